Context: an optimization exercise on an open-source flow, tuned for a short achievable clock period and few clock cycles. The choices shown serve that exercise and are no tape-out recipe.
Where RTL was checked, it was by simulation tests only, not by an equivalence proof against the original.
Runs are listed by start time; runs that overlapped did not see each other's results, and the first one shown may already differ from the original design.
Some runs may be left out. An edit can pass the tests and still lose a function that they never use.
No functional check of the RTL was part of runs 2 to 4.
Power figures rest on the tool's default switching activity, not on a simulated workload.

==> design.v <==
`timescale 1ns / 1ps
module ALU(
input	signed	[31:0]	ALU_A,		 
input	signed	[31:0]	ALU_B,		 
input			[2:0]	ALU_OP,		
output	reg		[31:0]	ALU_OUT,	
output	reg				zero		 
    );
parameter	A_NOP	= 3'h0;			
parameter	A_ADD	= 3'h1;			
parameter	A_SUB	= 3'h2;			
parameter	A_AND	= 3'h3;			
parameter	A_OR	= 3'h4;			
parameter	A_XOR	= 3'h5;			
parameter	A_NOR	= 3'h6;			
parameter	BGTZ	= 3'b111;
always@(*)
begin
	case(ALU_OP)
		A_NOP:		ALU_OUT = 32'h0;
		A_ADD:		ALU_OUT = ALU_A + ALU_B;
		A_SUB:		ALU_OUT = ALU_A - ALU_B;
		A_AND:		ALU_OUT = ALU_A & ALU_B;
		A_OR:		ALU_OUT = ALU_A | ALU_B;
		A_XOR:		ALU_OUT = ALU_A ^ ALU_B;
		A_NOR:		ALU_OUT = ~(ALU_A | ALU_B);
		BGTZ:		ALU_OUT = (ALU_A > 0) ? 32'h0 : 32'h1;
		default: 	ALU_OUT = 32'h0;
	endcase
end
always@(*)
begin
	zero = ALU_OUT ? 0 : 1;		 
end
endmodule
`timescale 1ns / 1ps
module Control_Unit(
input					clk,
input					rst_n,
input		[31:0]		memOut,
input					IorD,			
input					MemWrite,
input					MemtoReg,
input					IRWrite,
input					PCWrite,
input					RegWrite,
input					RegDst,
input					Branch,
input		[1:0]		PCSrc,
input		[2:0]		ALUControl,
input					ALUSrcA,
input		[1:0]		ALUSrcB,
input		[2:0]		ALUOP,
input		[31:0]		ALUResult,
input		[31:0]		r1_out,
input		[31:0]		r2_out,
input					zero,
output	reg	[7:0]		MemAddr,
output	reg	[31:0]		MemData,
output	reg	[4:0] 		r1_addr,
output	reg	[4:0]		r2_addr,
output	reg	[4:0]		r3_addr,
output	reg	[31:0]		r3_in,
output	reg	[31:0]		ALU_A,
output	reg	[31:0]		ALU_B,
output	reg	[31:0]		instr,
output	reg	[31:0]		data
    );
reg	signed	[31:0]	sign_extend;
reg			[31:0]		pc_sec;
reg			[31:0]		PC;
reg						PCEN;
reg			[31:0]		ALUOut;
always@(posedge clk or negedge rst_n)
begin
	if(~rst_n)
	begin
		instr <= 32'h0;
	end
	else
	begin
		instr <= IRWrite ? memOut : instr;
	end
end
always@(*)
begin
	if(~rst_n)
	begin
		data = 32'h0;
	end
	else
	begin
		data = memOut;
	end
end
always@(*)
begin
	sign_extend = $signed(instr[15:0]);
end
always@(*)
begin
	if(~rst_n)
	begin
		r1_addr = 5'h0;
		r2_addr = 5'h0;
		r3_addr = 5'h0;
	end
	else
	begin
		r1_addr = instr[25:21];
		r2_addr = instr[20:16];
		r3_addr = RegDst ? instr[15:11] : instr[20:16];
	end
end
always@(*)
begin
	if(~rst_n)
	begin
		ALU_A = 32'h0;
		ALU_B = 32'h0;
	end
	else
	begin
		ALU_A = ALUSrcA ? r1_out : PC;
		case(ALUSrcB)
			2'b00:	ALU_B = r2_out;
			2'b01:	ALU_B = 32'h4;
			2'b10:	ALU_B = sign_extend;
			2'b11:	ALU_B = (sign_extend << 2);
		endcase
	end
end
always@(posedge clk or negedge rst_n)
begin
	if(~rst_n)
	begin
		ALUOut <= 32'h0;
	end
	else
	begin
		ALUOut <= ALUResult;
	end
end
always@(*)
begin
	if(~rst_n)
	begin
		r3_in = 32'h0;
	end
	else
	begin
		r3_in = MemtoReg ? data : ALUOut;
	end
end
always@(*)
begin
	if(~rst_n)
	begin
		MemAddr = 8'd100;
	end
	else
	begin
		MemAddr = IorD ? (ALUOut >> 2) : (PC >> 2);		
	end
end
always@(*)
begin
	if(~rst_n)
	begin
		MemData = 32'h0;
	end
	else
	begin
		MemData = r2_out;
	end
end
always@(*)
begin
	if(~rst_n)
	begin
		pc_sec = 32'h0;
	end
	else
	begin
		case(PCSrc)
			2'b00:	pc_sec = ALUResult;
			2'b01:	pc_sec = ALUOut;
			2'b10:	pc_sec = {PC[31:28], instr[25:0], 2'b00};
			default:	pc_sec = {PC[31:28], instr[25:0], 2'b00};
		endcase
	end
end
always@(*)
begin
	if(~rst_n)
	begin
		PCEN = 0;
	end
	else
	begin
		PCEN = (zero && Branch) || PCWrite;
	end
end	
always@(posedge clk or negedge rst_n)
begin
	if(~rst_n)
	begin
		PC <= 32'h0;
	end
	else
	begin
		PC <= PCEN ? pc_sec : PC;
	end
end
endmodule
`timescale 1ns / 1ps
module Control_Unit_Signal(
input					clk,
input					rst_n,
input		[3:0]		curState,
output	reg				IorD,			 
output	reg				MemWrite,
output	reg				MemtoReg,
output	reg				IRWrite,
output	reg				PCWrite,
output	reg				RegWrite,
output	reg				RegDst,
output	reg				Branch,
output	reg	[1:0]		PCSrc,
output	reg	[2:0]		ALUControl,
output	reg				ALUSrcA,
output	reg	[1:0]		ALUSrcB,
output	reg	[2:0]		ALUOP
    );
parameter idle			= 4'b0000;
parameter fetch			= 4'b0001;		
parameter decode		= 4'b0010;		
parameter memAddress 	= 4'b0011;		
parameter memRead 		= 4'b0100;		
parameter memWriteBack	= 4'b0101;		
parameter memWrite		= 4'b0110;		
parameter execute		= 4'b0111;		
parameter ALUWriteBack	= 4'b1000;		 
parameter branch		= 4'b1001;		
parameter addiExecute	= 4'b1010;		 
parameter addiWriteBack = 4'b1011;		 
parameter jump			= 4'b1100;		
parameter suspend		= 4'b1101;
always@(*)
begin
	if(~rst_n)
	begin
		IorD		= 0;
		MemWrite	= 0;
		MemtoReg	= 0;
		IRWrite		= 0;
		PCWrite		= 0;
		RegWrite	= 0;
		RegDst		= 0;
		Branch		= 0;
		PCSrc		= 2'b00;
		ALUControl	= 3'b000;
		ALUSrcA		= 0;
		ALUSrcB		= 2'b00;
		ALUOP		= 2'b00;
	end
	else
	begin
		case(curState)
			idle:
				begin
					IorD		= 0;
					MemWrite	= 0;
					MemtoReg	= 0;
					IRWrite		= 0;
					PCWrite		= 0;
					RegWrite	= 0;
					RegDst		= 0;
					Branch		= 0;
					PCSrc		= 2'b00;
					ALUControl	= 3'b000;
					ALUSrcA		= 0;
					ALUSrcB		= 2'b00;
					ALUOP		= 2'b00;
				end
			fetch:
				begin
					IorD		= 0;
					MemWrite	= 0;
					MemtoReg	= 0;
					IRWrite		= 1;
					PCWrite		= 1;
					RegWrite	= 0;
					RegDst		= 0;
					Branch		= 0;
					PCSrc		= 2'b00;
					ALUControl	= 3'b000;
					ALUSrcA		= 0;
					ALUSrcB		= 2'b01;
					ALUOP		= 2'b001;
				end
			suspend:
				begin
					IorD		= 0;
					MemWrite	= 0;
					MemtoReg	= 0;
					IRWrite		= 1;
					PCWrite		= 0;
					RegWrite	= 0;
					RegDst		= 0;
					Branch		= 0;
					PCSrc		= 2'b00;
					ALUControl	= 3'b000;
					ALUSrcA		= 0;
					ALUSrcB		= 2'b01;
					ALUOP		= 2'b001;
				end
			decode:
				begin
					IorD		= 0;
					MemWrite	= 0;
					MemtoReg	= 0;
					IRWrite		= 0;
					PCWrite		= 0;
					RegWrite	= 0;
					RegDst		= 0;
					Branch		= 0;
					PCSrc		= 2'b00;
					ALUControl	= 3'b000;
					ALUSrcA		= 0;
					ALUSrcB		= 2'b11;
					ALUOP		= 2'b001;
				end
			memAddress:
				begin
					IorD		= 0;
					MemWrite	= 0;
					MemtoReg	= 0;
					IRWrite		= 0;
					PCWrite		= 0;
					RegWrite	= 0;
					RegDst		= 0;
					Branch		= 0;
					PCSrc		= 2'b00;
					ALUControl	= 3'b000;
					ALUSrcA		= 1;
					ALUSrcB		= 2'b10;
					ALUOP		= 2'b001;
				end
			memRead:
				begin
					IorD		= 1;
					MemWrite	= 0;
					MemtoReg	= 0;
					IRWrite		= 0;
					PCWrite		= 0;
					RegWrite	= 0;
					RegDst		= 0;
					Branch		= 0;
					PCSrc		= 2'b00;
					ALUControl	= 3'b000;
					ALUSrcA		= 0;
					ALUSrcB		= 2'b00;
					ALUOP		= 2'b001;
				end
			memWriteBack:
				begin
					IorD		= 0;
					MemWrite	= 0;
					MemtoReg	= 1;
					IRWrite		= 0;
					PCWrite		= 0;
					RegWrite	= 1;
					RegDst		= 0;
					Branch		= 0;
					PCSrc		= 2'b00;
					ALUControl	= 3'b000;
					ALUSrcA		= 0;
					ALUSrcB		= 2'b00;
					ALUOP		= 2'b001;
				end
			memWrite:
				begin
					IorD		= 1;
					MemWrite	= 1;
					MemtoReg	= 0;
					IRWrite		= 0;
					PCWrite		= 0;
					RegWrite	= 0;
					RegDst		= 0;
					Branch		= 0;
					PCSrc		= 2'b00;
					ALUControl	= 3'b000;
					ALUSrcA		= 0;
					ALUSrcB		= 2'b00;
					ALUOP		= 2'b001;
				end
			execute:
				begin
					IorD		= 0;
					MemWrite	= 0;
					MemtoReg	= 0;
					IRWrite		= 0;
					PCWrite		= 0;
					RegWrite	= 0;
					RegDst		= 0;
					Branch		= 0;
					PCSrc		= 2'b00;
					ALUControl	= 3'b000;
					ALUSrcA		= 1;
					ALUSrcB		= 2'b00;
					ALUOP		= 2'b001;
				end
			ALUWriteBack:
				begin
					IorD		= 0;
					MemWrite	= 0;
					MemtoReg	= 0;
					IRWrite		= 0;
					PCWrite		= 0;
					RegWrite	= 1;
					RegDst		= 1;
					Branch		= 0;
					PCSrc		= 2'b00;
					ALUControl	= 3'b000;
					ALUSrcA		= 0;
					ALUSrcB		= 2'b00;
					ALUOP		= 2'b001;
				end
			branch:
				begin
					IorD		= 0;
					MemWrite	= 0;
					MemtoReg	= 0;
					IRWrite		= 0;
					PCWrite		= 0;
					RegWrite	= 0;
					RegDst		= 0;
					Branch		= 1;
					PCSrc		= 2'b01;
					ALUControl	= 3'b000;
					ALUSrcA		= 1;
					ALUSrcB		= 2'b00;
					ALUOP		= 3'b111;
				end
			addiExecute:
				begin
					IorD		= 0;
					MemWrite	= 0;
					MemtoReg	= 0;
					IRWrite		= 0;
					PCWrite		= 0;
					RegWrite	= 0;
					RegDst		= 0;
					Branch		= 0;
					PCSrc		= 2'b00;
					ALUControl	= 3'b000;
					ALUSrcA		= 1;
					ALUSrcB		= 2'b10;
					ALUOP		= 2'b001;
				end
			addiWriteBack:
				begin
					IorD		= 0;
					MemWrite	= 0;
					MemtoReg	= 0;
					IRWrite		= 0;
					PCWrite		= 0;
					RegWrite	= 1;
					RegDst		= 0;
					Branch		= 0;
					PCSrc		= 2'b00;
					ALUControl	= 3'b000;
					ALUSrcA		= 0;
					ALUSrcB		= 2'b00;
					ALUOP		= 2'b001;
				end
			jump:
				begin
					IorD		= 0;
					MemWrite	= 0;
					MemtoReg	= 0;
					IRWrite		= 0;
					PCWrite		= 1;
					RegWrite	= 0;
					RegDst		= 0;
					Branch		= 0;
					PCSrc		= 2'b10;
					ALUControl	= 3'b000;
					ALUSrcA		= 0;
					ALUSrcB		= 2'b00;
					ALUOP		= 2'b001;
				end
			default:
				begin
					IorD		= 0;
					MemWrite	= 0;
					MemtoReg	= 0;
					IRWrite		= 0;
					PCWrite		= 0;
					RegWrite	= 0;
					RegDst		= 0;
					Branch		= 0;
					PCSrc		= 2'b00;
					ALUControl	= 3'b000;
					ALUSrcA		= 0;
					ALUSrcB		= 2'b00;
					ALUOP		= 2'b00;
				end
		endcase
	end
end
endmodule
`timescale 1ns / 1ps
module Finite_State_Machine(
input					clk,
input					rst_n,
input		[31:0]		In,
output	reg	[3:0]		currentState
    );
reg	[5:0]	OP;
reg	[5:0]	Funct;
reg	[3:0]	State;
reg	[3:0]	curState;
reg	[3:0]	nextState;
parameter idle			= 4'b0000;
parameter fetch			= 4'b0001;		
parameter decode		= 4'b0010;		
parameter memAddress 	= 4'b0011;		
parameter memRead 		= 4'b0100;		
parameter memWriteBack	= 4'b0101;		
parameter memWrite		= 4'b0110;		
parameter execute		= 4'b0111;		
parameter ALUWriteBack	= 4'b1000;		 
parameter branch		= 4'b1001;		
parameter addiExecute	= 4'b1010;		 
parameter addiWriteBack = 4'b1011;		 
parameter jump			= 4'b1100;		
parameter suspend		= 4'b1101;
parameter addi	= 6'b001000;
parameter add	= 6'b000000;
parameter lw	= 6'b100011;
parameter sw	= 6'b101011;
parameter bgtz	= 6'b000111;
parameter j		= 6'b000010;
always@(*)
begin
	OP = In[31:26];
	Funct = In[5:0];
end
always@(posedge clk or negedge rst_n)
begin
	if(~rst_n)
	begin
		curState <= idle;
	end
	else
	begin
		curState <= nextState;
	end
end
always@(*)
begin
	if(~rst_n)
	begin
		nextState = fetch;
	end
	else
	begin
		case(curState)
			idle:			nextState = fetch;
			fetch:			nextState = suspend;
			suspend:		nextState = decode;
			decode:
				case(OP)
					lw:		nextState = memAddress;
					sw:		nextState = memAddress;
					add:	nextState = execute;
					bgtz:	nextState = branch;
					addi:	nextState = addiExecute;
					j:		nextState = jump;
					default:	nextState = fetch;
				endcase
			memAddress:		nextState = OP == lw ? memRead : memWrite;
			memRead:		nextState = memWriteBack;
			memWriteBack:	nextState = fetch;
			memWrite:		nextState = fetch;
			execute:		nextState = ALUWriteBack;
			ALUWriteBack:	nextState = fetch;
			branch:			nextState = fetch;
			addiExecute:	nextState = addiWriteBack;
			addiWriteBack:	nextState = fetch;
			jump:			nextState = fetch;
			default:		nextState = fetch;
		endcase
	end
end
always@(*)
begin
	if(~rst_n)
	begin
		currentState = idle;
	end
	else
	begin
		currentState = curState;
	end
end
endmodule
`timescale 1ns / 1ps
module Register_File(
input							clk,
input							rst_n,
input			 		 [4:0] 	r1_addr,	 
input			 		 [4:0] 	r2_addr,	 
input					 [4:0] 	r3_addr,	
input			signed	[31:0]	r3_in,	
input							r3_we,	
output	reg 	signed	[31:0]	r1_out,	 
output	reg 	signed	[31:0]	r2_out	 
    );
reg [31:0] reg_stack [31:0];
integer i;
always@(posedge clk or negedge rst_n)
begin
	if(~rst_n)
	begin
		for(i = 0; i < 32; i = i + 1)
		begin
			reg_stack[i] <= 32'h0;
		end
	end
	else if(r3_we)
	begin
		reg_stack[r3_addr] <= r3_in;
	end
end
always@(posedge clk or negedge rst_n)
begin
	if(~rst_n)
		begin
			r1_out <= 32'h0;
			r2_out <= 32'h0;	
		end
	else
		begin
			r1_out <= reg_stack[r1_addr];
			r2_out <= reg_stack[r2_addr];
		end
end
endmodule
`timescale 1ns / 1ps
module Top(
input			clk,
input			rst_n,
output	[7:0]	mem_addr,
output	[31:0]	mem_wdata,
output			mem_we,
input	[31:0]	mem_rdata
    );
wire	[2:0]	add = 3'h1;
wire	[31:0]	memOut;
wire	[31:0]	PC;
wire			IorD;
wire			MemWrite;
wire			MemtoReg;
wire			IRWrite;
wire			PCWrite;
wire			RegWrite;
wire			RegDst;
wire			Branch;
wire	[1:0]	PCSrc;
wire	[2:0]	ALUControl;
wire			ALUSrcA;
wire	[1:0]	ALUSrcB;
wire	[2:0]	ALUOP;
wire	[31:0]	ALUResult;
wire	[31:0]	r1_out;
wire	[31:0]	r2_out;
wire	[31:0]	r3_in;
wire	[31:0]	ALU_A;
wire	[31:0]	ALU_B;
wire			zero;
wire	[7:0]	MemAddr;
wire	[31:0]	MemData;
wire	[4:0]	r1_addr;	
wire	[4:0]	r2_addr;
wire	[4:0]	r3_addr;
wire	[31:0]	data;
wire	[31:0]	instr;
wire	[3:0]	currentState;
Finite_State_Machine	u_Finite_State_Machine(
.clk		(clk),
.rst_n		(rst_n),
.In			(instr),
.currentState		(currentState)
);
ALU			u_ALU(
.ALU_A		(ALU_A),		 
.ALU_B		(ALU_B),		 
.ALU_OP		(ALUOP),		
.ALU_OUT	(ALUResult),	
.zero		(zero)		 
);
Control_Unit		u_Control_Unit(
.clk				(clk),
.rst_n				(rst_n),
.memOut				(memOut),
.IorD				(IorD),			
.MemWrite			(MemWrite),
.MemtoReg			(MemtoReg),
.IRWrite			(IRWrite),
.PCWrite			(PCWrite),
.RegWrite			(RegWrite),
.RegDst				(RegDst),
.Branch				(Branch),
.PCSrc				(PCSrc),
.ALUControl			(ALUControl),
.ALUSrcA			(ALUSrcA),
.ALUSrcB			(ALUSrcB),
.ALUOP				(ALUOP),
.ALUResult			(ALUResult),
.r1_out				(r1_out),
.r2_out				(r2_out),
.zero				(zero),
.MemAddr			(MemAddr),
.MemData			(MemData),
.r1_addr			(r1_addr),	
.r2_addr			(r2_addr),
.r3_addr			(r3_addr),
.r3_in				(r3_in),
.ALU_A				(ALU_A),
.ALU_B				(ALU_B),
.instr				(instr),
.data				(data)
);
Control_Unit_Signal		u_Control_Unit_Signal(
.clk				(clk),
.rst_n				(rst_n),
.curState			(currentState),
.IorD				(IorD),			
.MemWrite			(MemWrite),
.MemtoReg			(MemtoReg),
.IRWrite			(IRWrite),
.PCWrite			(PCWrite),
.RegWrite			(RegWrite),
.RegDst				(RegDst),
.Branch				(Branch),
.PCSrc				(PCSrc),
.ALUControl			(ALUControl),
.ALUSrcA			(ALUSrcA),
.ALUSrcB			(ALUSrcB),
.ALUOP				(ALUOP)
);
Register_File		u_Register_File(
.clk				(clk),
.rst_n				(rst_n),
.r1_addr			(r1_addr),	 
.r2_addr			(r2_addr),	 
.r3_addr			(r3_addr),	
.r3_in				(r3_in),	
.r3_we				(RegWrite),	
.r1_out				(r1_out),	 
.r2_out				(r2_out)	 
);
assign	mem_addr	= MemAddr;
assign	mem_wdata	= MemData;
assign	mem_we		= MemWrite;
assign	memOut		= mem_rdata;
endmodule
==> run.sh <==
#!/bin/bash
# synth_recipe.tcl (not shown) runs the flow's synth.tcl, then flattens the netlist and writes it again
# the make line also repeats each setting of config.mk as NAME=value (left out here)
make -C /OpenROAD-flow-scripts/flow DESIGN_CONFIG=/design/flow/config.mk WORK_HOME=/design/flow/orfs CLKGATE_MAP_FILE= SYNTH_SCRIPT=/design/flow/synth_recipe.tcl finish
==> config.mk <==
export PLATFORM = sky130hd
export DESIGN_NAME = Top
export DESIGN_NICKNAME = Top
export VERILOG_FILES = /design/flow/design.v
export SDC_FILE = /design/flow/constraint.sdc
export NUM_CORES = 4
export LEC_CHECK = 0
export CAP_MARGIN = 20
export CORE_MARGIN = 2
export CORE_UTILIZATION = 40
export PLACE_DENSITY = 0.6
export SLEW_MARGIN = 20
==> constraint.sdc <==
create_clock -name core_clock -period 10.0 [get_ports {clk}]
set_input_delay 2.0000 -clock core_clock [delete_from_list [all_inputs] [get_ports {clk}]]
set_output_delay 2.0000 -clock core_clock [all_outputs]
set_load 0.01 [all_outputs]
==> impl_metrics.ini, run 1 <==
[synth]
ys_ff_latch = 1188
synthFlopType = dfrtp_1
synth_cell_types = 71
yosysSeqAreaShare_pct = 51.8
netlist_area_um2 = 57400
synth_cells = 6238
async_flop_share_pct = 100
synth_edf_count = 0
yosysWarningCount = 6
synth_fp_nets = 6308
syn_avg_cell_area_um2 = 9.20

[floorplan]
initial_utilization_pct = 40.1
num_io_pins = 75
rows = 139
die_h_um = 383
die-area_um2 = 147000
coreArea_um2 = 143000
fp.dieW_um = 383

[global_routing]
grt_pass1_wl_mm = 409
grt_max_degree = 135
antenna_found_initial = 29
overflow = 0
grt_usage_pct = 39.4
grt_pass1_vias = 52328

[routing]
post_drt_via_cell_ratio = 7.05
routedWlPerCell_um = 36.6
via_count = 56853
firstDrtPassIters = 13
drt_iter0_drc = 12429
wirelength_mm = 295
drtAntennaViolNets = 0
drc = 0

[clock_tree]
postCtsSetupBuffers = 0
ctsResizeCount = 0
cts_buffers = 130
clock_sinks = 1188
cts_hold_buf = 0
clk_pin_slew_worst_paths_ns = 0.06
htree_num_levels = 4
cts_tree = built
clockBufferDepth = 3
clk_latency_ns = 0.82
clockRootBuffer = clkbuf_16

[sta]
max_freq_ghz = 0.128
drv_slew = 0
rsz0062_at_grt = no
fin_worst_skew_ns = 0.0425
relSlewSlack_pct = 14.1
fin_crit_ns = 7.84
fin_crit_sh_pct = 78.4
final-hold-violation-count = 0
finalSetupTns_ns = 0
worstMarginPinSlew_ns = 1.28
setup_violations = 0
fin_ws_ns = 2.16

[setup_path]
reg2reg_depth = 25
crit_path_start_kind = primary input
crit_fanout = 120
cp.required_ns = 10.70
worst_setup_path_end_kind = flop
timing_worst_setup_path_type = in -> reg
cp.arrival_ns = 8.54

[hold_path]
hold_class = reg -> reg
hold_depth = 2

[outcome]
status = complete, no violations

[power_and_ir_drop]
internal_power_uw = 8960
power_switching_uw = 4550
powerDensity_nw_per_um2 = 207
p_leak_uw = 0.0271
pwr-share-seq_pct = 41.8
p_sw_share_pct = 33.7
clkPwrFrac_pct = 38.7
peakVddDrop_uv = 139
p_comb_share_pct = 19.5

[placement]
place_area_um2 = 60500
place.gp.congestion = 0.971
dp_slack_ns = 1.45
io_buffers = 74
placed_cells = 7804
hpwl_mm = 168

[cells_and_area]
nets = 6106
fin_area_um2 = 65200
drive_gt1_share_pct = 9.14
instances_no_fill = 8060
fillers = 13584
syn_to_final_growth_pct = 13.6

[flow_run]
max-cap-violations = 0
-- stage by stage --
stage | total power (uW) | hold slack [ns] | util [%]
2_1_floorplan | 6880 | 0.469 | -
3_3_place_gp | 8170 | 0.487 | 42.3
3_5_place_dp | 8180 | 0.494 | 42.3
4_1_cts | 13300 | 0.508 | 45.5
5_1_grt | 13800 | 0.529 | 45.6
6_report | 13500 | 0.509 | 45.6
-- critical path, stage by stage --
cell      delay, ns
buf_16         0.27
nand2_1        0.18
ha_1           0.41
nor4b_2        0.62
nor2_1         0.36
nand2_1        0.18
or2_2          0.15
ha_1           0.19
inv_1          0.08
or3_1          0.51
nor2_4         0.15
and3_4         0.24
a21boi_0       0.19
o22ai_1        0.10
a21oi_1        0.28
ha_1           0.27
o211ai_1       0.14
a21oi_1        0.16
a211oi_1       0.07
a31oi_1        0.15
o31ai_1        0.21
o41ai_1        0.63
a21oi_1        0.20
or4_1          0.44
a41oi_1        0.19
-- flip-flops by register name, indices dropped and copies added, names as in the netlist --
name	flops
u_Register_File.reg_stack	1024
u_Control_Unit.ALUOut	32
u_Control_Unit.PC	32
u_Control_Unit.instr	32
u_Register_File.r1_out	32
u_Register_File.r2_out	32
u_Finite_State_Machine.curState	4
-- layout make-up --
cell class	count	area [um2]	area share [%]
sequential	1188	29700	45.6
timing repair buffer	230	2220	3.41
clock inverter	47	681	1.04
inverter	22	82.6	0.127
clock buffer	186	3890	5.96
antenna	20	50.0	0.0767
multi-input combinational	4464	26200	40.1
tap	1903	2380	3.65
-- cells in the mapped netlist (12+ instances only) --
library cell  instances  area share [%]
nand3_1             106            0.92
mux2_2               67             1.3
buf_1                38            0.25
a22oi_1             389             5.1
and2_1               45            0.49
clkbuf_1            509             3.3
nand2_1            1200             7.8
nand4_1             140             1.5
o22ai_1              22            0.24
a311oi_1             13            0.20
inv_1                22            0.14
xor2_1               22            0.34
a21oi_1             190             1.7
nor3_1               88            0.77
nor2_1              284             1.9
o31ai_1              28            0.37
xnor2_1              24            0.37
o21a_1               15            0.20
buf_2                12            0.10
a31oi_1              12            0.13
mux2i_1              30            0.52
a22o_1              195             3.0
a21o_1               25            0.33
a221oi_1            193             2.9
o21ai_0            1087             9.5
dfrtp_1            1188              52
nor4_1               16            0.17
ha_1                 35            0.76
a222oi_1            128             2.2
-- cells in the final DEF (no fill, tap or decap), types with 10 or more instances in the layout --
| master | count |
|---|---|
| a22oi_1 | 389 |
| nor2_1 | 222 |
| o21a_1 | 15 |
| nand3_1 | 106 |
| diode_2 | 20 |
| a21o_1 | 25 |
| nand2_1 | 1164 |
| mux2_2 | 67 |
| mux2i_1 | 30 |
| clkdlybuf4s50_1 | 73 |
| clkinv_2 | 18 |
| nand2_4 | 33 |
| clkbuf_1 | 19 |
| nor2b_1 | 10 |
| nor4_1 | 16 |
| a221oi_1 | 193 |
| xnor2_1 | 24 |
| a311oi_1 | 13 |
| o22ai_1 | 22 |
| dfrtp_1 | 1188 |
| a31oi_1 | 12 |
| a222oi_1 | 128 |
| a22o_1 | 195 |
| nor2_4 | 63 |
| clkbuf_16 | 135 |
| buf_4 | 133 |
| o21ai_0 | 1087 |
| nand4_1 | 140 |
| xor2_1 | 22 |
| ha_1 | 35 |
| nor3_1 | 87 |
| o31ai_1 | 27 |
| bufinv_16 | 14 |
| inv_1 | 21 |
| and2_1 | 45 |
| a21oi_1 | 188 |
| a32oi_1 | 11 |
| buf_12 | 22 |
| clkbuf_8 | 32 |
-- layer usage --
layer	global-route usage [%]	wire [um]	share of wire (%)	vias up
li1	-	-	-	22567
met1	49.2	105000	36	27233
met2	53.5	116000	39	5364
met3	19.3	49800	17	1653
met4	25.6	24000	8.1	36
met5	0.562	368	0.12	-
-- kinds of logic after synthesis --
family,Yosys count,synth area share [%]
buffers and inverters,586,3.92
adders and majority gates,36,0.798
DFF,1188,51.8
xor gates and xnor gates,46,0.702
and+or+nand+nor,1933,14.3
muxes,97,1.84
AOI/OAI and AO/OA,2352,26.7
-- power groups by stage --
stage                     Sequential [uW]  Combinational (uW)  Clock, uW
after floorplan                      5470                1410          0
after global placement               5710                2460          0
after detailed placement             5700                2480          0
after CTS                            5620                2490       5220
after global routing                 5670                2730       5400
final                                5650                2640       5230
-- worst paths after layout --
check	start	to	slack (ns)
max in group asynchronous	rst_n	u_Register_File.reg_stack[18][28]	5.09
max reg2reg	u_Finite_State_Machine.curState[0]	u_Control_Unit.PC[30]	3.17
min	u_Control_Unit.PC[13]	u_Control_Unit.PC[13]	0.51
min in group asynchronous	rst_n	u_Control_Unit.instr[3]	1.12
min reg2reg	u_Control_Unit.PC[13]	u_Control_Unit.PC[13]	0.51
max	rst_n	u_Control_Unit.PC[30]	2.16
Testbench counts, summed over its fixed seeds: cycles 123,263.
==> inputs of run 2 (changes only) <==
==> design.v (replaced) <==
module Register_File(
input              clk,
input              rst_n,
input       [4:0]  ra1,
input       [4:0]  ra2,
output      [31:0] rd1,
output      [31:0] rd2,
input              wea,
input       [4:0]  waa,
input       [31:0] wda,
input              web,
input       [4:0]  wab,
input       [31:0] wdb
);
reg [31:0] r [0:31];
genvar g;
generate
for (g = 0; g < 32; g = g + 1) begin : regs
    always @(posedge clk or negedge rst_n) begin
        if (!rst_n)
            r[g] <= 32'h0;
        else if (wea && waa == g)
            r[g] <= wda;
        else if (web && wab == g)
            r[g] <= wdb;
    end
end
endgenerate
assign rd1 = r[ra1];
assign rd2 = r[ra2];
endmodule
module Top(
input           clk,
input           rst_n,
output  [7:0]   mem_addr,
output  [31:0]  mem_wdata,
output          mem_we,
input   [31:0]  mem_rdata
    );
reg  [7:0]  M;
reg         WE;
reg  [31:0] WD;
assign mem_addr  = M;
assign mem_we    = WE;
assign mem_wdata = WD;
reg  [7:0]  FA;          
reg         MB;          
reg         FF;          
reg         DV;          
reg         DC;          
reg  [31:0] CI;
reg  [7:0]  DPC;
reg         IRv, SKv;
reg  [31:0] IR, SK;
reg  [7:0]  IRpc, SKpc;
reg         Xv, Xalu, Xlw, Xsw, Xbr, Xpred;
reg  [4:0]  Xd;
reg  [31:0] A, B, SD;
reg  [7:0]  Xalt, Xalt1, Xalt2;
reg         A0v, A0p, A1v, A1p;
reg  [31:0] A0i, A1i;
reg  [7:0]  A0g, A1g;
reg         L1v, L2v;
reg  [4:0]  L1d, L2d;
localparam IB = 6;               
localparam NC = 1 << IB;
localparam W  = 48;              
reg  [NC-1:0] CV;
reg  [7-IB:0] CT [0:NC-1];
reg  [31:0]   CD [0:NC-1];
reg           CP [0:NC-1];
reg  [7:0]    CG [0:NC-1];
wire [IB-1:0] li   = FA[IB-1:0];
wire          hit  = CV[li] && (CT[li] == FA[7:IB]);
wire [7:0]    fa1  = FA + 8'd1;
reg  [7:0]    PF;                
reg  [7:0]    RA;                
reg           MDF;               
wire [7:0]    pfd  = PF - FA;
wire          pfbh = (pfd == 8'd0) || pfd[7];    
wire          pfin = !pfbh && (pfd <= W);
wire [31:0] sum     = A + B;
wire        taken   = ~A[31] & (|A[30:0]);
wire        flushX  = Xv && Xbr && (taken != Xpred);
wire        dataopX = Xv && (Xlw || Xsw);
wire        xwr     = Xv && Xalu;
wire [31:0] dinst = DC ? CI : mem_rdata;
reg  [31:0] RDi;
reg  [7:0]  RDa;
reg         RDv, RDd;
wire        r_j   = RDi[31:26] == 6'h02;
wire        r_bb  = (RDi[31:26] == 6'h07) && RDi[15];
wire [7:0]  r_tgt = r_j ? RDi[7:0] : (RDa + 8'd1 + RDi[7:0]);
wire        redir_r = RDd && (r_j || r_bb) && !flushX;
wire        push  = DV && !flushX && !redir_r;
wire [5:0]  op     = IR[31:26];
wire        i_add  = op == 6'h00;
wire        i_addi = op == 6'h08;
wire        i_lw   = op == 6'h23;
wire        i_sw   = op == 6'h2b;
wire        i_br   = op == 6'h07;
wire        i_j    = op == 6'h02;
wire [4:0]  rs = IR[25:21];
wire [4:0]  rt = IR[20:16];
wire        use_rs = i_add | i_addi | i_lw | i_sw | i_br;
wire        use_rt = i_add | i_sw;
wire [31:0] rf1, rf2;
wire        x_rs  = xwr && (Xd == rs);
wire        x_rt  = xwr && (Xd == rt);
wire        st_rs = (Xv && Xlw && (Xd == rs)) || (L1v && (L1d == rs) && !x_rs);
wire        st_rt = (Xv && Xlw && (Xd == rt)) || (L1v && (L1d == rt) && !x_rt);
wire [31:0] v_rs  = x_rs ? sum : ((L2v && L2d == rs) ? mem_rdata : rf1);
wire [31:0] v_rt  = x_rt ? sum : ((L2v && L2d == rt) ? mem_rdata : rf2);
wire        stall    = IRv && ((use_rs && st_rs) || (use_rt && st_rt));
wire        consumed = IRv && !stall;
wire [7:0]  pc1   = IRpc + 8'd1;
wire        pred  = i_j || (i_br && IR[15]);
wire [7:0]  btgt  = pc1 + IR[7:0];
wire [7:0]  alt   = pred ? pc1 : btgt;
wire [7:0]  alt1  = alt + 8'd1;
wire [IB-1:0] a0x = alt[IB-1:0];
wire [IB-1:0] a1x = alt1[IB-1:0];
wire        a0hit = CV[a0x] && (CT[a0x] == alt[7:IB]);
wire        a1hit = CV[a1x] && (CT[a1x] == alt1[7:IB]);
wire [1:0]  q      = {1'b0, IRv} + {1'b0, SKv} + {1'b0, DV} - {1'b0, consumed};
wire        issue  = (q <= 2'd1) && (MDF || hit);
reg  [7:0]  FA_n;
always @(*) begin
    if (flushX)
        FA_n = !A0v ? Xalt : A0p ? A0g : !A1v ? Xalt1 : A1p ? A1g : Xalt2;
    else if (redir_r)
        FA_n = r_tgt;
    else if (!issue)
        FA_n = FA;
    else if (hit && CP[li])
        FA_n = CG[li];
    else
        FA_n = fa1;
end
wire        seq    = !flushX && !redir_r && issue && !(hit && CP[li]);
wire        hold   = !flushX && !redir_r && !issue;
wire        nfree  = (seq && !pfbh && (pfd >= 8'd3)) || (hold && hit);
wire        pfgo   = nfree && pfin && !dataopX;
wire [7:0]  PFa    = pfgo ? PF + 8'd1 : PF;
Register_File u_rf(
    .clk(clk), .rst_n(rst_n),
    .ra1(rs), .ra2(rt), .rd1(rf1), .rd2(rf2),
    .wea(xwr), .waa(Xd), .wda(sum),
    .web(L2v), .wab(L2d), .wdb(mem_rdata)
);
always @(posedge clk or negedge rst_n) begin
    if (!rst_n) begin
        M <= 8'h0; WE <= 1'b0; WD <= 32'h0;
        FA <= 8'h0; MB <= 1'b0; PF <= 8'h1; RA <= 8'h0; MDF <= 1'b1; RDi <= 32'h0; RDa <= 8'h0; RDv <= 1'b0; RDd <= 1'b0; FF <= 1'b0; DV <= 1'b0; DC <= 1'b0; CI <= 32'h0; DPC <= 8'h0;
        IRv <= 1'b0; SKv <= 1'b0; IR <= 32'h0; SK <= 32'h0; IRpc <= 8'h0; SKpc <= 8'h0;
        Xv <= 1'b0; Xalu <= 1'b0; Xlw <= 1'b0; Xsw <= 1'b0; Xbr <= 1'b0; Xpred <= 1'b0;
        Xd <= 5'h0; A <= 32'h0; B <= 32'h0; SD <= 32'h0; Xalt <= 8'h0; Xalt1 <= 8'h0; Xalt2 <= 8'h0;
        A0v <= 1'b0; A0p <= 1'b0; A1v <= 1'b0; A1p <= 1'b0; A0i <= 32'h0; A1i <= 32'h0; A0g <= 8'h0; A1g <= 8'h0;
        L1v <= 1'b0; L2v <= 1'b0; L1d <= 5'h0; L2d <= 5'h0;
    end else begin
        M  <= dataopX ? sum[9:2] : (pfgo ? PF : FA_n);
        MDF <= !dataopX && !pfgo;
        RA <= M;
        RDi <= mem_rdata;
        RDa <= RA;
        RDv <= FF && !(WE && M == RA);
        RDd <= push && !DC;
        PF <= pfbh ? fa1 : PFa;
        WE <= Xv && Xsw;
        WD <= SD;
        MB <= dataopX;
        FF <= !MB;
        FA  <= FA_n;
        DPC <= FA;
        DV  <= issue && !flushX && !redir_r;
        DC  <= hit;
        CI  <= CD[li];
        if (flushX) begin
            IRv <= A0v; IR <= A0i; IRpc <= Xalt;
            SKv <= A0v && !A0p && A1v; SK <= A1i; SKpc <= Xalt1;
        end else if (!IRv || (consumed && !SKv)) begin
            IRv <= push; IR <= dinst; IRpc <= DPC;
        end else if (consumed) begin
            IR <= SK; IRpc <= SKpc;
            SKv <= push; SK <= dinst; SKpc <= DPC;
        end else if (push) begin
            SKv <= 1'b1; SK <= dinst; SKpc <= DPC;
        end
        Xv    <= consumed && !flushX;
        Xalu  <= i_add | i_addi;
        Xlw   <= i_lw;
        Xsw   <= i_sw;
        Xbr   <= i_br;
        Xpred <= pred;
        Xd    <= i_add ? IR[15:11] : rt;
        A     <= v_rs;
        B     <= i_add ? v_rt : {{16{IR[15]}}, IR[15:0]};
        SD    <= v_rt;
        Xalt  <= alt;
        Xalt1 <= alt1;
        Xalt2 <= alt1 + 8'd1;
        A0v <= a0hit; A0i <= CD[a0x]; A0p <= CP[a0x]; A0g <= CG[a0x];
        A1v <= a1hit; A1i <= CD[a1x]; A1p <= CP[a1x]; A1g <= CG[a1x];
        L1v <= Xv && Xlw;
        L1d <= Xd;
        L2v <= L1v && !(xwr && Xd == L1d);
        L2d <= L1d;
    end
end
genvar g;
generate
for (g = 0; g < NC; g = g + 1) begin : cache
    wire fill = RDv && (RDa[IB-1:0] == g);
    wire [7-IB:0] tag_after = fill ? RDa[7:IB] : CT[g];
    wire inv  = WE && (M[IB-1:0] == g) && (tag_after == M[7:IB]);
    always @(posedge clk or negedge rst_n) begin
        if (!rst_n)
            CV[g] <= 1'b0;
        else
            CV[g] <= (CV[g] | fill) & ~inv;
    end
    always @(posedge clk) begin
        if (fill) begin
            CT[g] <= RDa[7:IB];
            CD[g] <= RDi;
            CP[g] <= r_j || r_bb;
            CG[g] <= r_tgt;
        end
    end
end
endgenerate
endmodule
==> flow/run.sh (new file) <==
#!/bin/bash
set -euo pipefail
cd "$(dirname "$0")/.."
bash standard.sh SETUP_SLACK_MARGIN=7 finish > flow_make.log 2>&1
==> standard.sh (new file) <==
#!/bin/bash
# synth_recipe.tcl (not shown) runs the flow's synth.tcl, then flattens the netlist and writes it again
# the make line also repeats each setting of config.mk as NAME=value (left out here)
make -C /OpenROAD-flow-scripts/flow DESIGN_CONFIG=/design/flow/config.mk WORK_HOME=/design/flow/orfs CLKGATE_MAP_FILE= SYNTH_SCRIPT=/design/flow/synth_recipe.tcl "${@:-finish}"
--- a/config.mk
+++ b/config.mk
@@ -7,2 +7,3 @@
 export LEC_CHECK = 0
+export ABC_CLOCK_PERIOD_IN_PS = 2500
 export CAP_MARGIN = 20
removed: run.sh
==> impl_metrics.ini, run 2 <==
[outcome]
status = stopped before the end
flow.stopped_at = global routing
toolErrorMsg = [ERROR GRT-0232] Routing congestion too high. Check the congestion heatmap in the GUI.

[synth]
ys_ff_latch = 4300
synth.area.top_cells = edfxtp_1 37%, dfrtp_1 18%, a22oi_1 9.4%
yosysSeqAreaShare_pct = 55.7
syn_avg_cell_area_um2 = 11.3
synth.most_common_cell = a22oi_1
yosysWarningCount = 7
synth_cell_types = 109
async_flop_share_pct = 36.0
synth_cells = 19112
synth_top_area_share_pct = 36.6
yosys.area.top_type = edfxtp_1
yosys-top-cells-count = 2700 x a22oi_1, 2624 x edfxtp_1, 1704 x nand2_1, 1546 x dfrtp_1, 1401 x clkbuf_1
synth_edf_count = 2624
synthFlopType = edfxtp_1
synth_fp_nets = 19216
netlist_area_um2 = 216000

[floorplan]
die_h_um = 738
rows = 269
num_io_pins = 75
initial_utilization_pct = 40.2
fp.dieW_um = 738

[clock_tree]
htree_num_levels = 5
clockBufferDepth = 4
clock_sinks = 4300
clockRootBuffer = clkbuf_16
cts_buffers = 479
cts_hold_buf = 0

[global_routing]
grt_usage_pct = 80.9
grt_max_degree = 150
overflow = 6

[placement]
place.gp.congestion = 1.10
placed_cells = 25617
io_buffers = 74
hpwl_mm = 1100
[run 2: cell types whose count changed after synthesis, sizes merged, moves of 538 or more]
cell    change
a22oi    +2311
mux2i    +1030
edfxtp   +2624
a221oi    +738
a22o      +691
a21oi     +538
clkbuf    +893
nor2      +661
[run 2: logic make-up after synthesis]
kind of cell	after synthesis	synth area share, %
AOI/OAI and AO/OA	6924	23.6
and+or+nand+nor	4369	9.45
DFF	4300	55.7
buffers and inverters	1890	3.40
muxes	1317	6.46
xor gates and xnor gates	242	0.990
adders and majority gates	70	0.420
[run 2: metal layers]
metal	GRT usage, %	GRT overflow
met2	89.1	0
met1	82.2	5
met4	78.3	0
met3	73.5	1
met5	54.8	0
[run 2: worst min-delay path by stage]
stage,slack [ns],depth (start not counted),to,start
detailed placement,0.33,0,WD[14],SD[14]
floorplan,0.33,0,WD[0],SD[0]
CTS,0.35,0,WD[14],SD[14]
global placement,0.34,0,WD[14],SD[14]
[run 2: timing repair]
action                                   CTS
endpoints found under the setup margin  3410
hold endpoints to repair                   0
gates cloned                             256
setup buffers                           1345
pin swaps                                780
gates resized for setup                 3983
[run 2: power groups by stage]
| stage | Sequential [uW] | Clock, uW | Combinational [uW] |
|---|---|---|---|
| 3_3_place_gp | 26500 | 0 | 69800 |
| 3_5_place_dp | 26500 | 0 | 69600 |
| 2_1_floorplan | 24400 | 0 | 33900 |
| 4_1_cts | 26100 | 18900 | 112000 |
[run 2: metrics by stage]
step	setup slack, ns	hold slack (ns)	total power [uW]	instance area, um2
2_1_floorplan	5.20	0.331	58300	217000
3_3_place_gp	2.29	0.337	96300	232000
3_5_place_dp	2.28	0.335	96100	232000
4_1_cts	5.09	0.348	157000	282000
==> inputs of run 3 (changes only) <==
--- a/design.v
+++ b/design.v
@@ -1 +1,51 @@
+module ALU(
+input   [31:0]  a,
+input   [31:0]  b,
+output  [31:0]  s
+);
+wire [31:0] p0 = a ^ b;
+wire [31:0] g0 = a & b;
+wire [31:0] g1, p1, g2, p2, g3, p3, g4, p4, g5, p5;
+genvar i;
+generate
+for (i = 0; i < 32; i = i + 1) begin : lvl
+    if (((i >> 0) & 1) == 1) begin : l1c
+        assign g1[i] = g0[i] | (p0[i] & g0[(i >> 1 << 1)]);
+        assign p1[i] = p0[i] & p0[(i >> 1 << 1)];
+    end else begin : l1p
+        assign g1[i] = g0[i];
+        assign p1[i] = p0[i];
+    end
+    if (((i >> 1) & 1) == 1) begin : l2c
+        assign g2[i] = g1[i] | (p1[i] & g1[(i >> 2 << 2) + 1]);
+        assign p2[i] = p1[i] & p1[(i >> 2 << 2) + 1];
+    end else begin : l2p
+        assign g2[i] = g1[i];
+        assign p2[i] = p1[i];
+    end
+    if (((i >> 2) & 1) == 1) begin : l3c
+        assign g3[i] = g2[i] | (p2[i] & g2[(i >> 3 << 3) + 3]);
+        assign p3[i] = p2[i] & p2[(i >> 3 << 3) + 3];
+    end else begin : l3p
+        assign g3[i] = g2[i];
+        assign p3[i] = p2[i];
+    end
+    if (((i >> 3) & 1) == 1) begin : l4c
+        assign g4[i] = g3[i] | (p3[i] & g3[(i >> 4 << 4) + 7]);
+        assign p4[i] = p3[i] & p3[(i >> 4 << 4) + 7];
+    end else begin : l4p
+        assign g4[i] = g3[i];
+        assign p4[i] = p3[i];
+    end
+    if (((i >> 4) & 1) == 1) begin : l5c
+        assign g5[i] = g4[i] | (p4[i] & g4[15]);
+        assign p5[i] = p4[i] & p4[15];
+    end else begin : l5p
+        assign g5[i] = g4[i];
+        assign p5[i] = p4[i];
+    end
+end
+endgenerate
+assign s = p0 ^ {g5[30:0], 1'b0};
+endmodule
 module Register_File(
@@ -64,2 +114,6 @@
 reg  [4:0]  L1d, L2d;
+reg         Yv;
+reg  [4:0]  Yd;
+reg  [31:0] Yval;
+reg  [7:0]  Mc;
 localparam IB = 6;               
@@ -81,3 +135,4 @@
 wire          pfin = !pfbh && (pfd <= W);
-wire [31:0] sum     = A + B;
+wire [31:0] sum;
+ALU u_add(.a(A), .b(B), .s(sum));
 wire        taken   = ~A[31] & (|A[30:0]);
@@ -111,4 +166,6 @@
 wire        st_rt = (Xv && Xlw && (Xd == rt)) || (L1v && (L1d == rt) && !x_rt);
-wire [31:0] v_rs  = x_rs ? sum : ((L2v && L2d == rs) ? mem_rdata : rf1);
-wire [31:0] v_rt  = x_rt ? sum : ((L2v && L2d == rt) ? mem_rdata : rf2);
+wire [31:0] o_rs  = (Yv && Yd == rs) ? Yval : ((L2v && L2d == rs) ? mem_rdata : rf1);
+wire [31:0] o_rt  = (Yv && Yd == rt) ? Yval : ((L2v && L2d == rt) ? mem_rdata : rf2);
+wire [31:0] v_rs  = x_rs ? sum : o_rs;
+wire [31:0] v_rt  = x_rt ? sum : o_rt;
 wire        stall    = IRv && ((use_rs && st_rs) || (use_rt && st_rt));
@@ -147,3 +204,3 @@
     .ra1(rs), .ra2(rt), .rd1(rf1), .rd2(rf2),
-    .wea(xwr), .waa(Xd), .wda(sum),
+    .wea(Yv), .waa(Yd), .wda(Yval),
     .web(L2v), .wab(L2d), .wdb(mem_rdata)
@@ -152,4 +209,4 @@
     if (!rst_n) begin
-        M <= 8'h0; WE <= 1'b0; WD <= 32'h0;
-        FA <= 8'h0; MB <= 1'b0; PF <= 8'h1; RA <= 8'h0; MDF <= 1'b1; RDi <= 32'h0; RDa <= 8'h0; RDv <= 1'b0; RDd <= 1'b0; FF <= 1'b0; DV <= 1'b0; DC <= 1'b0; CI <= 32'h0; DPC <= 8'h0;
+        WE <= 1'b0;
+        FA <= 8'h0; MB <= 1'b1; PF <= 8'h1; RA <= 8'h0; MDF <= 1'b0; RDi <= 32'h0; RDa <= 8'h0; RDv <= 1'b0; RDd <= 1'b0; FF <= 1'b0; DV <= 1'b0; DC <= 1'b0; CI <= 32'h0; DPC <= 8'h0;
         IRv <= 1'b0; SKv <= 1'b0; IR <= 32'h0; SK <= 32'h0; IRpc <= 8'h0; SKpc <= 8'h0;
@@ -158,10 +215,10 @@
         A0v <= 1'b0; A0p <= 1'b0; A1v <= 1'b0; A1p <= 1'b0; A0i <= 32'h0; A1i <= 32'h0; A0g <= 8'h0; A1g <= 8'h0;
-        L1v <= 1'b0; L2v <= 1'b0; L1d <= 5'h0; L2d <= 5'h0;
+        L1v <= 1'b0; L2v <= 1'b0; Yv <= 1'b0; Yd <= 5'h0; Mc <= 8'h0; L1d <= 5'h0; L2d <= 5'h0;
     end else begin
-        M  <= dataopX ? sum[9:2] : (pfgo ? PF : FA_n);
+        Mc <= dataopX ? sum[9:2] : (pfgo ? PF : FA_n);
         MDF <= !dataopX && !pfgo;
-        RA <= M;
+        RA <= Mc;
         RDi <= mem_rdata;
         RDa <= RA;
-        RDv <= FF && !(WE && M == RA);
+        RDv <= FF && !(WE && Mc == RA);
         RDd <= push && !DC;
@@ -169,3 +226,2 @@
         WE <= Xv && Xsw;
-        WD <= SD;
         MB <= dataopX;
@@ -205,3 +261,6 @@
         L1d <= Xd;
-        L2v <= L1v && !(xwr && Xd == L1d);
+        L2v <= L1v;
+        Yv  <= xwr;
+        Yd  <= Xd;
+        Yval <= sum;
         L2d <= L1d;
@@ -214,3 +273,3 @@
     wire [7-IB:0] tag_after = fill ? RDa[7:IB] : CT[g];
-    wire inv  = WE && (M[IB-1:0] == g) && (tag_after == M[7:IB]);
+    wire inv  = WE && (Mc[IB-1:0] == g) && (tag_after == Mc[7:IB]);
     always @(posedge clk or negedge rst_n) begin
@@ -231,2 +290,6 @@
 endgenerate
+always @(posedge clk) begin
+    WD <= SD;
+    M  <= dataopX ? sum[9:2] : (pfgo ? PF : FA_n);
+end
 endmodule
==> impl_metrics.ini, run 3 <==
[synth]
synth_cell_types = 104
netlist_area_um2 = 218000
yosysSeqAreaShare_pct = 55.6
async_flop_share_pct = 34.9
synth.area.top_cells = edfxtp_1 37%, dfrtp_1 17%, a22oi_1 9.5%
synth_fp_nets = 19604
yosys.area.top_type = edfxtp_1
synth_edf_count = 2656
synth_top_area_share_pct = 36.6
yosysWarningCount = 7
yosys-top-cells-count = 2763 x a22oi_1, 2656 x edfxtp_1, 1515 x dfrtp_1, 1436 x nand2_1, 1422 x clkbuf_1
synthFlopType = edfxtp_1
ys_ff_latch = 4341
synth.most_common_cell = a22oi_1
syn_avg_cell_area_um2 = 11.2
synth_cells = 19498

[floorplan]
rows = 271
die_h_um = 742
num_io_pins = 75
fp.dieW_um = 742
initial_utilization_pct = 40.1

[clock_tree]
cts_buffers = 522
clockRootBuffer = clkbuf_16
clockBufferDepth = 4
htree_num_levels = 6
cts_hold_buf = 0
clock_sinks = 4341

[global_routing]
grt_max_degree = 133
overflow = 5
grt_usage_pct = 78.3

[placement]
placed_cells = 26027
io_buffers = 74
dp_slack_ns = 2.77
place.gp.congestion = 1.11
hpwl_mm = 1120

[outcome]
flow.stopped_at = global routing
toolErrorMsg = [ERROR GRT-0232] Routing congestion too high. Check the congestion heatmap in the GUI.
status = stopped before the end
## run 3: changes by cell type after synthesis, moves of 58 or more
cell and change:
a31oi_1 +76, a22oi_1 +63, nor2_1 +397, mux2_2 -60
nand2_1 -268, a21oi_1 +324, buf_1 +65, mux2i_1 +112
a222oi_1 -83, a221o_1 +58, o21ai_0 -263
## run 3: cells by family after synthesis
kind of cell / synth area share, %
XOR/XNOR: 0.961
adder cells (fa/ha/maj): 0.441
multiplexers: 6.55
flip-flops: 55.6
AND/OR/NAND/NOR: 9.52
buffers and inverters: 3.43
AO/OA/AOI/OAI: 23.5
## run 3: power groups by stage
stage	registers [uW]	clock network, uW	logic [uW]
after floorplan	24700	0	32700
after global placement	27000	0	68700
after detailed placement	26800	0	68300
after CTS	26600	20200	96700
## run 3: worst min-delay path by stage
stage          depth (start not counted)  slack, ns      to
4_1_cts                                0       0.34  WD[12]
3_5_place_dp                           0       0.33  WD[12]
3_3_place_gp                           0       0.33   WD[7]
2_1_floorplan                          0       0.32   WD[0]
## run 3: stage by stage
| step | total power, uW | instance area [um2] |
|---|---|---|
| 2_1_floorplan | 57300 | 219000 |
| 4_1_cts | 144000 | 283000 |
| 3_5_place_dp | 95200 | 234000 |
| 3_3_place_gp | 95600 | 234000 |
## run 3: repair_timing
action | CTS
resized for setup | 3238
cloned | 196
buffers inserted | 1213
hold endpoints to repair | 0
pin swaps | 729
setup endpoints to repair | 3397
## run 3: routing by layer
metal  GRT usage, %  GRT overflow
met3           68.7             3
met2           87.6             0
met5           52.7             2
met4           75.0             0
met1           80.3             0
==> inputs of run 4 (changes only) <==
--- a/design.v
+++ b/design.v
@@ -105,2 +105,3 @@
 reg  [7:0]  IRpc, SKpc;
+reg  [7:0]  IRalt, SKalt, IRalt1, SKalt1;    
 reg         Xv, Xalu, Xlw, Xsw, Xbr, Xpred;
@@ -126,2 +127,3 @@
 reg  [7:0]    CG [0:NC-1];
+reg           CB [0:NC-1];      
 wire [IB-1:0] li   = FA[IB-1:0];
@@ -132,2 +134,3 @@
 reg           MDF;               
+reg           PFOK, PFOKH;       
 wire [7:0]    pfd  = PF - FA;
@@ -150,2 +153,7 @@
 wire        push  = DV && !flushX && !redir_r;
+wire        d_pred = (dinst[31:26] == 6'h02) || ((dinst[31:26] == 6'h07) && dinst[15]);
+wire [7:0]  dpc1  = DPC + 8'd1;
+wire [7:0]  dpc2  = DPC + 8'd2;
+wire [7:0]  dalt  = d_pred ? dpc1 : dpc1 + dinst[7:0];
+wire [7:0]  dalt1 = d_pred ? dpc2 : dpc2 + dinst[7:0];
 wire [5:0]  op     = IR[31:26];
@@ -172,7 +180,5 @@
 wire        consumed = IRv && !stall;
-wire [7:0]  pc1   = IRpc + 8'd1;
 wire        pred  = i_j || (i_br && IR[15]);
-wire [7:0]  btgt  = pc1 + IR[7:0];
-wire [7:0]  alt   = pred ? pc1 : btgt;
-wire [7:0]  alt1  = alt + 8'd1;
+wire [7:0]  alt   = IRalt;
+wire [7:0]  alt1  = IRalt1;
 wire [IB-1:0] a0x = alt[IB-1:0];
@@ -198,4 +204,6 @@
 wire        hold   = !flushX && !redir_r && !issue;
-wire        nfree  = (seq && !pfbh && (pfd >= 8'd3)) || (hold && hit);
-wire        pfgo   = nfree && pfin && !dataopX;
+wire [7:0]  pff    = PF - Xalt2;    
+wire [7:0]  pfr    = PF - r_tgt;    
+wire        bkw    = !flushX && !redir_r && issue && hit && CP[li] && CB[li] && (FA - CG[li] <= 8'd8);
+wire        pfgo   = ((seq && PFOK) || (hold && hit && PFOKH)) && !dataopX;
 wire [7:0]  PFa    = pfgo ? PF + 8'd1 : PF;
@@ -210,3 +218,3 @@
         WE <= 1'b0;
-        FA <= 8'h0; MB <= 1'b1; PF <= 8'h1; RA <= 8'h0; MDF <= 1'b0; RDi <= 32'h0; RDa <= 8'h0; RDv <= 1'b0; RDd <= 1'b0; FF <= 1'b0; DV <= 1'b0; DC <= 1'b0; CI <= 32'h0; DPC <= 8'h0;
+        FA <= 8'h0; MB <= 1'b1; PF <= 8'h1; RA <= 8'h0; MDF <= 1'b0; PFOK <= 1'b0; PFOKH <= 1'b0; IRalt <= 8'h0; SKalt <= 8'h0; IRalt1 <= 8'h0; SKalt1 <= 8'h0; RDi <= 32'h0; RDa <= 8'h0; RDv <= 1'b0; RDd <= 1'b0; FF <= 1'b0; DV <= 1'b0; DC <= 1'b0; CI <= 32'h0; DPC <= 8'h0;
         IRv <= 1'b0; SKv <= 1'b0; IR <= 32'h0; SK <= 32'h0; IRpc <= 8'h0; SKpc <= 8'h0;
@@ -225,2 +233,6 @@
         PF <= pfbh ? fa1 : PFa;
+        PFOK <= flushX ? (A0v && !A0p && A1v && !A1p && (pff >= 8'd4) && (pff < W)) :
+                redir_r ? ((pfr >= 8'd4) && (pfr < W)) :
+                !pfbh && ((pfd >= 8'd4) || (pfd == 8'd3 && pfgo)) && (pfd < W) && (seq || hold || bkw);
+        PFOKH <= !pfbh && (hold || bkw || (pfd >= 8'd2) || pfgo) && (pfd < W) && (seq || hold || bkw);
         WE <= Xv && Xsw;
@@ -234,11 +246,11 @@
         if (flushX) begin
-            IRv <= A0v; IR <= A0i; IRpc <= Xalt;
-            SKv <= A0v && !A0p && A1v; SK <= A1i; SKpc <= Xalt1;
+            IRv <= A0v; IR <= A0i; IRpc <= Xalt; IRalt <= A0p ? Xalt1 : A0g; IRalt1 <= A0p ? Xalt2 : A0g + 8'd1;
+            SKv <= A0v && !A0p && A1v; SK <= A1i; SKpc <= Xalt1; SKalt <= A1p ? Xalt2 : A1g; SKalt1 <= A1p ? Xalt2 + 8'd1 : A1g + 8'd1;
         end else if (!IRv || (consumed && !SKv)) begin
-            IRv <= push; IR <= dinst; IRpc <= DPC;
+            IRv <= push; IR <= dinst; IRpc <= DPC; IRalt <= dalt; IRalt1 <= dalt1;
         end else if (consumed) begin
-            IR <= SK; IRpc <= SKpc;
-            SKv <= push; SK <= dinst; SKpc <= DPC;
+            IR <= SK; IRpc <= SKpc; IRalt <= SKalt; IRalt1 <= SKalt1;
+            SKv <= push; SK <= dinst; SKpc <= DPC; SKalt <= dalt; SKalt1 <= dalt1;
         end else if (push) begin
-            SKv <= 1'b1; SK <= dinst; SKpc <= DPC;
+            SKv <= 1'b1; SK <= dinst; SKpc <= DPC; SKalt <= dalt; SKalt1 <= dalt1;
         end
@@ -286,2 +298,3 @@
             CG[g] <= r_tgt;
+            CB[g] <= r_bb;
         end
--- a/config.mk
+++ b/config.mk
@@ -10,4 +10,4 @@
 export CORE_MARGIN = 2
-export CORE_UTILIZATION = 40
-export PLACE_DENSITY = 0.6
+export CORE_UTILIZATION = 30
+export PLACE_DENSITY = 0.5
 export SLEW_MARGIN = 20
==> impl_metrics.ini, run 4 <==
[outcome]
status = stopped before the end
flow.stopped_at = global routing
toolErrorMsg = [ERROR GRT-0232] Routing congestion too high. Check the congestion heatmap in the GUI.

[synth]
ys_ff_latch = 4424
netlist_area_um2 = 220000
synth_fp_nets = 19602
synth_cells = 19464
yosysWarningCount = 8
async_flop_share_pct = 34.7
synth_edf_count = 2720
synth_cell_types = 108
synth_top_area_share_pct = 37.1
synth.area.top_cells = edfxtp_1 37%, dfrtp_1 17%, a22oi_1 12%
synth.most_common_cell = a22oi_1
yosysSeqAreaShare_pct = 56.0
syn_avg_cell_area_um2 = 11.3
yosys.area.top_type = edfxtp_1
synthFlopType = edfxtp_1
yosys-top-cells-count = 3551 x a22oi_1, 2720 x edfxtp_1, 1534 x dfrtp_1, 1439 x clkbuf_1, 1350 x nand2_1

[placement]
place_area_um2 = 239000
place.gp.congestion = 1.12
io_buffers = 74
hpwl_mm = 1100
placed_cells = 28493

[floorplan]
rows = 314
num_io_pins = 75
die_h_um = 861
initial_utilization_pct = 30.1
fp.dieW_um = 861

[global_routing]
overflow = 2
grt_usage_pct = 58.4
grt_max_degree = 154

[clock_tree]
clockRootBuffer = clkbuf_16
cts_hold_buf = 0
cts_buffers = 524
clock_sinks = 4424
clockBufferDepth = 4
htree_num_levels = 6
[run 4: cell count changes after synthesis, sizes merged, moves of 64 or more]
| cell | delta |
|---|---|
| nor2 | -67 |
| a22oi | +788 |
| nand3 | -75 |
| nand2 | -87 |
| a31oi | -111 |
| a21oi | -77 |
| edfxtp | +64 |
| a221oi | -197 |
| a22o | -219 |
[run 4: cells by family after synthesis]
logic type / Yosys count / synth area share [%]
mux: 1409 / 6.86
simple gates: 4320 / 9.10
compound gates: 6989 / 22.9
flops: 4424 / 56.0
fa+ha+maj: 104 / 0.628
buf+inv: 1946 / 3.36
xor+xnor: 272 / 1.09
[run 4: through the flow]
step	power, uW	setup slack (ns)	hold slack [ns]
floorplan	41400	5.77	0.324
global placement	59000	2.95	0.328
detailed placement	59000	3.35	0.328
CTS	90600	5.27	0.340
[run 4: worst min path at each step]
stage                  end  slack (ns)  depth (start not counted)
CTS                  WD[1]        0.34                          0
detailed placement  WD[21]        0.33                          0
global placement    WD[10]        0.33                          0
floorplan            WD[0]        0.32                          0
[run 4: repair_timing]
item / CTS
cloned: 176
endpoints found under the hold margin: 0
endpoints found under the setup margin: 3160
buffers inserted: 1386
gates resized for setup: 3116
pin swaps: 657
[run 4: metal layers]
metal,track usage (%),overflow
met5,37.4,2
met4,53.8,0
met3,51.7,0
met2,65.7,0
met1,60.2,0
[run 4: power groups by stage]
stage / sequential, uW / clock, uW / combinational (uW)
after detailed placement: 27700 / 0 / 31300
after global placement: 27800 / 0 / 31200
after CTS: 27400 / 20600 / 42700
after floorplan: 25400 / 0 / 16000
==> inputs of run 5 (changes only) <==
--- a/design.v
+++ b/design.v
@@ -50,2 +50,22 @@
 endmodule
+module Lookup #(parameter IB = 5, parameter W = 32) (
+input   [(W << IB) - 1:0]   flat,
+input   [IB-1:0]            idx,
+output  [W-1:0]             out
+);
+genvar l, k;
+generate
+for (l = 0; l <= IB; l = l + 1) begin : lv
+    wire [(W << (IB - l)) - 1:0] v;
+    if (l == 0) begin : leaf
+        assign v = flat;
+    end else begin : node
+        for (k = 0; k < (1 << (IB - l)); k = k + 1) begin : m
+            assign v[k*W +: W] = idx[l-1] ? lv[l-1].v[(2*k+1)*W +: W] : lv[l-1].v[2*k*W +: W];
+        end
+    end
+end
+endgenerate
+assign out = lv[IB].v;
+endmodule
 module Register_File(
@@ -64,3 +84,4 @@
 );
-reg [31:0] r [0:31];
+reg  [31:0]   r [0:31];
+wire [1023:0] flat;
 genvar g;
@@ -76,6 +97,7 @@
     end
+    assign flat[g*32 +: 32] = r[g];
 end
 endgenerate
-assign rd1 = r[ra1];
-assign rd2 = r[ra2];
+Lookup #(.IB(5), .W(32)) u_rd1 (.flat(flat), .idx(ra1), .out(rd1));
+Lookup #(.IB(5), .W(32)) u_rd2 (.flat(flat), .idx(ra2), .out(rd2));
 endmodule
@@ -119,7 +141,7 @@
 reg  [7:0]  Mc;
-localparam IB = 6;               
+localparam IB = 5;               
 localparam NC = 1 << IB;
-localparam W  = 48;              
+localparam W  = 24;              
 reg  [NC-1:0] CV;
-reg  [7-IB:0] CT [0:NC-1];
+reg  [7:0]    CT [0:NC-1];      
 reg  [31:0]   CD [0:NC-1];
@@ -129,3 +151,13 @@
 wire [IB-1:0] li   = FA[IB-1:0];
-wire          hit  = CV[li] && (CT[li] == FA[7:IB]);
+localparam EW = 51;
+wire [(EW << IB) - 1:0] cflat;
+wire [EW-1:0] le, a0e, a1e;
+Lookup #(.IB(IB), .W(EW)) u_lk  (.flat(cflat), .idx(li),  .out(le));
+wire          l_v = le[50];
+wire          l_b = le[49];
+wire          l_p = le[48];
+wire [7:0]    l_g = le[47:40];
+wire [7:0]    l_t = le[39:32];
+wire [31:0]   l_d = le[31:0];
+wire          hit  = l_v && (l_t == FA);
 wire [7:0]    fa1  = FA + 8'd1;
@@ -185,4 +217,6 @@
 wire [IB-1:0] a1x = alt1[IB-1:0];
-wire        a0hit = CV[a0x] && (CT[a0x] == alt[7:IB]);
-wire        a1hit = CV[a1x] && (CT[a1x] == alt1[7:IB]);
+Lookup #(.IB(IB), .W(EW)) u_lk0 (.flat(cflat), .idx(a0x), .out(a0e));
+Lookup #(.IB(IB), .W(EW)) u_lk1 (.flat(cflat), .idx(a1x), .out(a1e));
+wire        a0hit = a0e[50] && (a0e[39:32] == alt);
+wire        a1hit = a1e[50] && (a1e[39:32] == alt1);
 wire [1:0]  q      = {1'b0, IRv} + {1'b0, SKv} + {1'b0, DV} - {1'b0, consumed};
@@ -197,4 +231,4 @@
         FA_n = FA;
-    else if (hit && CP[li])
-        FA_n = CG[li];
+    else if (hit && l_p)
+        FA_n = l_g;
     else
@@ -202,7 +236,6 @@
 end
-wire        seq    = !flushX && !redir_r && issue && !(hit && CP[li]);
+wire        seq    = !flushX && !redir_r && issue && !(hit && l_p);
 wire        hold   = !flushX && !redir_r && !issue;
 wire [7:0]  pff    = PF - Xalt2;    
-wire [7:0]  pfr    = PF - r_tgt;    
-wire        bkw    = !flushX && !redir_r && issue && hit && CP[li] && CB[li] && (FA - CG[li] <= 8'd8);
+wire        bkw    = !flushX && !redir_r && issue && hit && l_p && l_b;
 wire        pfgo   = ((seq && PFOK) || (hold && hit && PFOKH)) && !dataopX;
@@ -234,3 +267,3 @@
         PFOK <= flushX ? (A0v && !A0p && A1v && !A1p && (pff >= 8'd4) && (pff < W)) :
-                redir_r ? ((pfr >= 8'd4) && (pfr < W)) :
+                redir_r ? 1'b0 :
                 !pfbh && ((pfd >= 8'd4) || (pfd == 8'd3 && pfgo)) && (pfd < W) && (seq || hold || bkw);
@@ -244,3 +277,3 @@
         DC  <= hit;
-        CI  <= CD[li];
+        CI  <= l_d;
         if (flushX) begin
@@ -269,4 +302,4 @@
         Xalt2 <= alt1 + 8'd1;
-        A0v <= a0hit; A0i <= CD[a0x]; A0p <= CP[a0x]; A0g <= CG[a0x];
-        A1v <= a1hit; A1i <= CD[a1x]; A1p <= CP[a1x]; A1g <= CG[a1x];
+        A0v <= a0hit; A0i <= a0e[31:0]; A0p <= a0e[48]; A0g <= a0e[47:40];
+        A1v <= a1hit; A1i <= a1e[31:0]; A1p <= a1e[48]; A1g <= a1e[47:40];
         L1v <= Xv && Xlw;
@@ -284,4 +317,5 @@
     wire fill = RDv && (RDa[IB-1:0] == g);
-    wire [7-IB:0] tag_after = fill ? RDa[7:IB] : CT[g];
-    wire inv  = WE && (Mc[IB-1:0] == g) && (tag_after == Mc[7:IB]);
+    wire [7:0] tag_after = fill ? RDa : CT[g];
+    assign cflat[g*EW +: EW] = {CV[g], CB[g], CP[g], CG[g], CT[g], CD[g]};
+    wire inv  = WE && (Mc[IB-1:0] == g) && (tag_after == Mc);
     always @(posedge clk or negedge rst_n) begin
@@ -294,3 +328,3 @@
         if (fill) begin
-            CT[g] <= RDa[7:IB];
+            CT[g] <= RDa;
             CD[g] <= RDi;
@@ -298,3 +332,3 @@
             CG[g] <= r_tgt;
-            CB[g] <= r_bb;
+            CB[g] <= r_bb && (&RDi[15:3]);
         end
--- a/config.mk
+++ b/config.mk
@@ -7,7 +7,7 @@
 export LEC_CHECK = 0
-export ABC_CLOCK_PERIOD_IN_PS = 2500
+export ABC_CLOCK_PERIOD_IN_PS = 1500
 export CAP_MARGIN = 20
 export CORE_MARGIN = 2
-export CORE_UTILIZATION = 30
-export PLACE_DENSITY = 0.5
+export CORE_UTILIZATION = 35
+export PLACE_DENSITY = 0.55
 export SLEW_MARGIN = 20
==> impl_metrics.ini, run 5 <==
[clock_tree]
clock_sinks = 3176
clk_latency_ns = 1.03
htree_num_levels = 5
clk_pin_slew_worst_paths_ns = 0.07
clockRootBuffer = clkbuf_16
clockBufferDepth = 4
cts_buffers = 351
cts_hold_buf = 0
cts_tree = built

[routing]
drtAntennaViolNets = 0
wirelength_mm = 771
routedWlPerCell_um = 37.1
drc = 0
post_drt_via_cell_ratio = 6.40
via_count = 132800
firstDrtPassIters = 6
drt_iter0_drc = 20876

[hold_path]
worstHoldStart = SD[9]
hold_class = reg -> reg
min_to = WD[9]
hold_depth = 0

[flow_run]
max-cap-violations = 0

[synth]
yosys-top-cells-count = 1745 x mux4_2, 1502 x dfrtp_1, 1482 x mux2i_1, 1376 x edfxtp_1, 1266 x nand2_1
synth_fp_nets = 13674
synth.area.top_cells = edfxtp_1 23%, mux4_2 22%, dfrtp_1 21%
netlist_area_um2 = 176000
synth_cells = 13557
synth.area.mux_share_pct = 32.4
syn_avg_cell_area_um2 = 13.0
synth_top_area_share_pct = 23.5
synth_edf_count = 1376
ys_ff_latch = 3176
yosysWarningCount = 8
synth_compound_area_share_pct = 7.39
yosys.area.top_type = edfxtp_1
async_flop_share_pct = 47.4
yosysSeqAreaShare_pct = 48.3
synth.most_common_cell = mux4_2
yosys.area_share.xor_xnor_pct = 1.42
synthAdderAreaFrac_pct = 0.633
synth_top_family_by_area = multiplexers
synthFlopType = dfrtp_1
yosys.area_share.simple_pct = 6.78
synth_cell_types = 93

[sta]
setup_violations = 0
relSlewSlack_pct = 20.4
fin_crit_ns = 3.84
drv_slew = 0
fin_worst_skew_ns = 0.0922
max_freq_ghz = 0.261
fin_crit_sh_pct = 38.4
final-hold-violation-count = 0
rsz0062_at_grt = yes
worstMarginPinSlew_ns = 1.19
finalSetupTns_ns = 0
fin_ws_ns = 6.16

[global_routing]
grt_usage_pct = 29.1
overflow = 0
grt_max_degree = 146
antenna_found_initial = 41
grt_pass1_wl_mm = 1040
grt_pass1_vias = 125292

[cells_and_area]
drive_gt1_share_pct = 31.7
nets = 13869
fillers = 45454
layout_common_cells = 1745 x mux4_2, 1454 x dfrtp_1, 1424 x mux2i_1, 1376 x edfxtp_1, 1218 x nand2_1
syn_to_final_growth_pct = 20.4
top_regs = CD: 1024 flops, u_rf.r: 1024 flops
final_common_cell = mux4_2

[setup_path]
crit_chain = inv_1, mux2_2, o22ai_4, nor4_4, nor4b_4, and4b_4, buf_6, buf_6, nand2_8, buf_4, mux2i_2, o211a_1, o22ai_2
cp.required_ns = 10.88
cpMostUsedCell = buf_6
cp_slowest_cell = dfrtp_4
reg2reg_depth = 13
worst_setup_path_end_kind = flop
cp.arrival_ns = 4.72
crit_fanout = 10
timing.rr.end = Mc[6]
crit_path_start_kind = flop
timing_worst_setup_path_type = reg -> reg
reg2reg_slack_ns = 6.16
r2r-start = FA[2]
critical-path-max-stage-delay_ns = 0.60

[placement]
place.gp.congestion = 0.912
dp_slack_ns = 4.41
io_buffers = 74
hpwl_mm = 403

[power_and_ir_drop]
peakVddDrop_uv = 301
p_leak_uw = 0.0762
powerDensity_nw_per_um2 = 313

[floorplan]
die-area_um2 = 508000
initial_utilization_pct = 35.1
fp.dieW_um = 713
coreArea_um2 = 501000
num_io_pins = 75
die_h_um = 713
rows = 260

[outcome]
status = complete, no violations
-- run 5: cell count changes after synthesis, sizes merged, moves of 139 or more --
cell    delta
o21ai    +195
nor2     -308
a22oi   -3537
mux4    +1683
mux2i    +317
clkbuf   -513
nand4    -606
a22o     -688
nand3    -281
a221oi   -681
nor4     -214
o221ai   +139
edfxtp  -1344
-- run 5: critical path, delay by kind of cell (launching register included) --
kind | cells | cell delay, ns
compound gates | 3 | 0.51
mux | 2 | 0.68
simple gates | 4 | 0.91
flops | 1 | 0.60
buf+inv | 4 | 0.97
-- run 5: final cells by class --
cell class / count / area, um2 / share of cell area (%)
diodes: 33 / 82.6 / 0.0390
clock buffers: 490 / 10000 / 4.73
clock inverters: 156 / 1930 / 0.913
inverters: 107 / 587 / 0.277
multi-input cells: 8985 / 89600 / 42.3
flip-flops and latches: 3176 / 85100 / 40.2
well taps: 6681 / 8360 / 3.95
repair buffers: 1128 / 16100 / 7.60
repair inverters: 3 / 26.3 / 0.0124
-- run 5: worst max path at each step --
stage	start	endpoint	slack, ns
global route	FA[0]	Mc[6]	6.17
finish	FA[2]	Mc[6]	6.16
floorplan	mem_rdata[1]	SKalt[7]	5.77
global placement	mem_rdata[27]	SKalt[7]	4.39
detailed placement	mem_rdata[27]	SKalt[7]	4.41
CTS	WD[24]	mem_wdata[24]	6.22
-- run 5: kinds of logic (layout without fill, tap and decap cells) --
| logic type | Yosys count | count (layout) |
|---|---|---|
| flip-flops | 3176 | 3176 |
| buffers and inverters | 1418 | 1884 |
| multiplexers | 3482 | 3482 |
| adder cells (fa/ha/maj) | 83 | 83 |
| other | 0 | 33 |
| XOR/XNOR | 286 | 286 |
| AND/OR/NAND/NOR | 2806 | 2819 |
| AO/OA/AOI/OAI | 2306 | 2315 |
-- run 5: repair_timing --
item / 4_1_cts / 5_1_grt
buffers inserted: 387 / 130
cloned: 143 / 46
pin swaps: 185 / 142
gates resized for setup: 1375 / 319
setup endpoints to repair: 1789 / 935
-- run 5: power by group --
group	total, uW	switching, uW	internal, uW
sequential	19400	2650	16800
clock	13800	5920	7890
combinational	33000	18600	14500
total	66200	27100	39100
-- run 5: routing by layer --
layer  routed length (um)  global-route usage, %  vias to the layer above
met4                49400                   15.3                       22
met5                  181                      0                        -
li1                     -                      -                    52411
met3               102000                   7.89                     1983
met2               328000                   42.2                     9712
met1               292000                   39.7                    68672
-- run 5: per-stage QoR --
step	hold slack, ns	cells	util, %	power (uW)	cell area [um2]
after floorplan	0.324	13557	-	36900	177000
after global placement	0.328	19370	36.8	46200	184000
after detailed placement	0.330	19373	36.8	46300	184000
after CTS	0.344	20549	41.6	64300	208000
after global routing	0.354	20728	42.3	68000	212000
final	0.341	20759	42.3	66200	212000
Testbench counts for the RTL of run 5, summed over its fixed seeds: cycles 30,081.
==> inputs of run 6 (changes only) <==
--- a/design.v
+++ b/design.v
@@ -70,2 +70,22 @@
 endmodule
+module LookupOH #(parameter L = 5, parameter W = 32, parameter N = 1 << L) (
+input   [N*W-1:0]   flat,
+input   [N-1:0]     sel,
+output  [W-1:0]     out
+);
+genvar l, k;
+generate
+for (l = 0; l <= L; l = l + 1) begin : lv
+    wire [(N >> l) * W - 1:0] v;
+    for (k = 0; k < (N >> l); k = k + 1) begin : m
+        if (l == 0) begin : leaf
+            assign v[k*W +: W] = flat[k*W +: W] & {W{sel[k]}};
+        end else begin : node
+            assign v[k*W +: W] = lv[l-1].v[2*k*W +: W] | lv[l-1].v[(2*k+1)*W +: W];
+        end
+    end
+end
+endgenerate
+assign out = lv[L].v;
+endmodule
 module Register_File(
@@ -73,4 +93,4 @@
 input              rst_n,
-input       [4:0]  ra1,
-input       [4:0]  ra2,
+input       [31:0] ra1,      
+input       [31:0] ra2,      
 output      [31:0] rd1,
@@ -100,4 +120,4 @@
 endgenerate
-Lookup #(.IB(5), .W(32)) u_rd1 (.flat(flat), .idx(ra1), .out(rd1));
-Lookup #(.IB(5), .W(32)) u_rd2 (.flat(flat), .idx(ra2), .out(rd2));
+LookupOH #(.L(5), .W(32)) u_rd1 (.flat(flat), .sel(ra1), .out(rd1));
+LookupOH #(.L(5), .W(32)) u_rd2 (.flat(flat), .sel(ra2), .out(rd2));
 endmodule
@@ -123,2 +143,3 @@
 reg  [31:0] CI;
+reg  [7:0]  CIa, CIa1;    
 reg  [7:0]  DPC;
@@ -126,4 +147,6 @@
 reg  [31:0] IR, SK;
+reg  [31:0] IRs1h, IRt1h, SKs1h, SKt1h;     
 reg  [7:0]  IRpc, SKpc;
-reg  [7:0]  IRalt, SKalt, IRalt1, SKalt1;    
+reg  [7:0]  IRalt, SKalt, IRalt1, SKalt1;
+reg         IRaok, SKaok;                    
 reg         Xv, Xalu, Xlw, Xsw, Xbr, Xpred;
@@ -143,3 +166,3 @@
 localparam NC = 1 << IB;
-localparam W  = 24;              
+localparam W  = 28;              
 reg  [NC-1:0] CV;
@@ -154,3 +177,4 @@
 wire [EW-1:0] le, a0e, a1e;
-Lookup #(.IB(IB), .W(EW)) u_lk  (.flat(cflat), .idx(li),  .out(le));
+reg  [NC-1:0] FAoh;             
+LookupOH #(.L(IB), .W(EW)) u_lk (.flat(cflat), .sel(FAoh), .out(le));
 wire          l_v = le[50];
@@ -185,7 +209,5 @@
 wire        push  = DV && !flushX && !redir_r;
-wire        d_pred = (dinst[31:26] == 6'h02) || ((dinst[31:26] == 6'h07) && dinst[15]);
-wire [7:0]  dpc1  = DPC + 8'd1;
-wire [7:0]  dpc2  = DPC + 8'd2;
-wire [7:0]  dalt  = d_pred ? dpc1 : dpc1 + dinst[7:0];
-wire [7:0]  dalt1 = d_pred ? dpc2 : dpc2 + dinst[7:0];
+wire [7:0]  dalt  = CIa;
+wire [7:0]  dalt1 = CIa1;
+wire        daok  = DC;
 wire [5:0]  op     = IR[31:26];
@@ -213,2 +235,4 @@
 wire        pred  = i_j || (i_br && IR[15]);
+wire [7:0]  rpc1  = IRpc + 8'd1;
+wire [7:0]  ralt  = pred ? rpc1 : rpc1 + IR[7:0];
 wire [7:0]  alt   = IRalt;
@@ -221,22 +245,22 @@
 wire        a1hit = a1e[50] && (a1e[39:32] == alt1);
-wire [1:0]  q      = {1'b0, IRv} + {1'b0, SKv} + {1'b0, DV} - {1'b0, consumed};
-wire        issue  = (q <= 2'd1) && (MDF || hit);
-reg  [7:0]  FA_n;
-always @(*) begin
-    if (flushX)
-        FA_n = !A0v ? Xalt : A0p ? A0g : !A1v ? Xalt1 : A1p ? A1g : Xalt2;
-    else if (redir_r)
-        FA_n = r_tgt;
-    else if (!issue)
-        FA_n = FA;
-    else if (hit && l_p)
-        FA_n = l_g;
-    else
-        FA_n = fa1;
-end
-wire        seq    = !flushX && !redir_r && issue && !(hit && l_p);
-wire        hold   = !flushX && !redir_r && !issue;
+wire        okC    = !(SKv && DV);                                   
+wire        okN    = !(IRv && SKv) && !(IRv && DV) && !(SKv && DV);   
+wire        sok    = consumed ? okC : okN;
+wire        avail  = MDF || hit;
+wire        issue  = sok && avail;
+wire        nrd    = !flushX && !redir_r;
+wire [7:0]  FA_r   = flushX ? (!A0v ? Xalt : A0p ? A0g : !A1v ? Xalt1 : A1p ? A1g : Xalt2) : r_tgt;
+wire [7:0]  FA_n1  = !nrd ? FA_r : !avail ? FA : (hit && l_p) ? l_g : fa1;
+wire [7:0]  FA_n0  = !nrd ? FA_r : FA;
+wire [7:0]  FA_n   = sok ? FA_n1 : FA_n0;
+wire        seq    = nrd && issue && !(hit && l_p);
+wire        hold   = nrd && !issue;
 wire [7:0]  pff    = PF - Xalt2;    
-wire        bkw    = !flushX && !redir_r && issue && hit && l_p && l_b;
-wire        pfgo   = ((seq && PFOK) || (hold && hit && PFOKH)) && !dataopX;
+wire        bkw    = nrd && issue && hit && l_p && l_b;
+wire        pfgo1  = ((nrd && avail && !(hit && l_p) && PFOK) || (nrd && !avail && hit && PFOKH)) && !dataopX;
+wire        pfgo0  = nrd && hit && PFOKH && !dataopX;
+wire        pfgo   = sok ? pfgo1 : pfgo0;
+wire [7:0]  M_n1   = dataopX ? sum[9:2] : (pfgo1 ? PF : FA_n1);
+wire [7:0]  M_n0   = dataopX ? sum[9:2] : (pfgo0 ? PF : FA_n0);
+wire [7:0]  M_n    = sok ? M_n1 : M_n0;
 wire [7:0]  PFa    = pfgo ? PF + 8'd1 : PF;
@@ -244,3 +268,3 @@
     .clk(clk), .rst_n(rst_n),
-    .ra1(rs), .ra2(rt), .rd1(rf1), .rd2(rf2),
+    .ra1(IRs1h), .ra2(IRt1h), .rd1(rf1), .rd2(rf2),
     .wea(Yv), .waa(Yd), .wda(Yval),
@@ -248,2 +272,18 @@
 );
+wire [NC-1:0] dec_fa;
+wire [31:0]   d_s1h, d_t1h, a0_s1h, a0_t1h, a1_s1h, a1_t1h;
+genvar h;
+generate
+for (h = 0; h < NC; h = h + 1) begin : dfa
+    assign dec_fa[h] = FA_n[IB-1:0] == h;
+end
+for (h = 0; h < 32; h = h + 1) begin : dreg
+    assign d_s1h[h]  = dinst[25:21] == h;
+    assign d_t1h[h]  = dinst[20:16] == h;
+    assign a0_s1h[h] = A0i[25:21] == h;
+    assign a0_t1h[h] = A0i[20:16] == h;
+    assign a1_s1h[h] = A1i[25:21] == h;
+    assign a1_t1h[h] = A1i[20:16] == h;
+end
+endgenerate
 always @(posedge clk or negedge rst_n) begin
@@ -251,3 +291,3 @@
         WE <= 1'b0;
-        FA <= 8'h0; MB <= 1'b1; PF <= 8'h1; RA <= 8'h0; MDF <= 1'b0; PFOK <= 1'b0; PFOKH <= 1'b0; IRalt <= 8'h0; SKalt <= 8'h0; IRalt1 <= 8'h0; SKalt1 <= 8'h0; RDi <= 32'h0; RDa <= 8'h0; RDv <= 1'b0; RDd <= 1'b0; FF <= 1'b0; DV <= 1'b0; DC <= 1'b0; CI <= 32'h0; DPC <= 8'h0;
+        FA <= 8'h0; FAoh <= {{(NC-1){1'b0}}, 1'b1}; IRs1h <= 32'h1; IRt1h <= 32'h1; SKs1h <= 32'h1; SKt1h <= 32'h1; MB <= 1'b1; PF <= 8'h1; RA <= 8'h0; MDF <= 1'b0; PFOK <= 1'b0; PFOKH <= 1'b0; IRalt <= 8'h0; SKalt <= 8'h0; IRalt1 <= 8'h0; SKalt1 <= 8'h0; IRaok <= 1'b0; SKaok <= 1'b0; CIa <= 8'h0; CIa1 <= 8'h0; RDi <= 32'h0; RDa <= 8'h0; RDv <= 1'b0; RDd <= 1'b0; FF <= 1'b0; DV <= 1'b0; DC <= 1'b0; CI <= 32'h0; DPC <= 8'h0;
         IRv <= 1'b0; SKv <= 1'b0; IR <= 32'h0; SK <= 32'h0; IRpc <= 8'h0; SKpc <= 8'h0;
@@ -258,3 +298,3 @@
     end else begin
-        Mc <= dataopX ? sum[9:2] : (pfgo ? PF : FA_n);
+        Mc <= M_n;
         MDF <= !dataopX && !pfgo;
@@ -274,2 +314,3 @@
         FA  <= FA_n;
+        FAoh <= dec_fa;
         DPC <= FA;
@@ -278,12 +319,14 @@
         CI  <= l_d;
+        CIa  <= l_p ? fa1 : l_g;
+        CIa1 <= l_p ? FA + 8'd2 : l_g + 8'd1;
         if (flushX) begin
-            IRv <= A0v; IR <= A0i; IRpc <= Xalt; IRalt <= A0p ? Xalt1 : A0g; IRalt1 <= A0p ? Xalt2 : A0g + 8'd1;
-            SKv <= A0v && !A0p && A1v; SK <= A1i; SKpc <= Xalt1; SKalt <= A1p ? Xalt2 : A1g; SKalt1 <= A1p ? Xalt2 + 8'd1 : A1g + 8'd1;
+            IRv <= A0v; IR <= A0i; IRs1h <= a0_s1h; IRt1h <= a0_t1h; IRpc <= Xalt; IRalt <= A0p ? Xalt1 : A0g; IRalt1 <= A0p ? Xalt2 : A0g + 8'd1; IRaok <= 1'b1;
+            SKv <= A0v && !A0p && A1v; SK <= A1i; SKs1h <= a1_s1h; SKt1h <= a1_t1h; SKpc <= Xalt1; SKalt <= A1p ? Xalt2 : A1g; SKalt1 <= A1p ? Xalt2 + 8'd1 : A1g + 8'd1; SKaok <= 1'b1;
         end else if (!IRv || (consumed && !SKv)) begin
-            IRv <= push; IR <= dinst; IRpc <= DPC; IRalt <= dalt; IRalt1 <= dalt1;
+            IRv <= push; IR <= dinst; IRs1h <= d_s1h; IRt1h <= d_t1h; IRpc <= DPC; IRalt <= dalt; IRalt1 <= dalt1; IRaok <= daok;
         end else if (consumed) begin
-            IR <= SK; IRpc <= SKpc; IRalt <= SKalt; IRalt1 <= SKalt1;
-            SKv <= push; SK <= dinst; SKpc <= DPC; SKalt <= dalt; SKalt1 <= dalt1;
+            IR <= SK; IRs1h <= SKs1h; IRt1h <= SKt1h; IRpc <= SKpc; IRalt <= SKalt; IRalt1 <= SKalt1; IRaok <= SKaok;
+            SKv <= push; SK <= dinst; SKs1h <= d_s1h; SKt1h <= d_t1h; SKpc <= DPC; SKalt <= dalt; SKalt1 <= dalt1; SKaok <= daok;
         end else if (push) begin
-            SKv <= 1'b1; SK <= dinst; SKpc <= DPC; SKalt <= dalt; SKalt1 <= dalt1;
+            SKv <= 1'b1; SK <= dinst; SKs1h <= d_s1h; SKt1h <= d_t1h; SKpc <= DPC; SKalt <= dalt; SKalt1 <= dalt1; SKaok <= daok;
         end
@@ -299,6 +342,6 @@
         SD    <= v_rt;
-        Xalt  <= alt;
+        Xalt  <= IRaok ? alt : ralt;
         Xalt1 <= alt1;
         Xalt2 <= alt1 + 8'd1;
-        A0v <= a0hit; A0i <= a0e[31:0]; A0p <= a0e[48]; A0g <= a0e[47:40];
+        A0v <= a0hit && IRaok; A0i <= a0e[31:0]; A0p <= a0e[48]; A0g <= a0e[47:40];
         A1v <= a1hit; A1i <= a1e[31:0]; A1p <= a1e[48]; A1g <= a1e[47:40];
@@ -339,3 +382,3 @@
     WD <= SD;
-    M  <= dataopX ? sum[9:2] : (pfgo ? PF : FA_n);
+    M  <= M_n;
 end
--- a/config.mk
+++ b/config.mk
@@ -13 +13,2 @@
 export SLEW_MARGIN = 20
+export TNS_END_PERCENT = 5
==> impl_metrics.ini, run 6 <==
[sta]
finalSetupTns_ns = 0
worstMarginPinSlew_ns = 1.42
fin_crit_ns = 3.77
fin_crit_sh_pct = 37.7
drv_slew = 0
max_freq_ghz = 0.265
relSlewSlack_pct = 5.37
final-hold-violation-count = 0
setup_violations = 0
rsz0062_at_grt = yes
fin_worst_skew_ns = 0.117

[clock_tree]
clock_sinks = 3370
cts_tree = built
cts_buffers = 382
clockBufferDepth = 4
htree_num_levels = 5
clk_latency_ns = 1.09
clockRootBuffer = clkbuf_16
clk_pin_slew_worst_paths_ns = 0.07

[routing]
drc = 0
drtAntennaViolNets = 0
wirelength_mm = 970
firstDrtPassIters = 13
via_count = 157292
post_drt_via_cell_ratio = 7.10
drt_iter0_drc = 32330
routedWlPerCell_um = 43.8

[synth]
synth_cells = 15040
synth_top_area_share_pct = 24.1
syn_avg_cell_area_um2 = 11.7
synth.most_common_cell = dfrtp_1
yosys-top-cells-count = 1691 x dfrtp_1, 1437 x a22oi_1, 1376 x edfxtp_1, 1360 x nand2_1, 1168 x mux2i_1
ys_ff_latch = 3370
synth_cell_types = 87
synth.area.top_cells = dfrtp_1 24%, edfxtp_1 24%, mux4_2 12%
yosysWarningCount = 8
synth_edf_count = 1376
async_flop_share_pct = 50.4
synth_fp_nets = 15149
yosysSeqAreaShare_pct = 51.2
synthFlopType = dfrtp_1
yosys.area.top_type = dfrtp_1
netlist_area_um2 = 175000

[placement]
hpwl_mm = 556
io_buffers = 74
place_area_um2 = 184000
placed_cells = 20871
place.gp.congestion = 0.991

[floorplan]
initial_utilization_pct = 35.1
die-area_um2 = 507000
fp.dieW_um = 712
coreArea_um2 = 500000
rows = 260
num_io_pins = 75
die_h_um = 712

[cells_and_area]
fin_area_um2 = 208000
syn_to_final_growth_pct = 18.3
regArea_um2 = 90100
final_common_cell = dfrtp_1
fillers = 46608
multiInputGateArea_um2 = 83500
layout_common_cells = 1547 x dfrtp_1, 1419 x a22oi_1, 1376 x edfxtp_1, 1305 x nand2_1, 1138 x mux2i_1
drive_gt1_share_pct = 22.5
nets = 15162
instances_no_fill = 22158
top_regs = CD: 1024 flops, u_rf.r: 1024 flops

[setup_path]
crit_path_start_kind = flop
critical-path-max-stage-delay_ns = 0.69
cp_slowest_cell = nor4_4
worst_setup_path_end_kind = flop
crit_fanout = 6
timing_worst_setup_path_type = reg -> reg
r2r-start = FAoh[8]
reg2reg_slack_ns = 6.23
timing.rr.end = FAoh[22]
cp.arrival_ns = 4.72
reg2reg_depth = 14
path_buf_inv = 3
cp.required_ns = 10.95
crit_chain = buf_12, a22oi_2, nand4_1, nor4_4, xnor2_2, nor4_4, buf_6, nand4_4, buf_12, mux2i_4, o221a_4, nor2_4, nand2_4, nor2_4
cp_top_family = simple AND/OR/NAND/NOR gates

[hold_path]
hold_depth = 0
hold_class = reg -> reg
worstHoldStart = SD[25]
min_to = WD[25]

[global_routing]
antenna_found_initial = 86
overflow = 0
grt_usage_pct = 36.3
grt_pass1_vias = 142834
grt_pass1_wl_mm = 1270
grt_max_degree = 144

[power_and_ir_drop]
peakVddDrop_uv = 327
powerDensity_nw_per_um2 = 378
p_leak_uw = 0.0751

[flow_run]
max-cap-violations = 0

[outcome]
status = complete, no violations
==> run 6: cell types whose count changed after synthesis, moves of 104 or more <==
cell / change
a22oi_1: +1423
mux4_2: -812
mux2i_1: -314
nand4_1: +244
nand3_1: +220
a221oi_1: +219
a22o_1: +215
dfrtp_1: +189
clkbuf_1: +169
mux2_2: -137
o221ai_1: -112
a21oi_1: -104
==> run 6: cell type report <==
class | instances | share of cell area [%]
Antenna cell | 97 | 0.117
Clock buffer | 543 | 5.33
Clock inverter | 168 | 0.799
Inverter | 119 | 0.283
Multi-Input combinational cell | 10120 | 40.2
Sequential cell | 3370 | 43.4
Tap cell | 6681 | 4.03
Timing Repair Buffer | 1059 | 5.78
Timing Repair inverter | 1 | 0.00422
==> run 6: worst max path at each step <==
| stage | start | endpoint | slack, ns | depth (start not counted) |
|---|---|---|---|---|
| floorplan | mem_rdata[20] | IRt1h[16] | 6.53 | 8 |
| global placement | IRt1h[15] | B[13] | 4.80 | 10 |
| detailed placement | A[23] | FAoh[22] | 4.94 | 10 |
| CTS | WD[31] | mem_wdata[31] | 6.36 | 1 |
| global route | RDa[0] | Mc[6] | 6.25 | 15 |
| finish | FAoh[8] | FAoh[22] | 6.23 | 14 |
==> run 6: layer usage <==
metal  global-route usage (%)  vias up  routed length [um]
met2                     49.9    16418              387000
li1                         -    58004                   -
met4                     25.7       46               91300
met3                     16.9     4905              160000
met1                     44.6    77919              330000
met5                    0.537        -                 990
==> run 6: cell families after synthesis <==
kind of cell             count (synthesis)  synth area share [%]
flip-flops                            3370                  51.2
adder cells (fa/ha/maj)                 75                 0.573
buffers and inverters                 1558                  3.38
XOR/XNOR                               304                  1.52
AND/OR/NAND/NOR                       3587                  9.19
AO/OA/AOI/OAI                         3931                  14.8
multiplexers                          2215                  19.4
==> run 6: timing repair <==
| item | CTS | global route |
|---|---|---|
| pin swaps | 87 | 158 |
| gates cloned | 43 | 20 |
| endpoints found under the setup margin | 2218 | 2258 |
| resized for setup | 563 | 726 |
| setup buffers | 194 | 216 |
| hold buffers | 0 | 0 |
==> run 6: where the power goes <==
part / internal, uW / leakage [uW] / total [uW] / switching, uW
clock network: 8280 / 0.00624 / 14700 / 6420
logic: 15300 / 0.0369 / 40700 / 25400
registers: 18400 / 0.0320 / 23100 / 4700
==> run 6: stage by stage <==
step	utilization (%)	worst slack, ns	total power [uW]	hold WS [ns]
2_1_floorplan	-	6.53	40900	0.324
5_1_grt	41.4	6.25	79300	0.352
3_5_place_dp	36.8	4.94	55700	0.340
3_3_place_gp	36.8	4.80	55500	0.325
6_report	41.5	6.23	78500	0.340
4_1_cts	40.3	6.36	72800	0.338
Testbench counts for the RTL of run 6, summed over its fixed seeds: cycles 29,814.

[separate check: timing with driven ports]
In the flow no input, the clock included, has a driving cell. The finished layouts below were timed again as built, in two steps. Step 1 sets driving cells, clkbuf_16 on the clock port and buf_2 on the other inputs (assumed; they add their load-dependent delay and slew). Step 2 moves the port delays by t, midway between the first and last clock arrival at a register: inputs arrive t later, outputs are due t later. That takes back most of the time a late clock gives input paths. Slacks: ideal ports / drivers / drivers and shift; pairs: ideal ports / drivers.
| run | shift t [ns] | setup WS [ns] | slew at the worst register clock pin (ns) | pins driven straight from the clock port |
|---|---|---|---|---|
| run 1 | 0.876 | 2.158 / 2.149 / 1.273 | 0.07 / 0.07 | 1 |
| run 5 | 1.119 | 6.163 / 6.156 / 5.329 | 0.07 / 0.07 | 1 |
| run 6 | 1.165 | 6.230 / 6.230 / 5.441 | 0.07 / 0.07 | 1 |
After both steps every run listed still meets setup and hold. The setup slack of run 1, which loses most, moves by -0.009 ns with the drivers and by -0.885 ns with both steps.
